Context: an optimization exercise on an open-source flow, tuned for small area. The choices shown serve that exercise and are no tape-out recipe.
In this exercise RTL edits were held to simulation tests only and were not proved equivalent to the original.
The runs stand in the order in which they began. Some may have run side by side, so a run need not build on the results above it, and the first need not be the original design.
Not every run is shown, and edits may drop behaviour that the tests do not exercise.
The clock cells of runs 7 to 12 come from the design's own scripts or RTL, not from TritonCTS.
The flow treats the clock pin as an ideal source. Dropping or thinning the clock tree relies on that and would not hold on a real chip.
Power and IR drop assume default switching activity.

===== flow/run.sh =====
#!/bin/bash
# synth_recipe.tcl (not shown) runs the flow's synth.tcl, then flattens the netlist and writes it again
# the make line also repeats each setting of config.mk as NAME=value (left out here)
make -C /OpenROAD-flow-scripts/flow DESIGN_CONFIG=/design/flow/config.mk WORK_HOME=/design/flow/orfs CLKGATE_MAP_FILE= SYNTH_SCRIPT=/design/flow/synth_recipe.tcl finish

===== flow/config.mk =====
export PLATFORM = sky130hd
export DESIGN_NAME = UART_top
export DESIGN_NICKNAME = UART_top
export VERILOG_FILES = /design/flow/design.v
export SDC_FILE = /design/flow/constraint.sdc
export NUM_CORES = 4
export LEC_CHECK = 0
export CAP_MARGIN = 20
export CORE_MARGIN = 2
export CORE_UTILIZATION = 40
export SLEW_MARGIN = 20

===== flow/constraint.sdc =====
create_clock -name core_clock -period 10.0 [get_ports {clk}]
set_input_delay 2.0000 -clock core_clock [delete_from_list [all_inputs] [get_ports {clk}]]
set_output_delay 2.0000 -clock core_clock [all_outputs]
set_load 0.01 [all_outputs]

===== flow/design.v =====
module d_ff
(
    input logic     d,
    input logic     RSTn,
    input logic     clk,
    output logic    q
);
always_ff @(posedge clk or negedge RSTn)
begin
if(!RSTn)
begin
  q <= 1'b0;
end
else
begin
  q <= d;
end
end
endmodule
module d_ff_en
(
    input logic          d,
    input logic          en,
    input logic          RSTn,
    input logic          clk,
    output logic         q
);
always_ff @(posedge clk or negedge RSTn)
begin
if(!RSTn)
begin
  q <= 1'b0;
end
else if(en == 1'b1)
begin
  q <= d;
end
end
endmodule
module d_reg #(parameter integer numBit = 16)
(
    input logic[numBit-1:0]     d,
    input logic                 RSTn,
    input logic                 clk,
    output logic[numBit-1:0]    q
);
always_ff @(posedge clk or negedge RSTn)
begin
if(!RSTn)
begin
  q <= {numBit{1'b0}};
end
else
begin
  q <= d;
end
end
endmodule
module debouncer #(parameter stable_time_cc =  10)
(
  input logic               clk,
  input logic               RSTn,
  input logic               button_in,
  output logic              button_out
);
logic d_ff_out_one;
logic d_ff_out_two;
d_ff first_d_ff (.d(button_in),
                 .RSTn(RSTn),
                 .clk(clk),
                 .q(d_ff_out_one)
);
d_ff second_d_ff (.d(d_ff_out_one),
                 .RSTn(RSTn),
                 .clk(clk),
                 .q(d_ff_out_two)
);
logic xor_d_ff;
assign xor_d_ff = d_ff_out_one ^ d_ff_out_two;
parameter COUNT        = 3'b001,
          THRESHOLD    = 3'b010,
          RESET        = 3'b100;
logic[2:0] state, next_state;
logic enable_out;
logic[31:0] counter;
always_comb
begin
  case(state)
    COUNT :
    begin
      if(counter == stable_time_cc - 1)
        next_state = THRESHOLD;
      else if(xor_d_ff == 1'b1)
        next_state = RESET;
      else
        next_state = COUNT;
    end
    THRESHOLD :
    begin
      next_state = COUNT;
    end
    RESET :
    begin
      if(xor_d_ff == 1'b1)
        next_state = RESET;
      else
        next_state = COUNT;
    end
    default :
      next_state = COUNT;
    endcase
end
always_ff @(posedge clk or negedge RSTn)
begin
  if (RSTn == 1'b0)
  begin
    counter     <= 32'b0;
    enable_out  <= 1'b0;
  end
  else
  case(state)
    COUNT :
    begin
      counter     <= counter + 1'b1;
      enable_out  <= 1'b0;
    end
    THRESHOLD :
    begin
      counter     <= 32'b0;
      enable_out  <= 1'b1;
    end
    RESET :
    begin
      counter     <= 32'b0;
      enable_out  <= 1'b0;
    end
    default :
    begin
      counter     <= 32'b0;
      enable_out  <= 1'b0;
    end
  endcase
end
always_ff @(posedge clk or negedge RSTn)
begin
  if (RSTn == 1'b0)
    state <= COUNT;
  else
    state <= next_state;
end
d_ff_en last_d_ff (.d(d_ff_out_two),
                   .en(enable_out),
                   .RSTn(RSTn),
                   .clk(clk),
                   .q(button_out)
);
endmodule
module one_shot
(
  input logic               clk,
  input logic               RSTn,
  input logic               sig_in,
  output logic              sig_out
);
logic first_out, second_out, third_out, inverted_third;
d_ff first_d_ff (.d(sig_in),
                 .RSTn(RSTn),
                 .clk(clk),
                 .q(first_out)
);
d_ff second_d_ff (.d(first_out),
                 .RSTn(RSTn),
                 .clk(clk),
                 .q(second_out)
);
d_ff third_d_ff (.d(second_out),
                 .RSTn(RSTn),
                 .clk(clk),
                 .q(third_out)
);
assign inverted_third = ~third_out;
assign sig_out = inverted_third & second_out;
endmodule
module tx_fsm #(parameter divisor = 10,
                parameter tx_num_bits = 8,
                parameter parity = 0)
(
  input logic               clk,
  input logic               RSTn,
  input logic               start,
  input logic[7:0]          data_in,
  output logic              TX
);
logic[7:0] sampled_data;
d_reg #(8) reg_data_in (.d(data_in),
                        .RSTn(RSTn),
                        .clk(clk),
                        .q(sampled_data)
);
logic[31:0] div_param, half_div_param;
logic[3:0] num_bits;
logic parity_bit;
logic[tx_num_bits-1:0] tx_data;
assign div_param = divisor;
assign half_div_param  = {1'b0, div_param[31:1]};
assign num_bits = tx_num_bits;
assign tx_data = sampled_data[tx_num_bits-1:0];
if(parity == 0)
  assign parity_bit = ^tx_data;
else
  assign parity_bit = ~(^tx_data);
parameter IDLE         = 3'b000,
          SYNC         = 3'b001,
          TX_BIT       = 3'b010,
          TX_STOP      = 3'b011,
          TX_START     = 3'b100,
          TX_PARITY    = 3'b101;
logic[2:0] state, next_state;
logic tx_sig;
logic[31:0] baud_count;
logic[3:0] bit_count;
logic start_done;
always_comb
begin
  case(state)
    IDLE :
    begin
      if(start == 1'b1)
        next_state = SYNC;
      else
        next_state = IDLE;
    end
    SYNC :
    begin
      if(bit_count == num_bits)
        if(baud_count == div_param - 32'b1)
          next_state = TX_PARITY;
        else
          next_state = SYNC;
      else if(bit_count == num_bits + 1)
        if(baud_count == div_param - 32'b1)
          next_state = TX_STOP;
        else
          next_state = SYNC;
      else if(start_done == 1'b0)
        if(baud_count == half_div_param - 32'b1)
          next_state = TX_START;
        else
          next_state = SYNC;
      else
        if(baud_count == div_param - 32'b1)
          next_state = TX_BIT;
        else
          next_state = SYNC;
    end
    TX_BIT :
    begin
      next_state = SYNC;
    end
    TX_STOP :
    begin
      next_state = IDLE;
    end
    TX_START :
    begin
      next_state = SYNC;
    end
    TX_PARITY :
    begin
      next_state = SYNC;
    end
    default :
      next_state = IDLE;
    endcase
end
always_ff @(posedge clk or negedge RSTn)
begin
  if (RSTn == 1'b0)
  begin
    tx_sig     <= 1'b1;
    baud_count <= 32'b0;
    bit_count  <= 4'b0;
    start_done <= 1'b0;
  end
  else
  case(state)
    IDLE :
    begin
      tx_sig     <= 1'b1;
      baud_count <= 32'b0;
      bit_count  <= 4'b0;
      start_done <= 1'b0;
    end
    SYNC :
    begin
      tx_sig     <= tx_sig;
      baud_count <= baud_count + 32'b1;
      bit_count  <= bit_count;
      start_done <= start_done;
    end
    TX_BIT :
    begin
      tx_sig     <= sampled_data[bit_count];
      baud_count <= 32'b0;
      bit_count  <= bit_count + 4'b1;
      start_done <= start_done;
    end
    TX_STOP :
    begin
      tx_sig     <= 1'b1;
      baud_count <= 32'b0;
      bit_count  <= 4'b0;
      start_done <= start_done;
    end
    TX_START :
    begin
      tx_sig     <= 1'b0;
      baud_count <= 32'b0;
      bit_count  <= 4'b0;
      start_done <= 1'b1;
    end
    TX_PARITY :
    begin
      tx_sig     <= parity_bit;
      baud_count <= 32'b0;
      bit_count  <= bit_count + 4'b1;
      start_done <= start_done;
    end
    default :
    begin
      tx_sig     <= 1'b1;
      baud_count <= 32'b0;
      bit_count  <= 4'b0;
      start_done <= 1'b0;
    end
  endcase
end
always_ff @(posedge clk or negedge RSTn)
begin
  if (RSTn == 1'b0)
    state <= IDLE;
  else
    state <= next_state;
end
assign TX = tx_sig;
endmodule
module rx_fsm #(parameter divisor = 10,
                parameter rx_num_bits = 8,
                parameter parity = 0)
(
  input logic               clk,
  input logic               RSTn,
  output logic[7:0]         data_out,
  input logic               RX
);
logic sampled_RX;
always_ff @(posedge clk or negedge RSTn)
begin
  if (RSTn == 1'b0)
    sampled_RX <= 1'b1;
  else
    sampled_RX <= RX;
end
logic[31:0] div_param, half_div_param;
logic[3:0] num_bits;
logic parity_bit;
logic[rx_num_bits-1:0] rx_data;
assign div_param = divisor;
assign half_div_param  = {1'b0, div_param[31:1]};
assign num_bits = rx_num_bits;
if(parity == 0)
  assign parity_bit = ^rx_data;
else
  assign parity_bit = ~(^rx_data);
parameter IDLE         = 3'b000,
          SYNC         = 3'b001,
          RX_BIT       = 3'b010,
          RX_STOP      = 3'b011,
          RX_START     = 3'b100,
          RX_PARITY    = 3'b101;
logic[2:0] state, next_state;
logic rx_sig;
logic[31:0] baud_count;
logic[3:0] bit_count;
logic start_done;
logic parity_rx_bit;
logic frame_error;
logic parity_error;
always_comb
begin
  case(state)
    IDLE :
    begin
      if(sampled_RX == 1'b1)
        next_state = IDLE;
      else
        next_state = SYNC;
    end
    SYNC :
    begin
      if(bit_count == num_bits)
        if(baud_count == div_param - 32'b1)
          next_state = RX_PARITY;
        else
          next_state = SYNC;
      else if(bit_count == num_bits + 1)
        if(baud_count == div_param - 32'b1)
          next_state = RX_STOP;
        else
          next_state = SYNC;
      else if(start_done == 1'b0)
        if(baud_count == half_div_param - 32'b1)
          next_state = RX_START;
        else
          next_state = SYNC;
      else
        if(baud_count == div_param - 32'b1)
          next_state = RX_BIT;
        else
          next_state = SYNC;
    end
    RX_BIT :
    begin
      next_state = SYNC;
    end
    RX_STOP :
    begin
      next_state = IDLE;
    end
    RX_START :
    begin
      next_state = SYNC;
    end
    RX_PARITY :
    begin
      next_state = SYNC;
    end
    default :
      next_state = IDLE;
    endcase
end
always_ff @(posedge clk or negedge RSTn)
begin
  if (RSTn == 1'b0)
  begin
    baud_count <= 32'b0;
    bit_count  <= 4'b0;
    start_done <= 1'b0;
    rx_data    <= 8'b0;
  end
  else
  case(state)
    IDLE :
    begin
      baud_count <= 32'b0;
      bit_count  <= 4'b0;
      start_done <= 1'b0;
    end
    SYNC :
    begin
      baud_count <= baud_count + 32'b1;
      bit_count  <= bit_count;
      start_done <= start_done;
    end
    RX_BIT :
    begin
      rx_data[bit_count] <= sampled_RX;
      baud_count <= 32'b0;
      bit_count  <= bit_count + 4'b1;
      start_done <= start_done;
    end
    RX_STOP :
    begin
      baud_count <= 32'b0;
      bit_count  <= 4'b0;
      start_done <= start_done;
    end
    RX_START :
    begin
      baud_count <= 32'b0;
      bit_count  <= 4'b0;
      start_done <= 1'b1;
    end
    RX_PARITY :
    begin
      parity_rx_bit <= sampled_RX;
      baud_count <= 32'b0;
      bit_count  <= bit_count + 4'b1;
      start_done <= start_done;
    end
    default :
    begin
      baud_count <= 32'b0;
      bit_count  <= 4'b0;
      start_done <= 1'b0;
    end
  endcase
end
always_ff @(posedge clk or negedge RSTn)
begin
  if (RSTn == 1'b0)
    state <= IDLE;
  else
    state <= next_state;
end
assign data_out = rx_data;
endmodule
module UART_top #(parameter debounce_period_Hz = 10000,
                  parameter clk_divisor = 868,
                  parameter num_bits = 8,
                  parameter parity = 0)
(
  input logic               clk,
  input logic               RSTn,
  input logic               start,
  input logic[7:0]          data_in,
  output logic[7:0]         data_out,
  input logic               RX,
  output logic              TX
);
logic button_debounced, one_shot_out;
debouncer #(debounce_period_Hz)
debouncer (.clk(clk),
                     .RSTn(RSTn),
                     .button_in(start),
                     .button_out(button_debounced)
);
one_shot one_shot (.clk(clk),
                   .RSTn(RSTn),
                   .sig_in(button_debounced),
                   .sig_out(one_shot_out)
);
tx_fsm #(.divisor(clk_divisor), .tx_num_bits(num_bits), .parity(parity))
tx_fsm (.clk(clk),
        .RSTn(RSTn),
        .start(one_shot_out),
        .data_in(data_in),
        .TX(TX)
);
rx_fsm #(.divisor(clk_divisor), .rx_num_bits(num_bits), .parity(parity))
rx_fsm (.clk(clk),
        .RSTn(RSTn),
        .data_out(data_out),
        .RX(RX)
);
endmodule

==> summary.md, run 1 <==
| Metric | Value |
|---|---|
| Syn. warnings | 6 |
| Vias in the first global route | 5,206 |
| Largest net degree at the start of global routing | 75 |
| TNS Setup | 0 ns |
| Synth area leader | dfrtp_1 |
| Fmax | about 290 MHz |
| Multi-input logic area | ~3200 sq um |
| Worst-skew pair later-pin latency | 0.42 ns |
| Antenna Nets Post-Route | 0 |
| Synth Cell Area | 6820 sq um |
| CTS tree | built |
| CTS Hold Buffers Added | 0 |
| # DRC | 0 |
| Final RePlAce weighted congestion | around 0.77 |
| Ys async rst share | 1.00 |
| Worst-Margin Slew | 1.05 ns |
| Final HPWL DP | between 8000 and 9000 um |
| Cells along the critical path | clkdlybuf4s50_1 |
| CTS Root Cell | clkbuf_16 |
| Clock slew at reported path FFs | 0.06 ns |
| First-pass GRT wire length | roughly 24,000 um |
| Leak Pwr | 0.00326 uW |
| Crit-path leading delay family | flip-flops |
| IO Port Bufs | 20 |
| Worst Path Buf+Inv | 1 |
| Vias | just over 5,000 |
| Syn avg cell area | just under 10 sq um |
| Vias/cell | about 5.3 |
| Register area share after synthesis | 0.514 |
| Pwr Density | 171 nW/um^2 |
| Overflow after GRT | 0 |
| Initial antenna violation count | 0 |
| Core area | about 17,000 sq um |
| Layout fillers | 1,523 |
| Synthesized instance count | roughly 690 |
| RSZ-0062 raised after global routing | false |
| Final-report hold violation count | 0 |
| CP Launch Type | flip-flop |
| Slew margin rel. | 0.295 |
| Worst reg2reg path endpoint | rx_fsm.rx_data[4] |
| Initial Util | 0.410 |
| Commonest non-fill, non-tap cell in the layout | dfrtp_1 |
| Synth area leaders | dfrtp_1, xor2_1, nor2_1 |
| Flop2flop setup slack | between 7 and 8 ns |
| Die height | 135 um |
| Hold crit path type | flip-flop to flip-flop |
| Crit path capture type | output port |
| Synthesis-stage register bit count | 140 |
| Crit path DAT | 1.46 ns |
| Max FO, Critical Path | 2 |
| Clk buf depth | 2 |
| PostCTS Resize Cnt | 0 |
| Crit-path slowest cell | dfstp_2 |
| H-Tree Depth | 4 |
| Final hold slack | between 0.3 and 0.4 ns |
| Setup CP Type | flip-flop to output port |
| Register area | 3510 sq um |
| Max cap viols | 0 |
| Fin crit share | 0.346 |
| WL final | 13,400 um |
| Synthesized Nets | 718 |
| Ant. Diodes | 0 |
| Crit-path max cell delay | between 0.5 and 0.6 ns |
| Total GRT Usage | 0.163 |
| # rows | 47 |
| Die width | ~130 um |
| Post-synth EDFFs | 0 |
| DIE AREA | 18,100 sq um |
| Yosys cell types | 49 |
| Inserted Clock Buffers | 17 |
| Wire per inst | between 10 and 15 um |
| # IOs | 21 |
| Final #Nets | 740 |
| Hold-critical path depth | 0 |
| Initial DRT Pass Iterations | 4 |
| Num Clock Sinks | 140 |
| Final setup violation count | 0 |
| Fraction of layout cells with a size suffix above 1 | 0.0714 |
| Top cell type's share of synthesized area | 0.502 |
| Worst hold endpoint | one_shot.second_d_ff.q |
| RR Startpoint | rx_fsm.bit_count[0] |
| Area Overhead vs Synth | 14.9% |
| VDD IR max | 0.000113 V |
| Clk_skew | just under 0.01 ns |
| Status | no timing/DRC/antenna violations |
| Tmin final | ~3.5 ns |
| Synth Flop Type | dfrtp_1 |
| Detailed router's first-iteration violation count | ~200 |
| Final Max Tran Viols | 0 |
| Crit path required time | 8.00 ns |
| Commonest non-fill, non-tap cells in the layout | dfrtp_1, nor2_1, xor2_1 |
| Worst-case reg-to-reg path depth | 6 |
| Setup Buffers After CTS | 0 |
| Hold path start | one_shot.first_d_ff.q |
[where the power goes]
group | leakage, uW | switching [uW] | internal, uW
registers | 0.00191 | 25.1 | 588
clock network | 0.000282 | 236 | 394
logic | 0.00107 | 63.1 | 33.4
[stage by stage]
step / utilization / area, sq um / setup WS, ns / total power, uW / std cells
after detailed placement: 0.435 / 7240 / 6.52 / 720 / 916
after global placement: 0.435 / 7240 / 6.57 / 716 / 916
after CTS: 0.471 / 7840 / 6.51 / 1360 / 948
after floorplan: - / 6820 / 7.47 / 685 / 693
final: 0.471 / 7840 / 6.54 / 1340 / 948
after global routing: 0.471 / 7840 / 6.48 / 1400 / 948
[registers in the layout, summed over array words and instances (netlist names), 3 cells and up]
signal / count
tx_fsm.state: 3
debouncer.counter: 32
rx_fsm.baud_count: 32
tx_fsm.baud_count: 32
debouncer.state: 3
tx_fsm.reg_data_in.q: 8
tx_fsm.bit_count: 4
rx_fsm.state: 3
rx_fsm.bit_count: 4
rx_fsm.rx_data: 8
[layer usage]
layer / GRT usage / wire, um
met3: 0.0462 / 358
met1: 0.204 / 6120
met4: 0.0608 / 193
met2: 0.271 / 6740
met5: 0 / 0
[cells by family after synthesis]
| group | count (synthesis) | share of synthesized area |
|---|---|---|
| AO/OA/AOI/OAI | 77 | 0.0640 |
| XOR/XNOR | 90 | 0.116 |
| adder cells (fa/ha/maj) | 13 | 0.0238 |
| buffers and inverters | 36 | 0.0202 |
| flip-flops | 140 | 0.514 |
| multiplexers | 6 | 0.0130 |
| AND/OR/NAND/NOR | 331 | 0.250 |
[area by class of cell]
type                            count  share of cell area
Sequential cell                   140               0.447
Multi-Input combinational cell    517               0.406
Clock buffer                       23              0.0622
Tap cell                          220              0.0351
Timing Repair Buffer               21              0.0266
Clock inverter                      9              0.0144
Inverter                           18             0.00862
[Yosys cell counts, types with 2 or more instances]
cell,instances
nor3_2,2
nor4_2,4
nand3_1,39
mux2_2,2
a21oi_1,26
clkbuf_1,14
o31a_1,2
nand2b_1,2
dfstp_2,3
nor3b_1,2
o21ai_0,34
nand3b_1,2
or2_2,2
nor3_1,14
and3_1,15
and4_1,9
buf_1,2
xor2_1,64
or4b_2,2
nand2_1,44
a21o_1,2
nor2b_1,5
nor4_1,24
ha_1,13
o21a_1,3
buf_2,2
xnor2_1,26
o22a_1,2
and2_1,2
nor4b_1,2
dfrtp_1,137
inv_1,18
mux4_2,2
nor2_1,109
or3_1,13
nand4_1,36
[worst max path at each step]
stage / startpoint / end / slack, ns / depth (start not counted)
floorplan: tx_fsm.tx_sig / TX / 7.47 / 0
global route: tx_fsm.tx_sig / TX / 6.48 / 1
finish: tx_fsm.tx_sig / TX / 6.54 / 1
CTS: tx_fsm.tx_sig / TX / 6.51 / 1
global placement: RSTn / tx_fsm.bit_count[1] / 6.57 / 2
detailed placement: RSTn / tx_fsm.bit_count[1] / 6.52 / 2
==> inputs of run 2 (changes only) <==
==> flow/design.v (replaced) <==
module UART_top #(parameter debounce_period_Hz = 10000,
                  parameter clk_divisor = 868,
                  parameter num_bits = 8,
                  parameter parity = 0)
(
  input  logic       clk,
  input  logic       RSTn,
  input  logic       start,
  input  logic [7:0] data_in,
  output logic [7:0] data_out,
  input  logic       RX,
  output logic       TX
);
logic       s1, s2, en, btn;
logic [13:0] dq;
wire d_x    = s1 ^ s2;
wire d_last = (dq == 14'd9999);
wire d_thr  = (dq == 14'd10000);
always_ff @(posedge clk or negedge RSTn)
  if (!RSTn) begin
    s1 <= 1'b0; s2 <= 1'b0; en <= 1'b0; btn <= 1'b0; dq <= 14'd0;
  end else begin
    s1 <= start;
    s2 <= s1;
    en <= d_thr;
    if (en) btn <= s2;
    if (d_thr)               dq <= 14'd0;
    else if (d_x && !d_last) dq <= 14'h3fff;
    else                     dq <= dq + 14'd1;
  end
logic o1, o2, o3;
always_ff @(posedge clk or negedge RSTn)
  if (!RSTn) begin o1 <= 1'b0; o2 <= 1'b0; o3 <= 1'b0; end
  else begin o1 <= btn; o2 <= o1; o3 <= o2; end
wire pulse = o2 & ~o3;
localparam logic [3:0] IDLE = 4'd11;
logic [3:0] tk;
logic [9:0] tc;
logic       txr, pre, f;
wire t_term = (tc == 10'd868);
wire t_idle = (tk == IDLE);
wire t_acc  = t_idle & pulse;
always_comb
  case (tk)
    4'd0:    f = 1'b0;
    4'd1:    f = data_in[0];
    4'd2:    f = data_in[1];
    4'd3:    f = data_in[2];
    4'd4:    f = data_in[3];
    4'd5:    f = data_in[4];
    4'd6:    f = data_in[5];
    4'd7:    f = data_in[6];
    4'd8:    f = data_in[7];
    4'd9:    f = ^data_in;
    default: f = 1'b1;
  endcase
always_ff @(posedge clk) pre <= f;
always_ff @(posedge clk or negedge RSTn)
  if (!RSTn) begin
    tk <= IDLE; tc <= 10'd0; txr <= 1'b1;
  end else begin
    if (t_term) txr <= pre;
    if (t_acc) begin
      tk <= 4'd0; tc <= 10'd434;
    end else begin
      tc <= t_term ? 10'd0 : tc + 10'd1;
      if (t_term && !t_idle) tk <= tk + 4'd1;
    end
  end
assign TX = txr;
logic       sr;
logic [3:0] rk;
logic [9:0] rc;
logic [7:0] dout;
wire r_term = (rc == 10'd868);
wire r_idle = (rk == IDLE);
wire r_acc  = r_idle & ~sr;
always_ff @(posedge clk or negedge RSTn)
  if (!RSTn) begin
    sr <= 1'b1; rk <= IDLE; rc <= 10'd0; dout <= 8'd0;
  end else begin
    sr <= RX;
    if (r_acc) begin
      rk <= 4'd0; rc <= 10'd434;
    end else begin
      rc <= r_term ? 10'd0 : rc + 10'd1;
      if (r_term && !r_idle) rk <= rk + 4'd1;
    end
    for (int i = 0; i < 8; i++)
      if (r_term && rk == i + 1) dout[i] <= sr;
  end
assign data_out = dout;
endmodule
==> run 2 against run 1 <==
  * Setup slack improved by 0.072 ns
  * Total power decreased by 51%
  * Cell count is 56% lower
  * Die area is 54% lower
  * Core utilization up 2.0 points
  * Still clean on timing, DRC and antenna
  * Final area fell by 54%
  * Synthesized cell count is 58% lower
  * Global-route usage decreased by 1.5 points
==> summary.md, run 2 <==
| Metric | Value |
|---|---|
| Detailed router's first-iteration violation count | 178 |
| Slew margin rel. | 0.433 |
| Hold-critical path depth | 0 |
| Wire per inst | about 13 um |
| Worst reg2reg path endpoint | tk[1] |
| Fmax | 295 MHz |
| Crit path required time | ~8.0 ns |
| VDD IR max | around 0.000093 V |
| First-pass GRT wire length | around 10000 um |
| Synthesized instance count | 290 |
| Pwr Density | 181 nW/um^2 |
| Clock slew at reported path FFs | approximately 0.060 ns |
| Die width | between 90 and 100 um |
| Flop2flop setup slack | 7.84 ns |
| Largest Register | dq |
| Total GRT Usage | 0.148 |
| CTS Root Cell | clkbuf_8 |
| Top Registers | dq: 14 flops, rc: 10 flops, tc: 10 flops |
| CTS Hold Buffers Added | 0 |
| # rows | 31 |
| Post-synth EDFFs | 0 |
| Core area | approximately 7300 sq um |
| Crit-path leading delay family | flip-flops |
| Crit path DAT | approximately 1.4 ns |
| Top cells by count, synth | dfrtp_1, nor2_1, xnor2_1, nand2_1, nand3_1 |
| WL final | 5510 um |
| Worst hold endpoint | o2 |
| Final-report hold violation count | 0 |
| Initial antenna violation count | 0 |
| Synth Flop Type | dfrtp_1 |
| Syn. warnings | 1 |
| Register area | 1510 sq um |
| Inserted Clock Buffers | 9 |
| Ys async rst share | 0.983 |
| Num Clock Sinks | 60 |
| Syn avg cell area | 10.5 sq um |
| Register area share after synthesis | 0.493 |
| Flip-flop count of the largest register after layout | 14 |
| Setup CP Type | flip-flop to output port |
| IO Port Bufs | 20 |
| # IOs | 21 |
| Vias/cell | 5.21 |
| Setup Buffers After CTS | 0 |
| Initial DRT Pass Iterations | 4 |
| Initial Util | 0.417 |
| TNS Setup | 0 ns |
| Synth area leader | dfrtp_1 |
| Die height | 91.4 um |
| Final RePlAce weighted congestion | roughly 0.77 |
| Core Util, Final | 0.491 |
| Clk buf depth | 2 |
| Hold crit path type | flip-flop to flip-flop |
| Area Overhead vs Synth | 17.8% |
| Clk_skew | about 0.0055 ns |
| Worst Path Buf+Inv | 1 |
| Commonest non-fill, non-tap cells in the layout | dfrtp_1, nor2_1, xnor2_1 |
| DIE AREA | 8360 sq um |
| CTS tree | built |
| Placed insts | just over 400 |
| Crit-path max cell delay | 0.53 ns |
| PostCTS Resize Cnt | 0 |
| Cells along the critical path | clkdlybuf4s50_1 |
| Tmin final | approximately 3.4 ns |
| Vias | 2,185 |
| Status | no timing/DRC/antenna violations |
| Max FO, Critical Path | 2 |
| Largest net degree at the start of global routing | 60 |
| Final hold slack | approximately 0.36 ns |
| Worst-Margin Slew | around 0.84 ns |
| Layout fillers | 681 |
| Hold path start | o1 |
| Leak Pwr | 0.00158 uW |
| Most numerous cell in the Yosys netlist | dfrtp_1 |
| Overflow after GRT | 0 |
| Final #Nets | ~340 |
| H-Tree Depth | 3 |
| Final setup violation count | 0 |
| Yosys cell types | 45 |
| Final Max Tran Viols | 0 |
| RR Startpoint | tc[0] |
| Fin crit share | 0.339 |
| Final HPWL DP | ~3800 um |
| Crit-path slowest cell | dfstp_2 |
| # DRC | 0 |
| Worst-skew pair later-pin latency | between 0.3 and 0.4 ns |
| Synthesis-stage register bit count | 60 |
| Ant. Diodes | 0 |
| Fraction of layout cells with a size suffix above 1 | 0.134 |
| Antenna Nets Post-Route | 0 |
| Synth area leaders | dfrtp_1, dfstp_2, xnor2_1 |
| Max cap viols | 0 |
| Crit path capture type | output port |
| Post-Layout Cell Count | between 400 and 500 |
| CP Launch Type | flip-flop |
| RSZ-0062 raised after global routing | false |
| Synthesized Nets | 316 |
| Top cell type's share of synthesized area | 0.418 |
| Synth Cell Area | around 3000 sq um |
| Vias in the first global route | approximately 2,200 |
| Commonest non-fill, non-tap cell in the layout | dfrtp_1 |
| Worst-case reg-to-reg path depth | 6 |
| Final Total Pwr | roughly 650 uW |
| Multi-input logic area | ~1500 sq um |
run 2: routing by layer:
metal	track usage	part of all wire	up-vias	wire length, um
li1	-	-	1069	-
met1	0.210	0.50	1060	2740
met2	0.212	0.44	49	2430
met3	0.0315	0.045	7	246
met4	0.0745	0.017	0	96
met5	0	0	-	0
run 2: worst max path at each step:
stage	cells after the start	startpoint	slack (ns)	end
floorplan	4	data_in[0]	7.22	pre
global placement	5	data_in[0]	6.71	pre
detailed placement	5	data_in[0]	6.69	pre
CTS	1	txr	6.59	TX
global route	1	txr	6.57	TX
finish	1	txr	6.61	TX
run 2: stage by stage:
step	setup WS [ns]	area [sq um]
finish	6.61	3600
global route	6.57	3600
CTS	6.59	3600
detailed placement	6.69	3360
global placement	6.71	3350
floorplan	7.22	3060
run 2: cells by family (layout without fill, tap and decap cells):
group	after synthesis	after routing	share of synthesized area
AND/OR/NAND/NOR	106	106	0.193
AO/OA/AOI/OAI	41	41	0.0856
buffers and inverters	24	54	0.0319
XOR/XNOR	32	32	0.0917
adder cells (fa/ha/maj)	14	14	0.0573
multiplexers	13	13	0.0479
flip-flops	60	60	0.493
run 2: layout make-up:
| type | count | area share |
|---|---|---|
| sequential | 60 | 0.418 |
| multi-input combinational | 206 | 0.407 |
| timing repair buffer | 22 | 0.0584 |
| clock buffer | 12 | 0.0459 |
| tap | 99 | 0.0344 |
| clock inverter | 4 | 0.0195 |
| inverter | 16 | 0.0167 |
run 2: worst reg2reg max path, cell delays in order (launching register included):
cell      delay, ns
dfrtp_1        0.42
inv_1          0.07
ha_1           0.15
nand4b_1       0.16
nor3_1         0.73
a21o_1         0.24
mux2_2         0.33
run 2: power breakdown:
part / leakage [uW] / switching [uW] / internal, uW / total, uW
Sequential: 0.000710 / 26.1 / 264 / 290
Clock: 0.000122 / 91.1 / 160 / 251
Combinational: 0.000744 / 57.8 / 52.5 / 110
==> inputs of run 3 (changes only) <==
==> flow/design.v (replaced) <==
module UART_top #(parameter debounce_period_Hz = 10000,
                  parameter clk_divisor = 868,
                  parameter num_bits = 8,
                  parameter parity = 0)
(
  input  logic       clk,
  input  logic       RSTn,
  input  logic       start,
  input  logic [7:0] data_in,
  output logic [7:0] data_out,
  input  logic       RX,
  output logic       TX
);
logic        s1, s2, en, btn;
logic [13:0] dq;
wire [13:0] dl     = dq ^ 14'h2aaa;
wire        d_x    = s1 ^ s2;
wire        d_last = (dl == 14'h3fa0);
wire        d_thr  = (dl == 14'h3f41);
wire [13:0] d_sh   = {dl[12:0], ^(dl & 14'h2001)};
wire [13:0] d_nx   = d_thr ? 14'h3 : (d_x && !d_last) ? 14'h1 : d_sh;
always_ff @(posedge clk or negedge RSTn)
  if (!RSTn) begin
    s1 <= 1'b0; s2 <= 1'b0; en <= 1'b0; btn <= 1'b0; dq <= 14'h2aa9;
  end else begin
    s1 <= start;
    s2 <= s1;
    en <= d_thr;
    if (en) btn <= s2;
    dq <= d_nx ^ 14'h2aaa;
  end
logic o1, o2, o3;
always_ff @(posedge clk or negedge RSTn)
  if (!RSTn) begin o1 <= 1'b0; o2 <= 1'b0; o3 <= 1'b0; end
  else begin o1 <= btn; o2 <= o1; o3 <= o2; end
wire pulse = o2 & ~o3;
localparam logic [3:0] IDLE = 4'd11;
logic [3:0] tk;
logic [9:0] tc;
logic       txr, pre, f;
wire [9:0] tl     = tc ^ 10'h2aa;
wire       t_term = (tl == 10'h355);
wire       t_idle = (tk == IDLE);
wire       t_acc  = t_idle & pulse;
wire [9:0] t_sh   = {tl[8:0], ^(tl & 10'h240)};
wire [9:0] t_nx   = t_acc ? 10'h307 : t_term ? 10'h1 : t_sh;
always_comb
  case (tk)
    4'd0:    f = 1'b0;
    4'd1:    f = data_in[0];
    4'd2:    f = data_in[1];
    4'd3:    f = data_in[2];
    4'd4:    f = data_in[3];
    4'd5:    f = data_in[4];
    4'd6:    f = data_in[5];
    4'd7:    f = data_in[6];
    4'd8:    f = data_in[7];
    4'd9:    f = ^data_in;
    default: f = 1'b1;
  endcase
always_ff @(posedge clk) begin
  pre <= f;
  tc  <= t_nx ^ 10'h2aa;
end
always_ff @(posedge clk or negedge RSTn)
  if (!RSTn) begin
    tk <= IDLE; txr <= 1'b1;
  end else begin
    if (t_acc) tk <= 4'd0;
    else if (t_term && !t_idle) begin
      tk  <= tk + 4'd1;
      txr <= pre;
    end
  end
assign TX = txr;
logic       sr;
logic [3:0] rk;
logic [9:0] rc;
logic [7:0] dout;
wire [9:0] rl     = rc ^ 10'h2aa;
wire       r_term = (rl == 10'h355);
wire       r_idle = (rk == IDLE);
wire       r_acc  = r_idle & ~sr;
wire [9:0] r_sh   = {rl[8:0], ^(rl & 10'h240)};
wire [9:0] r_nx   = r_acc ? 10'h307 : r_term ? 10'h1 : r_sh;
always_ff @(posedge clk) rc <= r_nx ^ 10'h2aa;
always_ff @(posedge clk or negedge RSTn)
  if (!RSTn) begin
    sr <= 1'b1; rk <= IDLE; dout <= 8'd0;
  end else begin
    sr <= RX;
    if (r_acc) rk <= 4'd0;
    else if (r_term && !r_idle) rk <= rk + 4'd1;
    for (int i = 0; i < 8; i++)
      if (r_term && rk == i + 1) dout[i] <= sr;
  end
assign data_out = dout;
endmodule
==> run 3 against run 2 <==
  * Sequential power is 15% lower
  * Clock skew up 0.0022 ns
  * Sequential cell count unchanged
  * Non-clock buffer count down 2
  * Hold slack got worse by 0.011 ns
  * Combinational power shrank 83%
  * Count of clock-buffer cells in the layout unchanged
  * First-iteration DRC count fell by 64%
  * Total power down 24%
  * Final area decreased by 20%
  * Routed wire length is 29% lower
  * Critical endpoint unchanged
  * Largest power group unchanged
  * Highest routed layer unchanged
==> summary.md, run 3 <==
| Metric | Value |
|---|---|
| Status | no timing/DRC/antenna violations |
| Crit-path max cell delay | 0.52 ns |
| Setup CP Type | flip-flop to output port |
| Clk_skew | between 0.007 and 0.008 ns |
| Flip-flop count of the largest register after layout | 14 |
| IO Port Bufs | 20 |
| Ant. Diodes | 0 |
| Synth area leaders | dfrtp_1, dfxtp_1, dfstp_2 |
| Core area | between 5000 and 6000 sq um |
| Post-synth EDFFs | 0 |
| Syn avg cell area | roughly 12 sq um |
| Fmax | between 200 and 300 MHz |
| Area Overhead vs Synth | 19.2% |
| Final setup violation count | 0 |
| Synth Flop Type | dfrtp_1 |
| Final Max Tran Viols | 0 |
| Die width | 81.9 um |
| Max cap viols | 0 |
| Vias/cell | ~4.9 |
| Tmin final | 3.37 ns |
| Fin crit share | 0.337 |
| Clk buf depth | 2 |
| Initial Util | 0.412 |
| Synthesized Nets | 225 |
| Vias in the first global route | roughly 1,500 |
| Worst path depth | 1 |
| Crit path DAT | 1.37 ns |
| Initial DRT Pass Iterations | 4 |
| CTS Root Cell | clkbuf_8 |
| CTS tree | built |
| Worst-skew pair later-pin latency | 0.33 ns |
| Wire per inst | between 10 and 15 um |
| Worst reg2reg path endpoint | dout[2] |
| VDD IR max | ~0.00010 V |
| Fraction of layout cells with a size suffix above 1 | 0.218 |
| Final RePlAce weighted congestion | 0.687 |
| Inserted Clock Buffers | 9 |
| Crit-path leading delay family | flip-flops |
| Syn. warnings | 1 |
| Clock slew at reported path FFs | ~0.060 ns |
| Worst-Margin Slew | 1.00 ns |
| Setup Buffers After CTS | 0 |
| Num Clock Sinks | 60 |
| Register area share after synthesis | 0.583 |
| Worst Path Buf+Inv | 1 |
| Final HPWL DP | 2590 um |
| Yosys cell types | 45 |
| Commonest non-fill, non-tap cell in the layout | nand2_1 |
| Final Total Pwr | between 400 and 500 uW |
| Top cells by count, synth | nand2_1, dfrtp_1, dfxtp_1, dfstp_2 |
| Commonest non-fill, non-tap cells in the layout | nand2_1, dfrtp_1, dfxtp_1 |
| Die height | 81.9 um |
| Final hold slack | 0.352 ns |
| RSZ-0062 raised after global routing | false |
| Top Registers | dq: 14 flops, rc: 10 flops, tc: 10 flops |
| DIE AREA | ~6700 sq um |
| # rows | 28 |
| Crit-path slowest cell | dfstp_2 |
| CP Launch Type | flip-flop |
| Initial antenna violation count | 0 |
| Final #Nets | 249 |
| Leak Pwr | 0.00124 uW |
| Cells along the critical path | clkdlybuf4s50_1 |
| Max FO, Critical Path | 2 |
| Flop2flop setup slack | between 8 and 9 ns |
| Worst-case reg-to-reg path depth | 4 |
| First-pass GRT wire length | 6690 um |
| Post-Layout Cell Count | 309 |
| Setup crit start | txr |
| CTS Hold Buffers Added | 0 |
| Synth Cell Area | 2430 sq um |
| Detailed router's first-iteration violation count | 64 |
| Synthesized instance count | 205 |
| Largest net degree at the start of global routing | 40 |
| PostCTS Resize Cnt | 0 |
| Top cell type's share of synthesized area | 0.247 |
| Total GRT Usage | 0.137 |
| Vias | ~1,500 |
| Ys async rst share | 0.650 |
| Crit path required time | about 8.0 ns |
| Slew margin rel. | 0.327 |
| Setup crit end | TX |
| Placed insts | approximately 300 |
| Pwr Density | around 170 nW/um^2 |
| Crit path capture type | output port |
| WL final | 3900 um |
| RR Startpoint | rc[0] |
| # IOs | 21 |
| Synth area leader | dfrtp_1 |
| TNS Setup | 0 ns |
| Final-report hold violation count | 0 |
| Most numerous cell in the Yosys netlist | nand2_1 |
| # DRC | 0 |
| Largest Register | dq |
| Synthesis-stage register bit count | 60 |
| H-Tree Depth | 3 |
| Hold crit path type | flip-flop to flip-flop |
| Antenna Nets Post-Route | 0 |
| Overflow after GRT | 0 |
## run 3: changes by cell type after synthesis, sizes merged, moves of 7 or more
cell / previous run / this run
nand2: 18 / 30
nor2: 23 / 15
o21ai: 9 / 1
inv: 16 / 4
dfstp: 8 / 15
nand3: 17 / 1
dfxtp: 1 / 21
a21oi: 16 / 7
dfrtp: 51 / 24
xnor2: 21 / 7
## run 3: final cells by class
type,instances,area (sq um)
Tap cell,75,93.8
Fill cell,541,2990
Multi-Input combinational cell,133,962
Clock inverter,4,73.8
Clock buffer,12,135
Inverter,5,18.8
Timing Repair Buffer,20,195
Sequential cell,60,1420
## run 3: routing by layer
metal,GRT usage,share of wire
met5,0,0
met4,0.0900,0.026
met3,0.0484,0.038
met2,0.188,0.42
met1,0.181,0.51
## run 3: how the worst min path moves through the flow
| stage | start | end | slack (ns) | cells past startpoint |
|---|---|---|---|---|
| after global placement | o1 | o2 | 0.34 | 0 |
| after floorplan | o1 | o2 | 0.33 | 0 |
| after global routing | o1 | o2 | 0.38 | 0 |
| after detailed placement | o1 | o2 | 0.33 | 0 |
| after CTS | o1 | o2 | 0.35 | 0 |
| final | o1 | o2 | 0.35 | 0 |
## run 3: kinds of logic (layout without fill, tap and decap cells)
| family | after synthesis | count (layout) | synth area share |
|---|---|---|---|
| simple gates | 80 | 80 | 0.188 |
| flops | 60 | 60 | 0.583 |
| mux | 17 | 17 | 0.0778 |
| compound gates | 16 | 16 | 0.0459 |
| xor+xnor | 12 | 12 | 0.0433 |
| buf+inv | 12 | 41 | 0.0206 |
| fa+ha+maj | 8 | 8 | 0.0412 |
## run 3: power breakdown
group          switching (uW)  internal (uW)
Combinational            9.21           9.03
Sequential               1.81            245
Clock                    89.7            141
Total                     101            394
## run 3: stage by stage
stage | cell area (sq um) | setup slack (ns) | util
after global placement | 2690 | 6.65 | 0.456
final | 2890 | 6.63 | 0.492
after CTS | 2890 | 6.60 | 0.492
after detailed placement | 2690 | 6.64 | 0.456
after global routing | 2890 | 6.58 | 0.492
after floorplan | 2430 | 7.17 | -
==> inputs of run 4 (changes only) <==
--- a/flow/config.mk
+++ b/flow/config.mk
@@ -9,3 +9,6 @@
 export CORE_MARGIN = 2
-export CORE_UTILIZATION = 40
+export CORE_UTILIZATION = 70
+export CTS_BUF_LIST = sky130_fd_sc_hd__clkbuf_4 sky130_fd_sc_hd__clkbuf_8
+export CTS_CLUSTER_DIAMETER = 500
+export CTS_CLUSTER_SIZE = 100
 export SLEW_MARGIN = 20
==> run 4 against run 3 <==
  * Hold slack improved by 0.025 ns
  * Count of clock-buffer cells in the layout rose by 1
  * Setup slack got worse by 0.082 ns
  * Combinational power rose by 4%
  * Area after synthesis did not move
  * Non-clock buffer count rose by 1
  * Routed wire length rose by 3.8%
  * Global-route usage rose by 11 points
  * Sequential cell count did not move
  * First-iteration DRC count rose by 47%
  * Die area fell by 41%
  * Cell count fell by 9.1%
==> summary.md, run 4 <==
| Metric | Value |
|---|---|
| Initial DRT Pass Iterations | 4 |
| Total GRT Usage | 0.242 |
| DIE AREA | a little under 4000 sq um |
| Initial antenna violation count | 0 |
| Vias/cell | around 5.6 |
| Slew margin rel. | 0.314 |
| Met2 Resource Use GR | 0.356 |
| Clock slew at reported path FFs | 0.09 ns |
| First-pass GRT wire length | approximately 7200 um |
| Worst-case reg-to-reg path depth | 4 |
| Die width | approximately 63 um |
| Placed insts | 265 |
| Synth area leaders | dfrtp_1, dfxtp_1, dfstp_2 |
| Cells along the critical path | clkdlybuf4s50_1 |
| Final-report hold violation count | 0 |
| Core area | approximately 3300 sq um |
| RSZ-0062 raised after global routing | false |
| M1 GR Usage | 0.317 |
| Largest Register | dq |
| Yosys cell types | 45 |
| Crit-path max cell delay | ~0.53 ns |
| VDD IR max | approximately 0.00013 V |
| Hold crit path type | flip-flop to flip-flop |
| WL final | between 4000 and 5000 um |
| Sw frac | 0.224 |
| Fin crit share | 0.346 |
| Pwr Density | between 100 and 150 nW/um^2 |
| Gr busiest metal | met2 |
| Synthesized Nets | between 200 and 250 |
| Fmax | between 200 and 300 MHz |
| # IOs | 21 |
| Post-synth EDFFs | 0 |
| # rows | 21 |
| Met3 usage | 0.0901 |
| Flip-flop count of the largest register after layout | 14 |
| Syn. warnings | 1 |
| Sequential Power Share | 0.607 |
| Crit path required time | 8.00 ns |
| CTS tree | built |
| H-Tree Depth | 3 |
| Commonest non-fill, non-tap cell in the layout | nand2_1 |
| Final hold slack | between 0.3 and 0.4 ns |
| Status | no timing/DRC/antenna violations |
| Final WS setup | 6.54 ns |
| PostCTS Resize Cnt | 0 |
| Ant. Diodes | 0 |
| Commonest non-fill, non-tap cells in the layout | nand2_1, dfrtp_1, dfxtp_1 |
| Top cell type's share of synthesized area | 0.247 |
| Area Overhead vs Synth | 14.3% |
| Overflow after GRT | 0 |
| Num Clock Sinks | 60 |
| Max cap viols | 0 |
| Syn avg cell area | between 10 and 15 sq um |
| Worst Path Buf+Inv | 1 |
| Worst-Margin Slew | 1.02 ns |
| Worst-skew pair later-pin latency | 0.40 ns |
| Most numerous cell in the Yosys netlist | nand2_1 |
| CTS Hold Buffers Added | 0 |
| Largest net degree at the start of global routing | 40 |
| Synthesized instance count | around 210 |
| Ys async rst share | 0.650 |
| Top cells by count, synth | nand2_1, dfrtp_1, dfxtp_1, dfstp_2 |
| IO Port Bufs | 20 |
| Inserted Clock Buffers | 9 |
| Clock power frac | 0.347 |
| Final RePlAce weighted congestion | 0.858 |
| Detailed router's first-iteration violation count | 94 |
| Synth Cell Area | around 2400 sq um |
| Vias in the first global route | 1,577 |
| Die height | around 63 um |
| Synthesis-stage register bit count | 60 |
| Leak Pwr | between 0.001 and 0.0015 uW |
| Clk buf depth | 2 |
| Pre-CTS setup slack | around 6.6 ns |
| Crit-path leading delay family | flip-flops |
| Internal power | approximately 320 uW |
| Vias | approximately 1,600 |
| Top Registers | dq: 14 flops, rc: 10 flops, tc: 10 flops |
| Crit path DAT | ~1.5 ns |
| TNS Setup | 0 ns |
| Setup Buffers After CTS | 0 |
| Worst path depth | 1 |
| CTS Root Cell | clkbuf_4 |
| Final Max Tran Viols | 0 |
| Psw | just over 90 uW |
| Synth area leader | dfrtp_1 |
| Setup CP Type | flip-flop to output port |
| # DRC | 0 |
| Register area share after synthesis | 0.583 |
| Hold-critical path depth | 0 |
| Crit-path slowest cell | dfstp_2 |
| Combinational share of power | 0.046 |
| CP Launch Type | flip-flop |
| Fraction of layout cells with a size suffix above 1 | 0.230 |
| Synth Flop Type | dfrtp_1 |
| Final #Nets | 250 |
| Final setup violation count | 0 |
| Clk_skew | between 0.009 and 0.01 ns |
| Crit path capture type | output port |
| Max FO, Critical Path | 2 |
| Final HPWL DP | around 2900 um |
| Antenna Nets Post-Route | 0 |
| Wire per inst | about 14 um |
| Post-Layout Cell Count | around 280 |
| Tmin final | 3.46 ns |
| Initial Util | 0.727 |
run 4: changes by cell type in the layout (fill, tap and decap cells not counted), moves of 2 or more:
cell / before / now
bufinv_16: 2 / 0
clkbuf_1: 3 / 0
clkbuf_4: 0 / 13
clkbuf_8: 9 / 0
clkinv_2: 1 / 3
run 4: kinds of logic (layout without fill, tap and decap cells):
group,count (synthesis),after routing,synth area share
AO/OA/AOI/OAI,16,16,0.0459
XOR/XNOR,12,12,0.0433
adder cells (fa/ha/maj),8,8,0.0412
buffers and inverters,12,42,0.0206
flip-flops,60,60,0.583
multiplexers,17,17,0.0778
AND/OR/NAND/NOR,80,80,0.188
run 4: cell type report:
class,instances,area [sq um]
inverters,5,18.8
clock inverters,3,15.0
multi-input cells,133,962
clock buffers,13,97.6
repair buffers,21,208
well taps,46,57.6
fillers,199,563
flip-flops and latches,60,1420
run 4: final timing paths:
path	start	to	slack, ns
setup / recovery	txr	TX	6.54
hold / removal	o1	o2	0.38
setup reg to reg	rc[0]	dout[2]	7.98
hold reg to reg	o1	o2	0.38
max in group asynchronous	RSTn	dq[3]	7.64
min in group asynchronous	RSTn	s2	2.02
run 4: power by group through the flow:
stage / logic [uW] / registers, uW / clock network (uW)
after floorplan: 9.61 / 250 / 0
after global placement: 18.1 / 251 / 0
after detailed placement: 18.9 / 251 / 0
after CTS: 19.1 / 246 / 145
after global routing: 21.1 / 247 / 157
final: 18.9 / 246 / 141
run 4: metrics by stage:
step	instance area (sq um)	total power, uW	util
floorplan	2430	260	-
global placement	2660	269	0.798
detailed placement	2660	270	0.798
CTS	2770	410	0.831
global route	2770	424	0.831
finish	2770	406	0.831
run 4: metal layers:
layer	part of all wire	wire length [um]	up-vias
met5	0	0	-
met4	0.018	72	0
met3	0.040	161	6
met2	0.47	1920	35
met1	0.47	1900	771
li1	-	-	761
==> inputs of run 5 (changes only) <==
==> flow/design.v (replaced) <==
module UART_top #(parameter debounce_period_Hz = 10000,
                  parameter clk_divisor = 868,
                  parameter num_bits = 8,
                  parameter parity = 0)
(
  input  logic       clk,
  input  logic       RSTn,
  input  logic       start,
  input  logic [7:0] data_in,
  output logic [7:0] data_out,
  input  logic       RX,
  output logic       TX
);
logic        s1, s2, thr, en, btn;
logic [13:0] dq;
wire [13:0] dl     = dq ^ 14'h2aaa;
wire        d_x    = s1 ^ s2;
wire        d_last = (dl == 14'h1560);
wire [13:0] d_sh   = {dl[12:0], ^(dl & 14'h2001)};
wire [13:0] d_nx   = thr ? 14'h3ffe : (d_x && !d_last) ? 14'h3fff : d_sh;
always_ff @(posedge clk or negedge RSTn)
  if (!RSTn) begin
    s1 <= 1'b0; s2 <= 1'b0; thr <= 1'b0; en <= 1'b0; btn <= 1'b0; dq <= 14'h1554;
  end else begin
    s1  <= start;
    s2  <= s1;
    thr <= d_last;
    en  <= thr;
    if (en) btn <= s2;
    dq  <= d_nx ^ 14'h2aaa;
  end
logic o1, o2;
always_ff @(posedge clk or negedge RSTn)
  if (!RSTn) begin o1 <= 1'b0; o2 <= 1'b0; end
  else begin o1 <= btn; o2 <= o1; end
wire pe = o1 & ~o2;
localparam logic [3:0] HALF = 4'd15, IDLE = 4'd10;
function automatic logic [3:0] inc4(input logic [3:0] k, input logic a);
  inc4 = k ^ {a & k[2] & k[1] & k[0], a & k[1] & k[0], a & k[0], a};
endfunction
logic [3:0] tk;
logic [9:0] tc;
logic       txr, pre, f;
wire [9:0] tl     = tc ^ 10'h2aa;
wire       t_term = (tl == 10'h155);
wire       t_idle = tk[3] & tk[1] & ~tk[0];
wire       t_stop = tk[3] & ~tk[1] & tk[0];
wire       t_acc  = pe & (t_idle | (t_stop & t_term));
wire [9:0] t_sh   = {tl[8:0], ^(tl & 10'h240)};
wire [9:0] t_nx   = t_acc ? 10'h20f : t_term ? 10'h4 : t_sh;
wire       par    = ^data_in;
always_comb
  if (tk[3]) f = ~tk[2] & (tk[0] | par);    
  else       f = data_in[tk[2:0]];
always_ff @(posedge clk) begin
  pre <= f;
  tc  <= t_nx ^ 10'h2aa;
end
always_ff @(posedge clk or negedge RSTn)
  if (!RSTn) begin
    tk <= IDLE; txr <= 1'b1;
  end else begin
    if (t_term && !t_idle) txr <= pre;
    if (t_acc) tk <= HALF;
    else       tk <= inc4(tk, t_term & ~t_idle);
  end
assign TX = txr;
logic       sr;
logic [3:0] rk;
logic [9:0] rc;
logic [7:0] dout;
wire [9:0] rl     = rc ^ 10'h2aa;
wire       r_term = (rl == 10'h155);
wire       r_idle = rk[3] & rk[1] & ~rk[0];
wire       r_acc  = r_idle & ~sr;
wire [9:0] r_sh   = {rl[8:0], ^(rl & 10'h240)};
wire [9:0] r_nx   = r_acc ? 10'h1f : r_term ? 10'h4 : r_sh;
always_ff @(posedge clk) rc <= r_nx ^ 10'h2aa;
always_ff @(posedge clk or negedge RSTn)
  if (!RSTn) begin
    sr <= 1'b1; rk <= IDLE; dout <= 8'd0;
  end else begin
    sr <= RX;
    if (r_acc) rk <= HALF;
    else       rk <= inc4(rk, r_term & ~r_idle);
    for (int i = 0; i < 8; i++)
      if (r_term && rk == i) dout[i] <= sr;
  end
assign data_out = dout;
endmodule
==> run 5 against run 4 <==
  * Hold slack better by 0.022 ns
  * Die area fell by 5.8%
  * Non-clock buffer count stayed put
  * Total power rose by 12%
  * Sequential share of layout area increased by 1.6 points
  * Count of clock-buffer cells in the layout decreased by 2
  * Critical path type unchanged
  * Still clean on timing, DRC and antenna
  * Clock skew is 0.0046 ns higher
  * Combinational power up 2%
  * Largest cell class unchanged
  * Core utilization increased by 4.1 points
==> summary.md, run 5 <==
| Metric | Value |
|---|---|
| Status | no timing/DRC/antenna violations |
| Syn. warnings | 1 |
| Internal power | 365 uW |
| Max FO, Critical Path | 2 |
| TNS Setup | 0 ns |
| Setup CP Type | flip-flop to output port |
| Hold crit path type | flip-flop to flip-flop |
| Initial Util | 0.740 |
| Ys async rst share | 0.650 |
| Crit-path max cell delay | 0.54 ns |
| Area Overhead vs Synth | 17.8% |
| PostCTS Resize Cnt | 0 |
| Num Clock Sinks | 60 |
| Final #Nets | between 200 and 250 |
| Top Registers | dq: 14 flops, rc: 10 flops, tc: 10 flops |
| Combinational share of power | 0.042 |
| Setup Buffers After CTS | 0 |
| Vias | about 1,500 |
| Synthesis-stage register bit count | 60 |
| Yosys cell types | 40 |
| Worst-skew pair later-pin latency | between 0.3 and 0.4 ns |
| Crit-path leading delay family | flip-flops |
| Worst Path Buf+Inv | 1 |
| Psw | between 90 and 100 uW |
| # IOs | 21 |
| H-Tree Depth | 3 |
| Overflow after GRT | 0 |
| WL final | 4260 um |
| Final Total Pwr | around 460 uW |
| First-pass GRT wire length | approximately 6900 um |
| Synth area leaders | dfrtp_1, dfxtp_1, dfstp_2 |
| Antenna Nets Post-Route | 0 |
| Sequential Power Share | 0.540 |
| Synth area leader | dfrtp_1 |
| CP Launch Type | flip-flop |
| Top cell type's share of synthesized area | 0.297 |
| Flip-flop count of the largest register after layout | 14 |
| Synthesized instance count | between 150 and 200 |
| Layout fillers | 160 |
| Detailed router's first-iteration violation count | roughly 140 |
| VDD IR max | approximately 0.00018 V |
| Synthesized Nets | about 210 |
| Vias in the first global route | between 1,500 and 2,000 |
| Vias/cell | between 5 and 6 |
| Cells along the critical path | clkdlybuf4s50_1 |
| Commonest non-fill, non-tap cells in the layout | dfrtp_1, nand2_1, dfxtp_1 |
| CTS tree | built |
| Die width | 61.1 um |
| Largest net degree at the start of global routing | 40 |
| Most numerous cell in the Yosys netlist | dfrtp_1 |
| Crit path DAT | 1.44 ns |
| Pwr Density | roughly 170 nW/um^2 |
| Worst-Margin Slew | approximately 0.75 ns |
| Fmax | between 200 and 300 MHz |
| Initial DRT Pass Iterations | 4 |
| DIE AREA | 3730 sq um |
| IO Port Bufs | 20 |
| Top cells by count, synth | dfrtp_1, nand2_1, dfxtp_1, nor2_1, dfstp_2 |
| Crit-path slowest cell | dfstp_2 |
| Post-synth EDFFs | 0 |
| Total GRT Usage | 0.270 |
| Final HPWL DP | between 2000 and 3000 um |
| Final Max Tran Viols | 0 |
| Largest Register | dq |
| Fin crit share | 0.344 |
| Max cap viols | 0 |
| Initial antenna violation count | 0 |
| Clock power frac | 0.418 |
| Leak Pwr | ~0.0011 uW |
| CTS Root Cell | clkbuf_4 |
| Slew margin rel. | 0.497 |
| Wire per inst | approximately 16 um |
| Clock slew at reported path FFs | about 0.10 ns |
| Fraction of layout cells with a size suffix above 1 | 0.202 |
| Synth Cell Area | 2280 sq um |
| RSZ-0062 raised after global routing | false |
| Core area | 3080 sq um |
| Syn avg cell area | about 12 sq um |
| Register area share after synthesis | 0.619 |
| # DRC | 0 |
| Flop2flop setup slack | 8.02 ns |
| # rows | 20 |
| Clk buf depth | 2 |
| Ant. Diodes | 0 |
| Crit path required time | around 8 ns |
| Clk_skew | around 0.014 ns |
| Crit path capture type | output port |
| Tmin final | between 3 and 4 ns |
| Synth Flop Type | dfrtp_1 |
| Inserted Clock Buffers | 9 |
| Final setup violation count | 0 |
| Sw frac | 0.202 |
| Commonest non-fill, non-tap cell in the layout | dfrtp_1 |
| Final-report hold violation count | 0 |
| Die height | 61.1 um |
| Final RePlAce weighted congestion | between 0.7 and 0.8 |
| CTS Hold Buffers Added | 0 |
-- run 5: changes by cell type in the layout (fill, tap and decap cells not counted), moves of 4 or more --
cell,before,now
nor3_1,6,1
nand2_1,30,22
ha_1,8,2
nand3_1,1,6
mux2_2,14,10
-- run 5: kinds of logic after synthesis --
| logic type | Yosys count | share of synthesized area |
|---|---|---|
| xor gates and xnor gates | 14 | 0.0571 |
| and+or+nand+nor | 74 | 0.167 |
| adders and majority gates | 3 | 0.0154 |
| buffers and inverters | 8 | 0.0148 |
| AOI/OAI and AO/OA | 20 | 0.0527 |
| muxes | 13 | 0.0736 |
| DFF | 60 | 0.619 |
-- run 5: path summary, 6_finish.rpt --
kind | start | to | cells after the start
min in group asynchronous | RSTn | dq[13] | 2
worst max-delay path | txr | TX | 1
worst max register to register | rc[6] | rk[0] | 6
max in group asynchronous | RSTn | dq[6] | 2
worst min register to register | rc[3] | rc[4] | 1
worst min-delay path | rc[3] | rc[4] | 1
-- run 5: final cells by class --
class	instances	area (sq um)	area share
sequential	60	1410	0.526
multi-input combinational	124	838	0.312
timing repair buffer	21	208	0.0774
clock buffer	11	88.8	0.0331
clock inverter	5	75.1	0.0280
tap	44	55.1	0.0205
inverter	2	7.51	0.00280
-- run 5: metrics by stage --
step / hold WS (ns) / util / cells / area [sq um] / setup slack, ns
3_5_place_dp: 0.368 / 0.817 / 251 / 2510 / 6.45
3_3_place_gp: 0.360 / 0.817 / 251 / 2510 / 6.52
2_1_floorplan: 0.347 / - / 192 / 2280 / 7.01
5_1_grt: 0.414 / 0.872 / 267 / 2680 / 6.49
6_report: 0.399 / 0.872 / 267 / 2680 / 6.56
4_1_cts: 0.394 / 0.870 / 267 / 2680 / 6.51
-- run 5: power groups by stage --
stage          clock [uW]  combinational (uW)  sequential (uW)
6_report              191                19.3              247
5_1_grt               205                21.3              247
4_1_cts               196                19.6              247
3_5_place_dp            0                19.4              251
3_3_place_gp            0                18.6              251
2_1_floorplan           0                9.70              251
-- run 5: metal layers --
layer,up-vias,part of all wire,global-route usage
met2,33,0.53,0.441
li1,720,-,-
met4,0,0.013,0.158
met1,757,0.42,0.315
met3,4,0.033,0.0861
met5,-,0,0
==> inputs of run 6 (changes only) <==
==> flow/flow/run.sh (new file) <==
#!/bin/bash
set -euo pipefail
export BUFFER_PORTS_ARGS="-buffer_cell sky130_fd_sc_hd__buf_1"
export CTS_ARGS="-sink_clustering_enable -repair_clock_nets -dont_use_dummy_load -sink_clustering_size 100 -sink_clustering_max_diameter 500 -buf_list {sky130_fd_sc_hd__clkbuf_4 sky130_fd_sc_hd__clkbuf_8 sky130_fd_sc_hd__clkbuf_16}"
bash standard.sh finish > standard.log 2>&1
==> flow/standard.sh (new file) <==
#!/bin/bash
# synth_recipe.tcl (not shown) runs the flow's synth.tcl, then flattens the netlist and writes it again
# the make line also repeats each setting of config.mk as NAME=value (left out here)
make -C /OpenROAD-flow-scripts/flow DESIGN_CONFIG=/design/flow/config.mk WORK_HOME=/design/flow/orfs CLKGATE_MAP_FILE= SYNTH_SCRIPT=/design/flow/synth_recipe.tcl "${@:-finish}"
removed: flow/run.sh
==> run 6 against run 5 <==
  * Non-clock buffer count is 1 lower
  * Clock skew increased by 0.013 ns
  * Cell count is 3.0% lower
  * Setup slack improved by 0.41 ns
  * Count of clock-buffer cells in the layout down 2
==> summary.md, run 6 <==
| Metric | Value |
|---|---|
| Tmin final | 3.03 ns |
| Overflow after GRT | 0 |
| Final Max Tran Viols | 0 |
| # DRC | 0 |
| Cells along the critical path | buf_1 |
| Clk_skew | 0.0273 ns |
| Max cap viols | 0 |
| Final RePlAce weighted congestion | 0.804 |
| Crit-path max cell delay | 0.53 ns |
| VDD IR max | 0.000140 V |
| DIE AREA | roughly 3700 sq um |
| Syn avg cell area | about 12 sq um |
| Worst-Margin Slew | around 0.89 ns |
| Die width | 61.1 um |
| Flip-flop count of the largest register after layout | 14 |
| Fraction of layout cells with a size suffix above 1 | 0.177 |
| Layout fillers | around 210 |
| Psw | 80.2 uW |
| Combinational share of power | 0.043 |
| Crit path capture type | output port |
| Pwr Density | about 150 nW/um^2 |
| Crit path required time | 8.00 ns |
| Crit path DAT | 1.03 ns |
| Initial antenna violation count | 0 |
| Worst-skew pair later-pin latency | between 0.3 and 0.4 ns |
| Clock slew at reported path FFs | about 0.060 ns |
| Hold crit path type | flip-flop to flip-flop |
| Ant. Diodes | 0 |
| Initial DRT Pass Iterations | 4 |
| Largest Register | dq |
| Final #Nets | approximately 230 |
| Vias in the first global route | roughly 1,500 |
| Top cells by count, synth | dfrtp_1, nand2_1, dfxtp_1, nor2_1, dfstp_2 |
| Final-report hold violation count | 0 |
| First-pass GRT wire length | 6730 um |
| Vias/cell | between 5 and 6 |
| Ys async rst share | 0.650 |
| Clk buf depth | 2 |
| Crit-path leading delay family | flip-flops |
| Most numerous cell in the Yosys netlist | dfrtp_1 |
| Inserted Clock Buffers | 9 |
| Worst Path Buf+Inv | 1 |
| Setup Buffers After CTS | 0 |
| CP Launch Type | flip-flop |
| Post-synth EDFFs | 0 |
| Synth area leader | dfrtp_1 |
| Synthesis-stage register bit count | 60 |
| Internal power | roughly 300 uW |
| Num Clock Sinks | 60 |
| Final setup violation count | 0 |
| Clock power frac | 0.296 |
| Core area | about 3000 sq um |
| Sequential Power Share | 0.661 |
| Syn. warnings | 1 |
| IO Port Bufs | 20 |
| Leak Pwr | 0.00105 uW |
| WL final | 4030 um |
| Area Overhead vs Synth | 7.80% |
| Yosys cell types | 40 |
| # rows | 20 |
| TNS Setup | 0 ns |
| Crit-path slowest cell | dfstp_2 |
| Fmax | ~330 MHz |
| PostCTS Resize Cnt | 0 |
| Sw frac | 0.215 |
| Initial Util | 0.740 |
| Detailed router's first-iteration violation count | roughly 160 |
| Slew margin rel. | 0.405 |
| Commonest non-fill, non-tap cells in the layout | dfrtp_1, nand2_1, dfxtp_1 |
| Top Registers | dq: 14 flops, rc: 10 flops, tc: 10 flops |
| Final Total Pwr | between 300 and 400 uW |
| Top cell type's share of synthesized area | 0.297 |
| Largest net degree at the start of global routing | 40 |
| CTS tree | built |
| Multi-input logic area | about 840 sq um |
| Commonest non-fill, non-tap cell in the layout | dfrtp_1 |
| Vias | 1,540 |
| Synthesized Nets | slightly above 200 |
| Synth Flop Type | dfrtp_1 |
| Synthesized instance count | 192 |
| RSZ-0062 raised after global routing | false |
| Fin crit share | 0.303 |
| Register area share after synthesis | 0.619 |
| CTS Hold Buffers Added | 0 |
| Antenna Nets Post-Route | 0 |
| Synth area leaders | dfrtp_1, dfxtp_1, dfstp_2 |
| Wire per inst | between 15 and 20 um |
| Die height | ~61 um |
| Status | no timing/DRC/antenna violations |
| Final HPWL DP | between 2000 and 3000 um |
| Register area | roughly 1400 sq um |
| CTS Root Cell | clkbuf_4 |
| H-Tree Depth | 3 |
| Total GRT Usage | 0.257 |
| # IOs | 21 |
| Synth Cell Area | about 2300 sq um |
| Max FO, Critical Path | 2 |
| Setup CP Type | flip-flop to output port |
-- run 6: path summary, 6_finish.rpt --
kind                            slack [ns]  cells after the start    end  start
min in group asynchronous             1.73                      1  rk[2]   RSTn
worst max-delay path                  6.97                      1     TX    txr
worst min register to register        0.38                      0     o2     o1
max in group asynchronous             7.70                      1  tk[2]   RSTn
worst min-delay path                  0.38                      0     o2     o1
worst max register to register        8.01                      5  tk[0]  tc[2]
-- run 6: kinds of logic (layout without fill, tap and decap cells) --
kind of cell,after synthesis,count (layout),synth area share
AO/OA/AOI/OAI,20,20,0.0527
XOR/XNOR,14,14,0.0571
adder cells (fa/ha/maj),3,3,0.0154
buffers and inverters,8,31,0.0148
flip-flops,60,60,0.619
multiplexers,13,13,0.0736
AND/OR/NAND/NOR,74,74,0.167
-- run 6: routing by layer --
layer  routed length [um]  vias to the layer above  GRT usage
met5                    0                        -          0
met4                   67                        0      0.118
met3                  164                        7      0.107
met2                 2080                       41      0.397
met1                 1710                      775      0.318
li1                     -                      717          -
-- run 6: cell type report --
| cell class | count | share of cell area |
|---|---|---|
| sequential | 60 | 0.575 |
| multi-input combinational | 124 | 0.341 |
| timing repair buffer | 20 | 0.0311 |
| clock buffer | 9 | 0.0275 |
| tap | 44 | 0.0224 |
| inverter | 2 | 0.00306 |
-- run 6: metrics by stage --
stage / hold WS (ns) / setup WS, ns / instances / area (sq um) / utilization
2_1_floorplan: 0.347 / 7.01 / 192 / 2280 / -
3_3_place_gp: 0.357 / 6.88 / 250 / 2380 / 0.774
3_5_place_dp: 0.365 / 6.83 / 250 / 2380 / 0.774
4_1_cts: 0.379 / 6.94 / 259 / 2450 / 0.796
5_1_grt: 0.386 / 6.92 / 259 / 2460 / 0.798
6_report: 0.377 / 6.97 / 259 / 2460 / 0.798
-- run 6: power by group through the flow --
stage / Sequential (uW) / Combinational, uW / Clock [uW]
2_1_floorplan: 251 / 9.70 / 0
3_3_place_gp: 251 / 15.2 / 0
3_5_place_dp: 252 / 16.1 / 0
4_1_cts: 247 / 16.3 / 114
5_1_grt: 247 / 18.2 / 125
6_report: 247 / 16.0 / 111
==> inputs of run 7 (changes only) <==
==> flow/flow/run.sh (replaced) <==
#!/bin/bash
# The standard layout (standard.sh) with two changes:
#  - the ports are buffered with the smallest buffer, sky130_fd_sc_hd__buf_1;
#  - the clock tree is one level of clock buffers (flow/cts_pre.tcl) instead
#    of TritonCTS's H-tree.
# Each step's full log is in orfs/logs/; make's own output goes to standard.log.
set -euo pipefail
here=$(pwd)
export BUFFER_PORTS_ARGS="-buffer_cell sky130_fd_sc_hd__buf_1"
export PRE_CTS_TCL="$here/flow/cts_pre.tcl"
bash standard.sh finish > standard.log 2>&1
==> flow/flow/cts_pre.tcl (new file) <==
# Clock tree for a small design: the clock port drives a few clock buffers,
# each driving the clock pins of one group of nearby registers. Groups come
# from cutting the registers' bounding box along its longer side, again and
# again. This replaces TritonCTS, whose H-tree adds a level of buffers.
if { ![info exists cts_buf] } { set cts_buf sky130_fd_sc_hd__clkbuf_8 }
if { ![info exists cts_groups] } { set cts_groups 3 }
set block [ord::get_db_block]
set clk_net [[$block findBTerm clk] getNet]

set sinks {}
foreach it [$clk_net getITerms] {
  set inst [$it getInst]
  if { ![[$inst getMaster] isSequential] } { continue }
  set b [$inst getBBox]
  lappend sinks [list [expr {([$b xMin] + [$b xMax]) / 2}] [expr {([$b yMin] + [$b yMax]) / 2}] $it]
}

# split pts into n groups: cut along the longer side, sizes in proportion
proc split_groups { pts n } {
  if { $n <= 1 } { return [list $pts] }
  set xs [lmap p $pts { lindex $p 0 }]
  set ys [lmap p $pts { lindex $p 1 }]
  set w [expr {[tcl::mathfunc::max {*}$xs] - [tcl::mathfunc::min {*}$xs]}]
  set h [expr {[tcl::mathfunc::max {*}$ys] - [tcl::mathfunc::min {*}$ys]}]
  set idx [expr {$w >= $h ? 0 : 1}]
  set s [lsort -integer -index $idx $pts]
  set n1 [expr {$n / 2}]
  set k [expr {[llength $s] * $n1 / $n}]
  return [concat [split_groups [lrange $s 0 [expr {$k - 1}]] $n1] \
                 [split_groups [lrange $s $k end] [expr {$n - $n1}]]]
}

set groups [split_groups $sinks $cts_groups]

set master [[ord::get_db] findMaster $cts_buf]
set i 0
foreach g $groups {
  if { [llength $g] == 0 } { continue }
  set sx 0
  set sy 0
  foreach p $g {
    set sx [expr {$sx + [lindex $p 0]}]
    set sy [expr {$sy + [lindex $p 1]}]
  }
  set n [llength $g]
  set buf [odb::dbInst_create $block $master "clkbuf_leaf_$i"]
  set net [odb::dbNet_create $block "clknet_leaf_$i"]
  $net setSigType CLOCK
  [$buf findITerm A] connect $clk_net
  [$buf findITerm X] connect $net
  foreach p $g {
    set it [lindex $p 2]
    $it disconnect
    $it connect $net
  }
  $buf setLocation [expr {$sx / $n}] [expr {$sy / $n}]
  $buf setPlacementStatus PLACED
  puts "clock buffer clkbuf_leaf_$i drives $n registers"
  incr i
}

# cts.tcl calls clock_tree_synthesis next; the tree is already built.
rename clock_tree_synthesis tritoncts_unused
proc clock_tree_synthesis { args } {
  puts "clock_tree_synthesis skipped: clock buffers inserted by cts_pre.tcl"
}
==> run 7 against run 6 <==
  * Total power down 7.4%
  * Sequential share of layout area grew 0.62 points
  * Cell count is 2.3% lower
  * Clock power is 25% lower
  * Global-route usage down 2.6 points
  * Critical path type is now primary input to flip-flop
  * Synthesized cell count stayed put
  * Critical path depth up 4
  * Still clean
  * Largest power group unchanged
==> summary.md, run 7 <==
| Metric | Value |
|---|---|
| Crit path DAT | ~3.0 ns |
| Wire per inst | about 15 um |
| Register area share after synthesis | 0.619 |
| VDD IR max | between 0.0001 and 0.00015 V |
| Synth Flop Type | dfrtp_1 |
| Clock power frac | 0.241 |
| Multi-input logic area | 838 sq um |
| Setup crit end | pre |
| Synthesized instance count | ~190 |
| Setup CP Type | primary input to flip-flop |
| Core area | ~3000 sq um |
| Synth area leader | dfrtp_1 |
| Initial antenna violation count | 0 |
| Total GRT Usage | 0.231 |
| Commonest non-fill, non-tap cells in the layout | dfrtp_1, nand2_1, dfxtp_1 |
| Worst-Margin Slew | about 0.87 ns |
| Initial DRT Pass Iterations | 4 |
| Synth area leaders | dfrtp_1, dfxtp_1, dfstp_2 |
| Hold crit path type | flip-flop to flip-flop |
| Setup Buffers After CTS | 0 |
| Post-synth EDFFs | 0 |
| Clk_skew | about 0.0024 ns |
| Synthesis-stage register bit count | 60 |
| IO Port Bufs | 20 |
| Status | no timing/DRC/antenna violations |
| RSZ-0062 raised after global routing | false |
| Tmin final | roughly 3 ns |
| PostCTS Resize Cnt | 0 |
| Sw frac | 0.192 |
| RR Startpoint | tc[2] |
| Fraction of layout cells with a size suffix above 1 | 0.153 |
| Top cell type's share of synthesized area | 0.297 |
| Final HPWL DP | around 2900 um |
| Overflow after GRT | 0 |
| Vias/cell | between 5 and 6 |
| Leak Pwr | 0.00103 uW |
| Worst-skew pair later-pin latency | around 0.16 ns |
| TNS Setup | 0 ns |
| Slew margin rel. | 0.418 |
| Commonest non-fill, non-tap cell in the layout | dfrtp_1 |
| Final RePlAce weighted congestion | ~0.80 |
| CTS Hold Buffers Added | 0 |
| WL final | 3880 um |
| Syn avg cell area | approximately 12 sq um |
| Largest net degree at the start of global routing | 40 |
| # DRC | 0 |
| Crit path capture type | flip-flop |
| Die width | ~60 um |
| Yosys cell types | 40 |
| # rows | 20 |
| Clock slew at reported path FFs | about 0.11 ns |
| Ys async rst share | 0.650 |
| Syn. warnings | 1 |
| Top cells by count, synth | dfrtp_1, nand2_1, dfxtp_1, nor2_1, dfstp_2 |
| # IOs | 21 |
| Max cap viols | 0 |
| Setup crit start | data_in[7] |
| Psw | roughly 66 uW |
| Fin crit share | 0.298 |
| Crit path required time | 10.05 ns |
| Worst-case reg-to-reg path depth | 5 |
| Initial Util | 0.740 |
| Flip-flop count of the largest register after layout | 14 |
| Final setup violation count | 0 |
| Top Registers | dq: 14 flops, rc: 10 flops, tc: 10 flops |
| Vias | roughly 1,500 |
| Final WS setup | about 7.0 ns |
| Pre-CTS setup slack | just under 7 ns |
| Sequential Power Share | 0.713 |
| Worst reg2reg path endpoint | tk[0] |
| Max FO, Critical Path | 2 |
| Final #Nets | 225 |
| Antenna Nets Post-Route | 0 |
| Internal power | roughly 280 uW |
| Synth Cell Area | roughly 2300 sq um |
| Final Max Tran Viols | 0 |
| Final-report hold violation count | 0 |
| Vias in the first global route | between 1,500 and 2,000 |
| Register area | approximately 1400 sq um |
| Layout fillers | 219 |
| CP Launch Type | primary input |
| First-pass GRT wire length | between 6000 and 7000 um |
| Area Overhead vs Synth | 6.64% |
| Die height | 61.1 um |
| Most numerous cell in the Yosys netlist | dfrtp_1 |
| Ant. Diodes | 0 |
| Synthesized Nets | roughly 210 |
| DIE AREA | around 3700 sq um |
| Flop2flop setup slack | roughly 8.0 ns |
| Largest Register | dq |
| Detailed router's first-iteration violation count | between 100 and 150 |
| Fmax | about 340 MHz |
| Pwr Density | 142 nW/um^2 |
| Combinational share of power | 0.046 |
## run 7: power by group through the flow
stage	combinational (uW)	clock, uW	sequential (uW)
floorplan	9.70	0	251
global placement	15.2	0	251
detailed placement	16.1	0	252
CTS	16.2	63.9	252
global route	18.2	93.8	247
finish	15.8	83.3	247
## run 7: worst min path at each step
stage | cells past startpoint | start | to | slack, ns
after floorplan | 0 | o1 | o2 | 0.35
after global placement | 0 | btn | o1 | 0.36
after detailed placement | 0 | o1 | o2 | 0.37
after CTS | 0 | o1 | o2 | 0.37
after global routing | 0 | btn | o1 | 0.40
final | 0 | btn | o1 | 0.39
## run 7: layout make-up
class,instances,area share
Buffer,3,0.0170
Tap cell,44,0.0227
Inverter,2,0.00309
Sequential cell,60,0.581
Timing Repair Buffer,20,0.0314
Multi-Input combinational cell,124,0.345
## run 7: critical path, stage by stage
cell	delay, ns
buf_1	0.09
mux4_2	0.46
or3_1	0.31
o311ai_0	0.10
a31oi_1	0.06
## run 7: metal layers
layer / vias to the layer above / global-route usage / wire length, um
li1: 703 / - / -
met1: 757 / 0.323 / 1700
met2: 34 / 0.394 / 1990
met3: 6 / 0.0273 / 139
met4: 0 / 0.0497 / 48
met5: - / 0 / 0
## run 7: logic make-up after synthesis
family | share of synthesized area
AO/OA/AOI/OAI | 0.0527
XOR/XNOR | 0.0571
adder cells (fa/ha/maj) | 0.0154
buffers and inverters | 0.0148
flip-flops | 0.619
multiplexers | 0.0736
AND/OR/NAND/NOR | 0.167
## run 7: stage by stage
step	instance area (sq um)	std cells	utilization	power [uW]	hold WS (ns)
after floorplan	2280	192	-	260	0.347
after global placement	2380	250	0.774	266	0.357
after CTS	2420	253	0.788	332	0.365
after global routing	2430	253	0.789	359	0.401
final	2430	253	0.789	346	0.388
after detailed placement	2380	250	0.774	268	0.365
==> inputs of run 8 (changes only) <==
==> flow/flow/run.sh (replaced) <==
#!/bin/bash
# The standard layout (standard.sh) with these changes:
#  - synthesis is the standard flow's script (synth_recipe.tcl) with ABC run on an
#    area-oriented script (flow/abc_area.script); registers are mapped before
#    ABC runs, so they are the standard synthesis's;
#  - the ports are buffered with the smallest buffer, sky130_fd_sc_hd__buf_1;
#  - the clock tree is one level of clock buffers (flow/cts_pre.tcl) instead
#    of TritonCTS's H-tree;
#  - after global routing, cells off the critical paths are downsized
#    (RECOVER_POWER).
# Each step's full log is in orfs/logs/; make's own output goes to standard.log.
set -euo pipefail
here=$(pwd)
cat flow/abc_hook.tcl synth_recipe.tcl > my_synth.tcl
sed "s#SYNTH_SCRIPT=[^ ]*#SYNTH_SCRIPT=$here/my_synth.tcl#" standard.sh > my_standard.sh
grep -q "SYNTH_SCRIPT=$here/my_synth.tcl" my_standard.sh
export MY_ABC_SCRIPT="$here/flow/abc_area.script"
export BUFFER_PORTS_ARGS="-buffer_cell sky130_fd_sc_hd__buf_1"
export PRE_CTS_TCL="$here/flow/cts_pre.tcl"
export RECOVER_POWER=100
bash my_standard.sh finish > standard.log 2>&1
==> flow/flow/abc_area.script (new file) <==
strash
ifraig
dc2
balance
dc2
dch -f
amap -F 8 -A 8
topo
==> flow/flow/abc_hook.tcl (new file) <==
# Run ABC with flow/abc_area.script (area-oriented mapping) in place of the
# script ORFS picks; everything else in the synthesis is the standard flow's own.
proc abc { args } {
  set i [lsearch -exact $args -script]
  if { $i >= 0 } { lset args [expr {$i + 1}] $::env(MY_ABC_SCRIPT) }
  yosys abc {*}$args
}
==> run 8 against run 7 <==
  * The layout now fails its checks (capacitance limit, slew limit)
  * Critical path depth decreased by 4
  * Largest power group unchanged
  * Sequential power about the same
  * Combinational power decreased by 25%
  * Clock power decreased by 0.8%
  * Cell count increased by 4.7%
  * Area after synthesis decreased by 4.2%
  * Largest cell class unchanged
  * First-iteration DRC count decreased by 7.1%
  * Sequential cell count unchanged
  * Register-to-register slack got worse by 0.86 ns
  * Core utilization decreased by 0.90 points
==> summary.md, run 8 <==
| Metric | Value |
|---|---|
| Status | finished with violations |
| SO Viols | capacitance limit, slew limit |
| Multi-input logic area | around 700 sq um |
| Setup CP Type | primary input to async pin |
| Core area | 3000 sq um |
| Overflow after GRT | 0 |
| Crit path required time | 9.92 ns |
| Flop2flop setup slack | approximately 7.2 ns |
| Register area | roughly 1400 sq um |
| # IOs | 21 |
| Final setup violation count | 0 |
| Max FO, Critical Path | 39 |
| # DRC | 0 |
| Setup Buffers After CTS | 0 |
| Crit-path leading delay family | buffers and inverters |
| Synthesized instance count | between 200 and 250 |
| Hold crit path type | flip-flop to flip-flop |
| Die height | roughly 60 um |
| Final-report hold violation count | 0 |
| Crit-path max cell delay | roughly 1.3 ns |
| WL final | approximately 3700 um |
| Initial DRT Pass Iterations | 4 |
| Wire per inst | 14.1 um |
| Worst reg2reg path endpoint | tc[6] |
| Hold path start | btn |
| Initial antenna violation count | 0 |
| Final Max Tran Viols | 40 |
| Crit path capture type | async pin |
| Synth area leaders | dfrtp_1, dfxtp_1, dfstp_2 |
| Slew margin rel. | -0.267 |
| Sequential Power Share | 0.722 |
| Fin crit share | 0.343 |
| RSZ-0062 raised after global routing | false |
| Die width | approximately 60 um |
| Worst hold endpoint | o1 |
| Max cap viols | 1 |
| Ys async rst share | 0.650 |
| Worst Path Buf+Inv | 1 |
| Worst-skew pair later-pin latency | ~0.17 ns |
| Internal power | roughly 280 uW |
| First-pass GRT wire length | 6200 um |
| Final RePlAce weighted congestion | ~0.85 |
| Final hold slack | roughly 0.39 ns |
| VDD IR max | 0.000118 V |
| Syn. warnings | 1 |
| Largest net degree at the start of global routing | 40 |
| Antenna Nets Post-Route | 0 |
| Setup crit start | RSTn |
| Leak Pwr | slightly below 0.001 uW |
| CTS Hold Buffers Added | 0 |
| Sw frac | 0.188 |
| Synth Cell Area | between 2000 and 2500 sq um |
| RR Startpoint | tc[6] |
| Syn avg cell area | between 10 and 15 sq um |
| Final #Nets | around 250 |
| Initial Util | 0.727 |
| Fmax | roughly 290 MHz |
| CP Launch Type | primary input |
| TNS Setup | 0 ns |
| Pre-CTS setup slack | 6.89 ns |
| Ant. Diodes | 0 |
| IO Port Bufs | 20 |
| Cells along the critical path | clkbuf_1 |
| Detailed router's first-iteration violation count | about 130 |
| Vias in the first global route | about 1,500 |
| Commonest non-fill, non-tap cells in the layout | nor2_1, dfrtp_1, clkinv_1, a21oi_1, dfxtp_1 |
| Top cells by count, synth | dfrtp_1, nor2_1, a21oi_1, clkinv_1, dfxtp_1 |
| Worst-case reg-to-reg path depth | 9 |
| Fraction of layout cells with a size suffix above 1 | 0.0603 |
| Synthesized Nets | around 220 |
| Clock slew at reported path FFs | between 0.1 and 0.15 ns |
| # rows | 20 |
| Synth area leader | dfrtp_1 |
| Crit path DAT | approximately 3.4 ns |
| Clk_skew | roughly 0.0060 ns |
| Crit-path slowest cell | clkbuf_1 |
| Flip-flop count of the largest register after layout | 14 |
| Pwr Density | roughly 140 nW/um^2 |
| Synth Flop Type | dfrtp_1 |
| Post-synth EDFFs | 0 |
| Tmin final | ~3.4 ns |
| Vias | around 1,600 |
| Top Registers | dq: 14 flops, rc: 10 flops, tc: 10 flops |
| PostCTS Resize Cnt | 0 |
| Final WS setup | ~6.6 ns |
| Final Total Pwr | between 300 and 400 uW |
| Combinational share of power | 0.035 |
| Clock power frac | 0.244 |
| Vias/cell | between 6 and 7 |
| Top cell type's share of synthesized area | 0.310 |
| Final HPWL DP | 2710 um |
| Total GRT Usage | 0.219 |
| Yosys cell types | 27 |
| Layout fillers | ~210 |
| Synthesis-stage register bit count | 60 |
| DIE AREA | ~3600 sq um |
| Hold-critical path depth | 0 |
| Psw | 63.9 uW |
| Largest Register | dq |
| Register area share after synthesis | 0.647 |
| Worst-Margin Slew | about 1.9 ns |
| Area Overhead vs Synth | 7.40% |
==> run 8: cell types whose count changed in the layout (fill, tap and decap cells not counted), sizes merged, moves of 10 or more <==
| cell | change |
|---|---|
| clkinv | +21 |
| nor2 | +11 |
| a21oi | +11 |
| nand2 | -11 |
| mux2 | -10 |
| xnor2 | -10 |
==> run 8: power by group through the flow <==
stage,combinational (uW),clock (uW),sequential (uW)
2_1_floorplan,5.32,0,249
3_3_place_gp,11.3,0,249
3_5_place_dp,12.2,0,250
4_1_cts,12.2,63.9,250
5_1_grt,13.6,93.5,245
6_report,11.8,82.6,245
==> run 8: metrics by stage <==
step / std cells / area [sq um] / util
after detailed placement: 262 / 2310 / 0.768
after global placement: 262 / 2310 / 0.768
final: 265 / 2340 / 0.780
after CTS: 265 / 2350 / 0.782
after global routing: 265 / 2340 / 0.780
after floorplan: 208 / 2180 / -
==> run 8: worst max-delay path by stage <==
stage | endpoint | slack (ns) | depth (start not counted)
global placement | pre | 7.01 | 7
global route | dout[2] | 6.24 | 1
CTS | pre | 6.88 | 7
finish | dout[2] | 6.57 | 1
floorplan | pre | 7.16 | 7
detailed placement | pre | 6.89 | 7
==> run 8: cell families (layout without fill, tap and decap cells) <==
logic type / Yosys count / in the layout / synth area share
and+or+nand+nor: 76 / 76 / 0.169
DFF: 60 / 60 / 0.647
AOI/OAI and AO/OA: 49 / 49 / 0.136
buffers and inverters: 21 / 45 / 0.0361
adders and majority gates: 2 / 2 / 0.0115
==> run 8: area by class of cell <==
class	instances	share of cell area
tap	33	0.0176
inverter	21	0.0336
sequential	60	0.602
timing repair buffer	21	0.0336
buffer	3	0.0176
multi-input combinational	127	0.295
==> run 8: metal layers <==
metal | GRT usage | vias to the layer above | part of all wire
li1 | - | 793 | -
met5 | 0 | - | 0
met1 | 0.304 | 783 | 0.45
met4 | 0.0317 | 0 | 0.0077
met2 | 0.390 | 54 | 0.50
met3 | 0.0130 | 4 | 0.041
==> inputs of run 9 (changes only) <==
--- a/flow/flow/run.sh
+++ b/flow/flow/run.sh
@@ -7,5 +7,3 @@
 #  - the clock tree is one level of clock buffers (flow/cts_pre.tcl) instead
-#    of TritonCTS's H-tree;
-#  - after global routing, cells off the critical paths are downsized
-#    (RECOVER_POWER).
+#    of TritonCTS's H-tree.
 # Each step's full log is in orfs/logs/; make's own output goes to standard.log.
@@ -19,3 +17,2 @@
 export PRE_CTS_TCL="$here/flow/cts_pre.tcl"
-export RECOVER_POWER=100
 bash my_standard.sh finish > standard.log 2>&1
==> run 9 against run 8 <==
  * Now clean on timing, DRC and antenna
  * Hold slack barely moved
  * Sequential cell count is the same
  * Area after synthesis stayed put
  * Routed wire length increased by 0.11%
  * Clock power barely moved
  * Sequential power about the same
  * Largest cell class unchanged
  * Via count is 1.2% lower
  * Final area grew 0.21%
  * Synthesized cell count is the same
  * First-iteration DRC count up 20%
  * Combinational power barely moved
==> summary.md, run 9 <==
| Metric | Value |
|---|---|
| Status | no timing/DRC/antenna violations |
| Worst path depth | 7 |
| Ys async rst share | 0.650 |
| Ant. Diodes | 0 |
| Sequential Power Share | 0.721 |
| Combinational share of power | 0.036 |
| Core area | 3000 sq um |
| VDD IR max | between 0.0001 and 0.00015 V |
| Final Max Tran Viols | 0 |
| Final setup violation count | 0 |
| Worst-skew pair later-pin latency | ~0.17 ns |
| Max cap viols | 0 |
| Post-synth EDFFs | 0 |
| Max FO, Critical Path | 3 |
| Met3 usage | 0.0130 |
| Fin crit share | 0.297 |
| Synthesis-stage register bit count | 60 |
| Synthesized instance count | 208 |
| First-pass GRT wire length | roughly 6200 um |
| Area Overhead vs Synth | 7.63% |
| Tmin final | 2.97 ns |
| Hold-critical path depth | 0 |
| Layout fillers | between 200 and 250 |
| Syn avg cell area | around 10 sq um |
| Final #Nets | about 250 |
| Psw | ~64 uW |
| Vias in the first global route | roughly 1,500 |
| Sw frac | 0.188 |
| Final Total Pwr | 340 uW |
| CP Launch Type | primary input |
| Vias | approximately 1,600 |
| RSZ-0062 raised after global routing | false |
| Wire per inst | 14.2 um |
| Crit-path leading delay family | compound AO/OA/AOI/OAI gates |
| Top cells by count, synth | dfrtp_1, nor2_1, a21oi_1, clkinv_1, dfxtp_1 |
| Final WS setup | 7.03 ns |
| Synth Cell Area | ~2200 sq um |
| # rows | 20 |
| Register area share after synthesis | 0.647 |
| Crit-path max cell delay | around 0.28 ns |
| DIE AREA | around 3600 sq um |
| Cells along the critical path | buf_1, nor2_1, a21oi_1, o21ai_0, a21oi_1, o21ai_0, a32o_1 |
| Die height | roughly 60 um |
| Crit path DAT | a little over 3 ns |
| Internal power | about 280 uW |
| # DRC | 0 |
| Final HPWL DP | approximately 2700 um |
| Clk_skew | around 0.0060 ns |
| Initial DRT Pass Iterations | 4 |
| Worst-case reg-to-reg path depth | 9 |
| Detailed router's first-iteration violation count | ~160 |
| Synth area leaders | dfrtp_1, dfxtp_1, dfstp_2 |
| Top cell type's share of synthesized area | 0.310 |
| Final-report hold violation count | 0 |
| Gr busiest metal | met2 |
| Vias/cell | roughly 6.1 |
| Setup Buffers After CTS | 0 |
| Pwr Density | about 140 nW/um^2 |
| TNS Setup | 0 ns |
| Final RePlAce weighted congestion | 0.850 |
| # IOs | 21 |
| Crit path required time | about 10 ns |
| Clock power frac | 0.243 |
| Clock slew at reported path FFs | ~0.11 ns |
| Total GRT Usage | 0.219 |
| Slew margin rel. | 0.405 |
| IO Port Bufs | 20 |
| Largest net degree at the start of global routing | 40 |
| M1 GR Usage | 0.304 |
| Antenna Nets Post-Route | 0 |
| Die width | roughly 60 um |
| Worst-Margin Slew | 0.893 ns |
| Met2 Resource Use GR | 0.390 |
| Initial antenna violation count | 0 |
| Worst Path Buf+Inv | 1 |
| Fraction of layout cells with a size suffix above 1 | 0.0733 |
| Commonest non-fill, non-tap cells in the layout | nor2_1, dfrtp_1, clkinv_1, a21oi_1, dfxtp_1 |
| Largest Register | dq |
| Synth area leader | dfrtp_1 |
| Synth Flop Type | dfrtp_1 |
| Syn. warnings | 1 |
| PostCTS Resize Cnt | 0 |
| Initial Util | 0.727 |
| Leak Pwr | between 0.0009 and 0.001 uW |
| Hold crit path type | flip-flop to flip-flop |
| Pre-CTS setup slack | just under 7 ns |
| Synthesized Nets | roughly 220 |
| Flip-flop count of the largest register after layout | 14 |
| WL final | roughly 3800 um |
| Fmax | 337 MHz |
| Crit-path slowest cell | a32o_1 |
| CTS Hold Buffers Added | 0 |
| Yosys cell types | 27 |
| Top Registers | dq: 14 flops, rc: 10 flops, tc: 10 flops |
| Setup CP Type | primary input to flip-flop |
| Overflow after GRT | 0 |
| Crit path capture type | flip-flop |
[run 9: cell families after synthesis]
| family | share of synthesized area |
|---|---|
| simple gates | 0.169 |
| flops | 0.647 |
| compound gates | 0.136 |
| buf+inv | 0.0361 |
| fa+ha+maj | 0.0115 |
[run 9: power groups by stage]
stage / Combinational [uW] / Clock [uW] / Sequential [uW]
final: 12.1 / 82.6 / 245
after global routing: 14.0 / 93.5 / 245
after CTS: 12.2 / 63.9 / 250
after detailed placement: 12.2 / 0 / 250
after global placement: 11.3 / 0 / 249
after floorplan: 5.32 / 0 / 249
[run 9: worst register-to-register path, cell delays in order (launching register included)]
cell and delay (ns):
dfxtp_1 0.37, clkinv_1 0.10, nor4_1 0.43, clkinv_1 0.36, nor2_1 0.23, a31oi_1 0.11, nor3b_1 0.54, clkinv_1 0.34
nand2_1 0.21, nor2_1 0.06
[run 9: area by class of cell]
class                           count  area [sq um]  share of cell area
Tap cell                           33          41.3              0.0176
Buffer                              3          41.3              0.0176
Inverter                           21          78.8              0.0336
Timing Repair Buffer               21          83.8              0.0357
Sequential cell                    60          1410               0.601
Multi-Input combinational cell    127           692               0.295
[run 9: metrics by stage]
step	area, sq um	util	std cells	hold slack (ns)
floorplan	2180	-	208	0.346
global placement	2310	0.768	262	0.357
detailed placement	2310	0.768	262	0.366
CTS	2350	0.782	265	0.367
global route	2350	0.782	265	0.402
finish	2350	0.782	265	0.392
[run 9: metal layers]
layer  wire, um  vias up
li1           -      793
met5          0        -
met2       1860       53
met1       1700      763
met4         33        0
met3        158        6
[run 9: path summary, 6_finish.rpt]
| kind | start | to | slack, ns |
|---|---|---|---|
| max | data_in[6] | pre | 7.03 |
| min | btn | o1 | 0.39 |
| max reg2reg | tc[6] | tc[6] | 7.17 |
| min reg2reg | btn | o1 | 0.39 |
| max in group asynchronous | RSTn | dout[2] | 7.51 |
| min in group asynchronous | RSTn | dq[0] | 1.94 |
==> inputs of run 10 (changes only) <==
--- a/flow/design.v
+++ b/flow/design.v
@@ -13,12 +13,13 @@
 );
-logic        s1, s2, thr, en, btn;
+logic        s1, s2, thr, btn;
 logic [13:0] dq;
-wire [13:0] dl     = dq ^ 14'h2aaa;
+wire [13:0] dl     = dq ^ 14'h1555;
 wire        d_x    = s1 ^ s2;
-wire        d_last = (dl == 14'h1560);
-wire [13:0] d_sh   = {dl[12:0], ^(dl & 14'h2001)};
-wire [13:0] d_nx   = thr ? 14'h3ffe : (d_x && !d_last) ? 14'h3fff : d_sh;
+wire        d_last = (dl == 14'h2a9f);
+wire [13:0] d_sh   = {dl[12:0], ~^(dl & 14'h2001)};
+wire [13:0] d_nx   = thr ? 14'h1 : (d_x && !d_last) ? 14'h0 : d_sh;
+wire        go     = thr & s1 & ~btn;
 always_ff @(posedge clk or negedge RSTn)
   if (!RSTn) begin
-    s1 <= 1'b0; s2 <= 1'b0; thr <= 1'b0; en <= 1'b0; btn <= 1'b0; dq <= 14'h1554;
+    s1 <= 1'b0; s2 <= 1'b0; thr <= 1'b0; btn <= 1'b0; dq <= 14'h1554;
   end else begin
@@ -27,11 +28,5 @@
     thr <= d_last;
-    en  <= thr;
-    if (en) btn <= s2;
-    dq  <= d_nx ^ 14'h2aaa;
+    if (thr) btn <= s1;
+    dq  <= d_nx ^ 14'h1555;
   end
-logic o1, o2;
-always_ff @(posedge clk or negedge RSTn)
-  if (!RSTn) begin o1 <= 1'b0; o2 <= 1'b0; end
-  else begin o1 <= btn; o2 <= o1; end
-wire pe = o1 & ~o2;
 localparam logic [3:0] HALF = 4'd15, IDLE = 4'd10;
@@ -44,8 +39,7 @@
 wire [9:0] tl     = tc ^ 10'h2aa;
-wire       t_term = (tl == 10'h155);
+wire       t_term = (tl == 10'h2aa);
 wire       t_idle = tk[3] & tk[1] & ~tk[0];
-wire       t_stop = tk[3] & ~tk[1] & tk[0];
-wire       t_acc  = pe & (t_idle | (t_stop & t_term));
+wire       t_acc  = go;
 wire [9:0] t_sh   = {tl[8:0], ^(tl & 10'h240)};
-wire [9:0] t_nx   = t_acc ? 10'h20f : t_term ? 10'h4 : t_sh;
+wire [9:0] t_nx   = t_acc ? 10'he0 : t_term ? 10'h2 : t_sh;
 wire       par    = ^data_in;
@@ -72,3 +66,3 @@
 wire [9:0] rl     = rc ^ 10'h2aa;
-wire       r_term = (rl == 10'h155);
+wire       r_term = (rl == 10'h2aa);
 wire       r_idle = rk[3] & rk[1] & ~rk[0];
@@ -76,3 +70,3 @@
 wire [9:0] r_sh   = {rl[8:0], ^(rl & 10'h240)};
-wire [9:0] r_nx   = r_acc ? 10'h1f : r_term ? 10'h4 : r_sh;
+wire [9:0] r_nx   = r_acc ? 10'h20f : r_term ? 10'h2 : r_sh;
 always_ff @(posedge clk) rc <= r_nx ^ 10'h2aa;
==> flow/flow/abc_area.script (replaced) <==
strash
ifraig
scorr
dc2
dch -f
amap -F 4 -A 4
topo
--- a/flow/config.mk
+++ b/flow/config.mk
@@ -9,6 +9,3 @@
 export CORE_MARGIN = 2
-export CORE_UTILIZATION = 70
-export CTS_BUF_LIST = sky130_fd_sc_hd__clkbuf_4 sky130_fd_sc_hd__clkbuf_8
-export CTS_CLUSTER_DIAMETER = 500
-export CTS_CLUSTER_SIZE = 100
+export CORE_UTILIZATION = 50
 export SLEW_MARGIN = 20
==> run 10 against run 9 <==
  * First-iteration DRC count shrank 57%
  * Total power shrank 4.4%
  * Hold slack lost 0.00067 ns
  * Setup slack gained 0.11 ns
  * Sequential cell count shrank 3
  * Clock power shrank 3.5%
  * Core utilization shrank 22 points
  * Die area grew 31%
  * Routed wire length shrank 12%
  * Fmax grew 3.9%
  * Synthesized cell count grew 0.96%
  * Critical path type unchanged
  * Critical endpoint unchanged
==> summary.md, run 10 <==
| Metric | Value |
|---|---|
| WL final | about 3300 um |
| Largest Register | dq |
| # rows | 23 |
| Total GRT Usage | 0.152 |
| Hold path start | tc[8] |
| M1 WL | around 1600 um |
| Max cap viols | 0 |
| Synth Cell Area | roughly 2100 sq um |
| Worst-skew pair later-pin latency | ~0.16 ns |
| IO Port Bufs | 20 |
| Commonest non-fill, non-tap cell in the layout | nor2_1 |
| Wire per inst | 11.6 um |
| Max FO, Critical Path | 2 |
| # IOs | 21 |
| Worst hold endpoint | tc[9] |
| Fraction of layout cells with a size suffix above 1 | 0.0687 |
| Worst reg2reg path endpoint | dq[2] |
| Initial antenna violation count | 0 |
| Detailed router's first-iteration violation count | a little under 70 |
| Crit path capture type | flip-flop |
| Initial Util | 0.522 |
| Final Max Tran Viols | 0 |
| Status | no timing/DRC/antenna violations |
| Die width | 68.6 um |
| Top Registers | dq: 14 flops, rc: 10 flops, tc: 10 flops |
| Initial DRT Pass Iterations | 4 |
| Vias/cell | about 5.2 |
| Crit path DAT | a little under 3 ns |
| # DRC | 0 |
| TNS Setup | 0 ns |
| Post-synth EDFFs | 0 |
| Setup CP Type | primary input to flip-flop |
| Hold-critical path depth | 1 |
| Synthesized Nets | between 200 and 250 |
| Area Overhead vs Synth | 8.63% |
| Overflow after GRT | 0 |
| Final-report hold violation count | 0 |
| Register area share after synthesis | 0.640 |
| Top sig layer | met4 |
| Antenna Nets Post-Route | 0 |
| CP Launch Type | primary input |
| Final RePlAce weighted congestion | roughly 0.71 |
| Detail Route met3 WL | between 90 and 100 um |
| Synth area leader | dfrtp_1 |
| Die height | about 70 um |
| Post-Layout Cell Count | 283 |
| RSZ-0062 raised after global routing | false |
| Vias | 1,480 |
| RR Startpoint | dq[3] |
| Synthesis-stage register bit count | 57 |
| Vias in the first global route | 1,397 |
| Synthesized instance count | 210 |
| Top cell type's share of synthesized area | 0.288 |
| Hold crit path type | flip-flop to flip-flop |
| PostCTS Resize Cnt | 0 |
| Final #Nets | roughly 250 |
| Synth Flop Type | dfrtp_1 |
| Fin crit share | 0.285 |
| DIE AREA | between 4000 and 5000 sq um |
| Crit path required time | around 10 ns |
| Commonest non-fill, non-tap cells in the layout | nor2_1, clkinv_1, dfrtp_1 |
| Largest net degree at the start of global routing | 37 |
| Synth area leaders | dfrtp_1, dfxtp_1, dfstp_2 |
| Yosys cell types | 26 |
| Syn. warnings | 1 |
| Final setup violation count | 0 |
| Worst-Margin Slew | 0.886 ns |
| Placed insts | 280 |
| Clock slew at reported path FFs | ~0.11 ns |
| Flop2flop setup slack | 7.84 ns |
| Most numerous cell in the Yosys netlist | nor2_1 |
| Final Total Pwr | roughly 320 uW |
| Clk_skew | around 0.0085 ns |
| Tmin final | 2.85 ns |
| Final HPWL DP | ~2500 um |
| Ant. Diodes | 0 |
| Setup Buffers After CTS | 0 |
| Core area | about 4000 sq um |
| VDD IR max | 0.000103 V |
| Top cells by count, synth | nor2_1, clkinv_1, dfrtp_1, dfxtp_1 |
| Worst-case reg-to-reg path depth | 6 |
| Leak Pwr | ~0.00093 uW |
| CTS Hold Buffers Added | 0 |
| Syn avg cell area | 9.94 sq um |
| Core Util, Final | 0.567 |
| Flip-flop count of the largest register after layout | 14 |
| Met2 WL | 1530 um |
| First-pass GRT wire length | about 5800 um |
| Fmax | approximately 350 MHz |
| Pwr Density | approximately 140 nW/um^2 |
| Slew margin rel. | 0.409 |
| Ys async rst share | 0.632 |
[run 10: worst max-delay path by stage]
stage | startpoint | to | slack [ns] | depth (start not counted)
2_1_floorplan | data_in[2] | pre | 7.22 | 7
3_3_place_gp | data_in[2] | pre | 7.05 | 8
3_5_place_dp | data_in[2] | pre | 6.96 | 8
4_1_cts | data_in[2] | pre | 6.95 | 8
5_1_grt | data_in[2] | pre | 7.05 | 8
6_report | data_in[2] | pre | 7.15 | 8
[run 10: layer usage]
metal,vias to the layer above,GRT usage
met2,19,0.268
met3,4,0.00974
met1,697,0.212
met4,0,0.0150
li1,760,-
met5,-,0
[run 10: final cells by class]
cell class | instances | area [sq um]
tap | 50 | 62.6
multi-input combinational | 128 | 657
inverter | 25 | 93.8
timing repair buffer | 20 | 76.3
fill | 359 | 1730
buffer | 3 | 41.3
sequential | 57 | 1340
[run 10: stage by stage]
stage / cell area [sq um] / setup WS [ns] / hold WS, ns
finish: 2270 / 7.15 / 0.391
global route: 2270 / 7.05 / 0.423
CTS: 2270 / 6.95 / 0.368
detailed placement: 2230 / 6.96 / 0.366
global placement: 2230 / 7.05 / 0.365
floorplan: 2090 / 7.22 / 0.358
[run 10: cells by family (layout without fill, tap and decap cells)]
family / Yosys count / count (layout) / share of synthesized area
adder cells (fa/ha/maj): 2 / 2 / 0.0120
buffers and inverters: 25 / 48 / 0.0450
AND/OR/NAND/NOR: 82 / 82 / 0.175
flip-flops: 57 / 57 / 0.640
AO/OA/AOI/OAI: 44 / 44 / 0.128
[run 10: critical path, stage by stage]
cell and delay (ns):
buf_1 0.09, clkinv_1 0.08, o22ai_1 0.17, o21ai_0 0.15
a21oi_1 0.17, o21ai_0 0.09, nand3_1 0.09, o21ai_0 0.07
[run 10: power breakdown]
part	internal [uW]	total, uW	switching [uW]
Clock	27.9	79.7	51.7
Sequential	231	233	1.19
Combinational	3.86	12.1	8.22
==> inputs of run 11 (changes only) <==
--- a/flow/design.v
+++ b/flow/design.v
@@ -13,18 +13,17 @@
 );
-logic        s1, s2, thr, btn;
+logic        s1, thr, btn;
 logic [13:0] dq;
 wire [13:0] dl     = dq ^ 14'h1555;
-wire        d_x    = s1 ^ s2;
-wire        d_last = (dl == 14'h2a9f);
-wire [13:0] d_sh   = {dl[12:0], ~^(dl & 14'h2001)};
+wire        d_x    = start ^ s1;
+wire        d_last = (dl == 14'h184b);
+wire [13:0] d_sh   = {dl[12:0], ~^(dl & 14'h3000)};
 wire [13:0] d_nx   = thr ? 14'h1 : (d_x && !d_last) ? 14'h0 : d_sh;
-wire        go     = thr & s1 & ~btn;
+wire        go     = thr & start & ~btn;
 always_ff @(posedge clk or negedge RSTn)
   if (!RSTn) begin
-    s1 <= 1'b0; s2 <= 1'b0; thr <= 1'b0; btn <= 1'b0; dq <= 14'h1554;
+    s1 <= 1'b0; thr <= 1'b0; btn <= 1'b0; dq <= 14'h1556;
   end else begin
     s1  <= start;
-    s2  <= s1;
     thr <= d_last;
-    if (thr) btn <= s1;
+    if (thr) btn <= start;
     dq  <= d_nx ^ 14'h1555;
@@ -43,3 +42,3 @@
 wire [9:0] t_sh   = {tl[8:0], ^(tl & 10'h240)};
-wire [9:0] t_nx   = t_acc ? 10'he0 : t_term ? 10'h2 : t_sh;
+wire [9:0] t_nx   = t_acc ? 10'h270 : t_term ? 10'h2 : t_sh;
 wire       par    = ^data_in;
==> flow/flow/abc_area.script (replaced) <==
strash
ifraig
dc2
balance
dc2
dch -f
amap -F 8 -A 8
topo
==> run 11 against run 10 <==
  * Still clean on timing, DRC and antenna
  * Sequential share of layout area shrank 0.34 points
  * Fmax shrank 0.35%
  * Sequential cell count shrank 1
  * Combinational power is essentially flat
  * Synthesized cell count shrank 3.3%
  * Routed wire length grew 5.1%
  * Hold slack lost 0.0015 ns
  * Cell count shrank 2.5%
  * Largest cell class unchanged
==> summary.md, run 11 <==
| Metric | Value |
|---|---|
| Status | no timing/DRC/antenna violations |
| Worst-Margin Slew | roughly 0.82 ns |
| Pwr Density | 143 nW/um^2 |
| TNS Setup | 0 ns |
| Crit path capture type | flip-flop |
| Commonest non-fill, non-tap cells in the layout | nor2_1, clkinv_1, dfrtp_1 |
| Fin crit share | 0.286 |
| Yosys cell types | 26 |
| PostCTS Resize Cnt | 0 |
| CP Launch Type | primary input |
| Final WS setup | just over 7 ns |
| Core area | 3970 sq um |
| Crit-path slowest cell | o22ai_1 |
| Pre-CTS setup slack | ~6.9 ns |
| Post-synth EDFFs | 0 |
| Top Registers | dq: 14 flops, rc: 10 flops, tc: 10 flops |
| DIE AREA | approximately 4600 sq um |
| Layout fillers | between 300 and 400 |
| Setup CP Type | primary input to flip-flop |
| Fraction of layout cells with a size suffix above 1 | 0.0752 |
| Final setup violation count | 0 |
| Area Overhead vs Synth | 8.75% |
| RSZ-0062 raised after global routing | false |
| Syn avg cell area | 10.1 sq um |
| Final hold slack | slightly below 0.4 ns |
| Vias | 1,499 |
| Ys async rst share | 0.625 |
| Synthesized Nets | 218 |
| Vias/cell | 5.43 |
| Setup Buffers After CTS | 0 |
| Flip-flop count of the largest register after layout | 14 |
| Largest Register | dq |
| Syn. warnings | 1 |
| Leak Pwr | roughly 0.0009 uW |
| Synth area leaders | dfrtp_1, dfxtp_1, dfstp_2 |
| Fmax | approximately 350 MHz |
| Cells along the critical path | buf_1, clkinv_1, o22ai_1, o21ai_0, a21oi_1, o21ai_0, nand3_1, o21ai_0 |
| Top cell type's share of synthesized area | 0.267 |
| Crit-path leading delay family | compound AO/OA/AOI/OAI gates |
| Crit path required time | about 10 ns |
| Synthesis-stage register bit count | 56 |
| Synth Cell Area | slightly above 2000 sq um |
| Initial DRT Pass Iterations | 4 |
| Vias in the first global route | about 1,400 |
| Crit-path max cell delay | between 0.15 and 0.2 ns |
| Slew margin rel. | 0.456 |
| Most numerous cell in the Yosys netlist | nor2_1 |
| Synth area leader | dfrtp_1 |
| Final Max Tran Viols | 0 |
| Wire per inst | between 10 and 15 um |
| Largest net degree at the start of global routing | 36 |
| Max FO, Critical Path | 2 |
| Final #Nets | between 200 and 250 |
| Die width | between 60 and 70 um |
| Antenna Nets Post-Route | 0 |
| Die height | 68.2 um |
| Clock slew at reported path FFs | roughly 0.10 ns |
| Final-report hold violation count | 0 |
| Synth Flop Type | dfrtp_1 |
| Synthesized instance count | 203 |
| Worst-skew pair later-pin latency | between 0.15 and 0.2 ns |
| Tmin final | ~2.9 ns |
| Flop2flop setup slack | approximately 7.5 ns |
| Hold crit path type | flip-flop to flip-flop |
| Final RePlAce weighted congestion | around 0.78 |
| First-pass GRT wire length | between 5000 and 6000 um |
| Total GRT Usage | 0.157 |
| Initial antenna violation count | 0 |
| WL final | 3460 um |
| Worst Path Buf+Inv | 2 |
| VDD IR max | ~0.000077 V |
| Top cells by count, synth | nor2_1, clkinv_1, dfrtp_1, dfxtp_1, nand2_1 |
| # DRC | 0 |
| Ant. Diodes | 0 |
| Commonest non-fill, non-tap cell in the layout | nor2_1 |
| Detailed router's first-iteration violation count | roughly 100 |
| Register area share after synthesis | 0.637 |
| Final Total Pwr | 321 uW |
| IO Port Bufs | 20 |
| Most Frequent Cell on Critical Path | o21ai_0 |
| Max cap viols | 0 |
| Clk_skew | 0.00376 ns |
| Overflow after GRT | 0 |
| # IOs | 21 |
| Initial Util | 0.519 |
| CTS Hold Buffers Added | 0 |
| Final HPWL DP | roughly 2600 um |
| Crit path DAT | 2.92 ns |
| # rows | 23 |
[run 11: cell count changes after synthesis, sizes merged, moves of 3 or more]
cell,delta
a21oi,+3
a31oi,+3
clkinv,-3
nand2b,-4
nand3,+4
nor2,-7
nor3,-4
or4,+3
[run 11: kinds of logic (layout without fill, tap and decap cells)]
family | after synthesis | in the layout | share of synthesized area
AOI/OAI and AO/OA | 47 | 47 | 0.138
adders and majority gates | 3 | 3 | 0.0182
buffers and inverters | 22 | 45 | 0.0401
DFF | 56 | 56 | 0.637
and+or+nand+nor | 75 | 75 | 0.166
[run 11: final timing paths]
path	startpoint	end	depth (start not counted)
min reg2reg	rc[4]	rc[5]	1
min	rc[4]	rc[5]	1
max	data_in[2]	pre	8
min in group asynchronous	RSTn	tk[0]	1
max in group asynchronous	RSTn	rk[2]	1
max reg2reg	rc[5]	rk[0]	6
[run 11: where the power goes]
group | internal (uW) | switching [uW] | leakage (uW)
clock network | 28.0 | 52.0 | 0.0000216
registers | 228 | 0.940 | 0.000610
logic | 3.81 | 8.24 | 0.000276
[run 11: area by class of cell]
| class | count | area, sq um | share of cell area |
|---|---|---|---|
| repair buffers | 20 | 76.3 | 0.0341 |
| inverters | 22 | 82.6 | 0.0369 |
| flip-flops and latches | 56 | 1310 | 0.586 |
| well taps | 50 | 62.6 | 0.0279 |
| multi-input cells | 125 | 664 | 0.297 |
| plain buffers | 3 | 41.3 | 0.0184 |
[run 11: through the flow]
step           std cells  area, sq um   util
5_1_grt              276         2240  0.564
3_5_place_dp         273         2200  0.554
6_report             276         2240  0.564
3_3_place_gp         273         2200  0.554
4_1_cts              276         2240  0.564
2_1_floorplan        203         2060      -
[run 11: worst register-to-register path: cells and delay by family (launching register included)]
family        cells  cell delay (ns)
buf+inv           1             0.27
fa+ha+maj         1             0.25
simple gates      4             1.53
flops             1             0.32
[run 11: metal layers]
| layer | global-route usage | share of wire | up-vias |
|---|---|---|---|
| met3 | 0.0115 | 0.036 | 4 |
| met5 | 0 | 0 | - |
| met4 | 0.0175 | 0.012 | 0 |
| li1 | - | - | 751 |
| met1 | 0.223 | 0.49 | 724 |
| met2 | 0.272 | 0.46 | 20 |
==> inputs of run 12 (changes only) <==
--- a/flow/design.v
+++ b/flow/design.v
@@ -15,7 +15,7 @@
 logic [13:0] dq;
-wire [13:0] dl     = dq ^ 14'h1555;
+wire [13:0] dl     = dq ^ 14'h2aaa;
 wire        d_x    = start ^ s1;
-wire        d_last = (dl == 14'h184b);
-wire [13:0] d_sh   = {dl[12:0], ~^(dl & 14'h3000)};
-wire [13:0] d_nx   = thr ? 14'h1 : (d_x && !d_last) ? 14'h0 : d_sh;
+wire        d_last = (dl == 14'h1560);
+wire [13:0] d_sh   = {dl[12:0], ^(dl & 14'h2001)};
+wire [13:0] d_nx   = thr ? 14'h3ffe : (d_x && !d_last) ? 14'h3fff : d_sh;
 wire        go     = thr & start & ~btn;
@@ -23,3 +23,3 @@
   if (!RSTn) begin
-    s1 <= 1'b0; thr <= 1'b0; btn <= 1'b0; dq <= 14'h1556;
+    s1 <= 1'b0; thr <= 1'b0; btn <= 1'b0; dq <= 14'h1557;
   end else begin
@@ -28,3 +28,3 @@
     if (thr) btn <= start;
-    dq  <= d_nx ^ 14'h1555;
+    dq  <= d_nx ^ 14'h2aaa;
   end
@@ -37,8 +37,8 @@
 logic       txr, pre, f;
-wire [9:0] tl     = tc ^ 10'h2aa;
-wire       t_term = (tl == 10'h2aa);
+wire [9:0] tl     = tc ^ 10'h155;
+wire       t_term = (tl == 10'h155);
 wire       t_idle = tk[3] & tk[1] & ~tk[0];
 wire       t_acc  = go;
-wire [9:0] t_sh   = {tl[8:0], ^(tl & 10'h240)};
-wire [9:0] t_nx   = t_acc ? 10'h270 : t_term ? 10'h2 : t_sh;
+wire [9:0] t_sh   = {tl[8:0], ^(tl & 10'h300)};
+wire [9:0] t_nx   = t_acc ? 10'h141 : t_term ? 10'h4 : t_sh;
 wire       par    = ^data_in;
@@ -49,3 +49,3 @@
   pre <= f;
-  tc  <= t_nx ^ 10'h2aa;
+  tc  <= t_nx ^ 10'h155;
 end
@@ -64,9 +64,9 @@
 logic [7:0] dout;
-wire [9:0] rl     = rc ^ 10'h2aa;
-wire       r_term = (rl == 10'h2aa);
+wire [9:0] rl     = rc ^ 10'h155;
+wire       r_term = (rl == 10'h155);
 wire       r_idle = rk[3] & rk[1] & ~rk[0];
 wire       r_acc  = r_idle & ~sr;
-wire [9:0] r_sh   = {rl[8:0], ^(rl & 10'h240)};
-wire [9:0] r_nx   = r_acc ? 10'h20f : r_term ? 10'h2 : r_sh;
-always_ff @(posedge clk) rc <= r_nx ^ 10'h2aa;
+wire [9:0] r_sh   = {rl[8:0], ^(rl & 10'h300)};
+wire [9:0] r_nx   = r_acc ? 10'h3e : r_term ? 10'h4 : r_sh;
+always_ff @(posedge clk) rc <= r_nx ^ 10'h155;
 always_ff @(posedge clk or negedge RSTn)
==> run 12 against run 11 <==
  * Clock power is 2.8% higher
  * Clock skew grew 0.0080 ns
  * Via count fell by 1.7%
  * Critical path type unchanged
  * Critical endpoint is now dq[12]
  * Total power grew 0.61%
  * Fmax down 6.2%
  * Cell count did not move
  * Sequential cell count stayed put
  * Hold slack better by 0.0040 ns
==> summary.md, run 12 <==
| Metric | Value |
|---|---|
| Sequential Power Share | 0.707 |
| Synthesized instance count | between 200 and 250 |
| Largest Register | dq |
| Vias in the first global route | 1,377 |
| Final Total Pwr | 323 uW |
| Crit-path max cell delay | 0.51 ns |
| VDD IR max | around 0.00012 V |
| Tmin final | just over 3 ns |
| Antenna Nets Post-Route | 0 |
| Core area | a little under 4000 sq um |
| Detailed router's first-iteration violation count | 50 |
| Total GRT Usage | 0.161 |
| Status | no timing/DRC/antenna violations |
| Crit path DAT | roughly 3.2 ns |
| Sw frac | 0.196 |
| Top Registers | dq: 14 flops, rc: 10 flops, tc: 10 flops |
| Synth Area in Adders | 0.0122 |
| Syn avg cell area | approximately 10 sq um |
| Overflow after GRT | 0 |
| RSZ-0062 raised after global routing | false |
| Vias/cell | about 5.3 |
| Fin crit share | 0.305 |
| Ant. Diodes | 0 |
| Crit path required time | just over 10 ns |
| Syn. warnings | 1 |
| Synth Flop Type | dfxtp_1 |
| Die width | 68.0 um |
| Worst-skew pair later-pin latency | around 0.17 ns |
| Final setup violation count | 0 |
| Vias | 1,473 |
| CTS Hold Buffers Added | 0 |
| Pwr Density | 145 nW/um^2 |
| WL final | around 3500 um |
| Flop2flop setup slack | 7.83 ns |
| Post-synth EDFFs | 0 |
| Post-synthesis xor/xnor area fraction | 0 |
| Worst-case reg-to-reg path depth | 6 |
| Final RePlAce weighted congestion | just under 0.8 |
| Synth Area in Simple Gates | 0.178 |
| Commonest non-fill, non-tap cell in the layout | nor2_1 |
| Synthesized Nets | 217 |
| Max FO, Critical Path | 13 |
| Final #Nets | about 240 |
| Synthesis-stage register bit count | between 50 and 60 |
| Worst-Margin Slew | 0.845 ns |
| Initial Util | 0.515 |
| Top cells by count, synth | nor2_1, dfrtp_1, dfxtp_1, clkinv_1, nand2_1 |
| Main combinational cell family by area after synthesis | simple AND/OR/NAND/NOR gates |
| # IOs | 21 |
| Yosys cell types | 25 |
| Clk_skew | ~0.012 ns |
| Largest net degree at the start of global routing | 36 |
| Crit path capture type | flip-flop |
| Hold-critical path depth | 2 |
| Ys async rst share | 0.625 |
| First-pass GRT wire length | approximately 5900 um |
| Max cap viols | 0 |
| Placed Area | between 2000 and 2500 sq um |
| Register area share after synthesis | 0.642 |
| Multiplexer share of the synthesized area | 0 |
| Clock slew at reported path FFs | about 0.11 ns |
| Worst hold endpoint | txr |
| Leak Pwr | 0.000879 uW |
| Slew margin rel. | 0.437 |
| Clock power frac | 0.254 |
| Combinational share of power | 0.038 |
| Fraction of layout cells with a size suffix above 1 | 0.0796 |
| Flip-flop count of the largest register after layout | 14 |
| Cells along the critical path | buf_1, nor2_1, a211oi_1, or2_0, nand2b_1 |
| # rows | 23 |
| Commonest non-fill, non-tap cells in the layout | nor2_1, dfrtp_1, dfxtp_1 |
| Multi-input logic area | ~660 sq um |
| Initial DRT Pass Iterations | 4 |
| Wire per inst | around 13 um |
| IO Port Bufs | 20 |
| Layout fillers | around 370 |
| Fmax | 327 MHz |
| Register area | between 1000 and 1500 sq um |
| Setup CP Type | primary input to flip-flop |
| PostCTS Resize Cnt | 0 |
| Placed insts | approximately 270 |
| Area Overhead vs Synth | 8.80% |
| TNS Setup | 0 ns |
| Synth area leaders | dfrtp_1, dfxtp_1, dfstp_2 |
| Top cell type's share of synthesized area | 0.257 |
| Final HPWL DP | 2550 um |
| RR Startpoint | dq[3] |
| Hold path start | pre |
| Internal power | about 260 uW |
| Crit-path slowest cell | or2_0 |
| Synth area leader | dfrtp_1 |
| Psw | around 63 uW |
| Initial antenna violation count | 0 |
| Post-synthesis compound-gate area fraction | 0.133 |
| Hold crit path type | flip-flop to flip-flop |
| Die height | 68.0 um |
| Final-report hold violation count | 0 |
| CP Launch Type | primary input |
| Synth Cell Area | 2050 sq um |
| Fin area | 2230 sq um |
| Setup Buffers After CTS | 0 |
| # DRC | 0 |
| Post-Layout Cell Count | around 280 |
| Worst reg2reg path endpoint | dq[4] |
| Most numerous cell in the Yosys netlist | nor2_1 |
| Final Max Tran Viols | 0 |
| DIE AREA | 4620 sq um |
run 12: cell count changes after synthesis, moves of 2 or more:
cell      delta
nand3_1      -6
nor2_1       +6
nand2b_1     +4
nor3_1       +4
a211oi_1     +3
clkinv_1     -3
or4_1        -3
a31oi_1      -2
a32oi_1      +2
nand2_1      -2
nor4_1       +2
run 12: per-stage QoR:
step / utilization / worst slack (ns) / hold WS, ns
after floorplan: - / 7.15 / 0.358
after global placement: 0.550 / 6.84 / 0.367
after global routing: 0.561 / 6.69 / 0.411
after CTS: 0.561 / 6.76 / 0.374
final: 0.561 / 6.95 / 0.393
after detailed placement: 0.550 / 6.76 / 0.367
run 12: worst max-delay path by stage:
stage | start | to
after floorplan | start | dq[2]
after global placement | start | dq[6]
after detailed placement | start | dq[10]
after CTS | start | dq[12]
after global routing | start | dq[12]
final | start | dq[12]
run 12: final cells by class:
cell class,count,area share
Multi-Input combinational cell,128,0.297
Tap cell,50,0.0281
Buffer,3,0.0185
Inverter,19,0.0320
Sequential cell,56,0.590
Timing Repair Buffer,20,0.0343
run 12: kinds of logic (layout without fill, tap and decap cells):
logic type,after synthesis,after routing
simple gates,81,81
buf+inv,19,42
fa+ha+maj,2,2
flops,56,56
compound gates,45,45
run 12: worst max-delay path: cells and delay by family:
| kind | cells | cell delay (ns) |
|---|---|---|
| simple gates | 3 | 0.77 |
| compound gates | 1 | 0.25 |
| buf+inv | 1 | 0.14 |
run 12: power by group through the flow:
| stage | logic [uW] | clock network [uW] | registers (uW) |
|---|---|---|---|
| finish | 12.4 | 82.1 | 228 |
| global route | 14.6 | 93.7 | 229 |
| CTS | 12.8 | 61.4 | 233 |
| detailed placement | 12.7 | 0 | 233 |
| global placement | 12.1 | 0 | 233 |
| floorplan | 6.09 | 0 | 233 |
run 12: routing by layer:
layer | track usage | up-vias | routed length (um)
met4 | 0.0200 | 0 | 53
met3 | 0.00987 | 6 | 112
met5 | 0 | - | 0
met1 | 0.225 | 696 | 1730
met2 | 0.284 | 19 | 1580
li1 | - | 752 | -
==> inputs of run 13 (changes only) <==
==> flow/run.sh (new file) <==
#!/bin/bash
# synth_recipe.tcl (not shown) runs the flow's synth.tcl, then flattens the netlist and writes it again
# the make line also repeats each setting of config.mk as NAME=value (left out here)
make -C /OpenROAD-flow-scripts/flow DESIGN_CONFIG=/design/flow/config.mk WORK_HOME=/design/flow/orfs CLKGATE_MAP_FILE= SYNTH_SCRIPT=/design/flow/synth_recipe.tcl finish
--- a/flow/config.mk
+++ b/flow/config.mk
@@ -10,2 +10,5 @@
 export CORE_UTILIZATION = 50
+export CTS_BUF_LIST = sky130_fd_sc_hd__clkbuf_4 sky130_fd_sc_hd__clkbuf_8
+export CTS_CLUSTER_DIAMETER = 500
+export CTS_CLUSTER_SIZE = 100
 export SLEW_MARGIN = 20
removed: flow/flow/run.sh
removed: flow/flow/abc_area.script
removed: flow/flow/abc_hook.tcl
removed: flow/flow/cts_pre.tcl
removed: flow/standard.sh
==> run 13 against run 12 <==
  * Area after synthesis up 6.0%
  * Core utilization up 5.4 points
  * Synthesized cell count down 8.9%
  * Clock power rose by about 50%
  * Clock skew is 0.0015 ns higher
  * Critical path depth fell by 4
  * Sequential cell count did not move
  * Register-to-register slack improved by 0.40 ns
  * Via count decreased by 6.0%
==> summary.md, run 13 <==
| Metric | Value |
|---|---|
| Die height | 69.9 um |
| Worst Path Buf+Inv | 1 |
| Multi-input logic area | roughly 820 sq um |
| Total GRT Usage | 0.160 |
| Num Clock Sinks | 56 |
| PostCTS Resize Cnt | 0 |
| # DRC | 0 |
| RSZ-0062 raised after global routing | false |
| Crit-path leading delay family | flip-flops |
| Vias | roughly 1,400 |
| Clock slew at reported path FFs | 0.10 ns |
| Slew margin rel. | 0.678 |
| Largest Register | dq |
| Top cells by count, synth | nor2_1, dfrtp_1, dfxtp_1, nand2_1, dfstp_2 |
| Max cap viols | 0 |
| Yosys cell types | 39 |
| Syn avg cell area | approximately 12 sq um |
| Fin crit share | 0.339 |
| # rows | 23 |
| Fin area | between 2000 and 3000 sq um |
| Final WS setup | between 6 and 7 ns |
| CTS Hold Buffers Added | 0 |
| Tmin final | between 3 and 4 ns |
| CTS Root Cell | clkbuf_8 |
| H-Tree Depth | 2 |
| Commonest non-fill, non-tap cell in the layout | nor2_1 |
| Final #Nets | between 200 and 250 |
| Leak Pwr | 0.00106 uW |
| DIE AREA | roughly 4900 sq um |
| Clk buf depth | 2 |
| IO Port Bufs | 20 |
| Pre-CTS setup slack | 6.65 ns |
| Antenna Nets Post-Route | 0 |
| Synth area leaders | dfrtp_1, dfxtp_1, dfstp_2 |
| Inserted Clock Buffers | 5 |
| # IOs | 21 |
| Setup Buffers After CTS | 0 |
| Top cell type's share of synthesized area | 0.242 |
| Register area share after synthesis | 0.606 |
| Pwr Density | 148 nW/um^2 |
| Synth area leader | dfrtp_1 |
| Synthesis-stage register bit count | 56 |
| Final Max Tran Viols | 0 |
| Wire per inst | ~14 um |
| Die width | roughly 70 um |
| Post-synth EDFFs | 0 |
| Final HPWL DP | approximately 2600 um |
| Ant. Diodes | 0 |
| Fraction of layout cells with a size suffix above 1 | 0.148 |
| Worst-Margin Slew | between 0.4 and 0.5 ns |
| Layout fillers | roughly 350 |
| Clk_skew | approximately 0.013 ns |
| Detailed router's first-iteration violation count | 71 |
| Max FO, Critical Path | 2 |
| Final RePlAce weighted congestion | around 0.77 |
| TNS Setup | 0 ns |
| Setup CP Type | flip-flop to output port |
| Initial Util | 0.531 |
| Fmax | just under 300 MHz |
| Commonest non-fill, non-tap cells in the layout | nor2_1, dfrtp_1, dfxtp_1 |
| Top Registers | dq: 14 flops, rc: 10 flops, tc: 10 flops |
| VDD IR max | ~0.000085 V |
| Crit path DAT | between 1 and 1.5 ns |
| Crit path capture type | output port |
| Final-report hold violation count | 0 |
| CTS tree | built |
| Final setup violation count | 0 |
| Crit path required time | roughly 8.0 ns |
| Synth Cell Area | ~2200 sq um |
| Cells along the critical path | clkdlybuf4s50_1 |
| Synthesized instance count | 185 |
| WL final | ~3600 um |
| Register area | 1310 sq um |
| Flip-flop count of the largest register after layout | 14 |
| Overflow after GRT | 0 |
| Vias/cell | 5.32 |
| Core area | ~4000 sq um |
| Syn. warnings | 1 |
| Worst-skew pair later-pin latency | 0.30 ns |
| Ys async rst share | 0.625 |
| Crit-path max cell delay | 0.55 ns |
| Vias in the first global route | 1,464 |
| Crit-path slowest cell | dfstp_2 |
| Synthesized Nets | about 200 |
| Synth Flop Type | dfxtp_1 |
| Largest net degree at the start of global routing | 36 |
| CP Launch Type | flip-flop |
| Hold crit path type | flip-flop to flip-flop |
| Initial DRT Pass Iterations | 4 |
| Most numerous cell in the Yosys netlist | nor2_1 |
| Initial antenna violation count | 0 |
| First-pass GRT wire length | about 6300 um |
| Placed Area | around 2400 sq um |
| Status | no timing/DRC/antenna violations |
| Area Overhead vs Synth | 15.7% |
run 13: cell count changes after synthesis, sizes merged, moves of 6 or more:
cell / delta
o21ai: -7
clkinv: -19
nor2: -15
xnor2: +12
a31oi: -6
mux2: +9
a21oi: -11
run 13: cell families (layout without fill, tap and decap cells):
family / after synthesis / in the layout / synth area share
fa+ha+maj: 2 / 2 / 0.0115
mux: 11 / 11 / 0.0675
buf+inv: 8 / 33 / 0.0156
xor+xnor: 14 / 14 / 0.0565
compound gates: 14 / 14 / 0.0427
simple gates: 80 / 80 / 0.201
flops: 56 / 56 / 0.606
run 13: metrics by stage:
stage           util  cells  hold WS, ns  total power, uW
2_1_floorplan      -    185        0.358              243
3_3_place_gp   0.592    252        0.379              253
3_5_place_dp   0.592    252        0.368              254
4_1_cts        0.615    260        0.404              375
5_1_grt        0.615    260        0.429              387
6_report       0.615    260        0.402              372
run 13: area by class of cell:
cell class / instances / area share
tap: 50 / 0.0249
inverter: 4 / 0.00598
sequential: 56 / 0.523
clock buffer: 6 / 0.0304
timing repair buffer: 21 / 0.0827
multi-input combinational: 121 / 0.327
clock inverter: 2 / 0.00548
run 13: final timing paths:
kind,slack (ns),startpoint,endpoint,cells after the start
setup / recovery,6.61,txr,TX,1
hold / removal,0.40,dq[11],dq[12],1
setup reg to reg,8.23,tc[4],tk[0],5
hold reg to reg,0.40,dq[11],dq[12],1
max in group asynchronous,7.56,RSTn,rk[3],2
min in group asynchronous,2.10,RSTn,dq[3],2
run 13: routing by layer:
layer	GRT usage	vias to the layer above	share of wire
li1	-	685	-
met1	0.205	668	0.48
met2	0.262	27	0.46
met3	0.0447	4	0.047
met4	0.0513	0	0.010
met5	0	-	0
run 13: power by group:
| group | switching [uW] | internal [uW] | leakage, uW | total (uW) |
|---|---|---|---|---|
| sequential | 1.65 | 229 | 0.000597 | 230 |
| clock | 70.1 | 52.8 | 0.0000490 | 123 |
| combinational | 8.73 | 9.75 | 0.000416 | 18.5 |
| total | 80.5 | 291 | 0.00106 | 372 |

## afterwards: timing with drivers on the ports
No port has a modelled driver above. Below, the same layouts with a new extraction and two added sets of constraints. Step 1 (the two cells are an assumption about what drives the block):
set clk [get_ports {clk}]
set_driving_cell -lib_cell sky130_fd_sc_hd__clkbuf_16 $clk
set_driving_cell -lib_cell sky130_fd_sc_hd__buf_2 [delete_from_list [all_inputs] $clk]
Step 2 times the ports against the registers' clock, not the clock port: input delays grow and output delays shrink by t, the midpoint of the rising clock arrivals with the driver on. Slacks: ideal / step 1 / step 2; pairs: ideal / step 1.
run | t, ns | setup slack, ns | slew at the worst register clock pin (ns) | worst slew at a driven data input, ns
run 1 | 0.459 | 6.540 / 6.495 / 6.607 | 0.06 / 0.06 | 0.04
run 2 | 0.358 | 6.612 / 6.584 / 6.686 | 0.07 / 0.07 | 0.04
run 3 | 0.359 | 6.625 / 6.596 / 6.627 | 0.07 / 0.07 | 0.04
run 4 | 0.417 | 6.543 / 6.518 / 6.580 | 0.09 / 0.09 | 0.04
run 5 | 0.395 | 6.562 / 6.535 / 6.457 | 0.10 / 0.10 | 0.04
run 6 | 0.390 | 6.975 / 6.952 / 6.812 | 0.10 / 0.10 | 0.03
run 7 | 0.209 | 7.023 / 7.047 / 6.838 | 0.11 / 0.11 | 0.03
run 8 | 0.205 | 6.573 / 6.578 / 6.373 | 0.11 / 0.11 | 0.03
run 9 | 0.205 | 7.034 / 7.052 / 6.847 | 0.11 / 0.11 | 0.03
run 10 | 0.202 | 7.146 / 7.106 / 6.960 | 0.11 / 0.11 | 0.04
run 11 | 0.206 | 7.136 / 7.111 / 6.956 | 0.10 / 0.10 | 0.03
run 12 | 0.204 | 6.945 / 6.966 / 6.762 | 0.11 / 0.11 | 0.03
run 13 | 0.321 | 6.613 / 6.586 / 6.665 | 0.10 / 0.10 | 0.03
For run 8, which loses most, drivers alone change the setup slack by +0.005 ns; drivers and shift together by -0.200 ns. The worst setup slack also covers recovery checks on asynchronous resets.
